This design comes from an exercise in tuning for small area and a short achievable clock period on the open sky130 flow, not from production work.
In this exercise RTL edits were held to simulation tests only and were not proved equivalent to the original.
The runs stand in the order in which they began. Some may have run side by side, so a run need not build on the results above it, and the first need not be the original design.
Some runs may be left out. An edit can pass the tests and still lose a function that they never use.
Power figures rest on the tool's default switching activity, not on a simulated workload.

File: flow/run.sh
#!/bin/bash
# synth_recipe.tcl (not shown) runs the flow's synth.tcl, then flattens the netlist and writes it again
# the make line also repeats each setting of config.mk as NAME=value (left out here)
make -C /OpenROAD-flow-scripts/flow DESIGN_CONFIG=/design/flow/config.mk WORK_HOME=/design/flow/orfs CLKGATE_MAP_FILE= SYNTH_SCRIPT=/design/flow/synth_recipe.tcl finish
File: flow/config.mk
export PLATFORM = sky130hd
export DESIGN_NAME = MAC
export DESIGN_NICKNAME = MAC
export VERILOG_FILES = /design/flow/design.v
export SDC_FILE = /design/flow/constraint.sdc
export NUM_CORES = 4
export LEC_CHECK = 0
export CAP_MARGIN = 20
export CORE_MARGIN = 2
export CORE_UTILIZATION = 40
export SLEW_MARGIN = 20
File: flow/constraint.sdc
create_clock -name core_clock -period 11.0 [get_ports {clk}]
set_input_delay 2.2000 -clock core_clock [delete_from_list [all_inputs] [get_ports {clk}]]
set_output_delay 2.2000 -clock core_clock [all_outputs]
set_load 0.01 [all_outputs]
File: flow/design.v
module dr_rx #(
    parameter N = 16
) (
    input               clk,
    input               rst,
    input [2*N-1:0]     in,              
    output reg [N-1:0]  out,             
    output reg          out_rdy
);
    genvar i;
    integer j;
    wire [N-1:0]    in_rdy;
    wire            in_all_rdy;
    generate
    for (i = 0; i < N; i = i+1) begin
        assign in_rdy[i] = in[i*2] | in[(i*2)+1];    
    end
    endgenerate
    assign in_all_rdy = &in_rdy;     
    always @(posedge clk) begin
        if (rst) begin
            out <= 0;
            out_rdy <= 0;
        end else begin
            for (j = 0; j < N; j = j+1) begin
                out[j] <= in[(j*2)+1];
            end
            out_rdy <= in_all_rdy;
        end
    end
endmodule
module dr_tx #(
    parameter N = 16
) (
    input [N-1:0]           in,              
    input                   in_rdy,
    output wire [2*N-1:0]   out              
);
    genvar i;
    generate
    for (i = 0; i < N; i = i+1) begin
        assign out[i*2] = in_rdy ? (~in[i]) : 0;
        assign out[i*2+1] = in_rdy ? (in[i]) : 0;
    end
    endgenerate
endmodule
module MAC #(
    parameter NOC_WID = 16,
    parameter REGIONAL_ADDR_WID = 11
)(
    input                       clk,
    input                       rst,
    input [NOC_WID-1:0]                 cfg_dat,
    input [REGIONAL_ADDR_WID-1:0]       cfg_adr,
    input [REGIONAL_ADDR_WID-1:0]       slv_addr,
    input                       xr,
    input [1:0]                 xd,              
    output wire                 xa,
    input [2*(NOC_WID+1)-1:0]   ad,              
    output wire                 aa,
    output wire [2*NOC_WID-1:0] fd,              
    input                       fa
);
    reg [NOC_WID-1:0]   bits_peek, xmid, m;
    always @(posedge clk) begin
        if (rst) begin
            bits_peek <= 0;
            xmid <= 0;
            m <= 0;
        end else begin
            if (cfg_adr == slv_addr) begin
                bits_peek <= cfg_dat;
            end else if (cfg_adr == slv_addr+4) begin
                xmid <= cfg_dat;
            end else if (cfg_adr == slv_addr+8) begin
                m <= cfg_dat;
            end
        end
    end
    localparam [1:0]
        RX_IDLE     = 2'b00,
        RX_ACK_HI   = 2'b01,
        RX_ACK_LO   = 2'b10;
    reg [1:0]                   rx_state;
    reg [NOC_WID-1:0]           x;
    reg [$clog2(NOC_WID):0]     bits_recvd;
    wire                        xd_arrived;
    assign xd_arrived = xd[0] || xd[1];
    assign xa = (rx_state == RX_ACK_HI);
    always @(posedge clk) begin
        if (rst) begin
            rx_state <= RX_IDLE;
            x <= 0;
            bits_recvd <= 0;
        end else begin
            case (rx_state)
                RX_IDLE: begin
                    if (xr) begin
                        rx_state <= RX_ACK_HI;
                        x <= 0;
                        bits_recvd <= 0;
                    end
                end
                RX_ACK_HI: begin
                    if (xd_arrived) begin
                        rx_state <= RX_ACK_LO;
                        if (bits_recvd < bits_peek) begin
                            x <= (x << 1) | xd[1];
                            bits_recvd <= bits_recvd + 1;
                        end
                    end else if (~xr) begin
                        rx_state <= RX_IDLE;
                    end
                end
                RX_ACK_LO: begin
                    if (~xd_arrived) rx_state <= RX_ACK_HI;
                end
                default: begin
                    rx_state <= RX_IDLE;
                    x <= 0;
                    bits_recvd <= 0;
                end
            endcase
        end
    end
    wire [NOC_WID:0]    a_sync;
    wire                a_sync_rdy;
    dr_rx #(
        .N(NOC_WID+1)
    ) i_dr_rx (
        .clk(clk),
        .rst(rst),
        .in(ad),
        .out(a_sync),
        .out_rdy(a_sync_rdy)
    );
    wire                a_MSb;
    wire [NOC_WID-1:0]  b;
    assign a_MSb = a_sync[NOC_WID];
    assign b = a_sync[NOC_WID-1:0];
    wire [NOC_WID-1:0]  s_left, s_right;
    assign s_left = m*x;
    assign s_right = m*(xmid-x);
    wire [NOC_WID-1:0]  f_sync;
    reg                 f_sync_rdy;
    assign f_sync = a_MSb ? s_right : s_left;
    dr_tx #(
        .N(NOC_WID)
    ) i_dr_tx (
        .in(f_sync),
        .in_rdy(f_sync_rdy),
        .out(fd)
    );
    always @(posedge clk) begin
        if (rst) begin
            f_sync_rdy <= 0;
        end else begin
            f_sync_rdy <= a_sync_rdy;
        end
    end
    assign aa = fa;      
endmodule
==> results of run 1 <==
cells in the mapped netlist, drive strengths merged (13+ instances only):
cell	instances	area share (%)
a21oi	35	1.5
xor2	23	1.6
o21ai	31	1.3
nor2	107	3.3
fa	161	26
mux2i	57	4.7
dfxtp	74	12
clkbuf	58	1.8
a22oi	16	0.98
xnor2	73	5.2
nand2b	25	1.3
and2	174	8.9
nand2	90	2.8
inv	251	7.7
nor3	13	0.53
ha	120	12
nor2b	47	2.4
metrics by stage:
step | setup WS (ps) | cell area [um2] | hold WS [ps] | utilization [%]
detailed placement | 520 | 13800 | 485 | 45.4
global placement | 612 | 13800 | 478 | 45.4
CTS | 147 | 14100 | 501 | 46.5
finish | 492 | 14100 | 497 | 46.6
floorplan | 1260 | 12200 | 414 | -
global route | -17.7 | 14100 | 525 | 46.6
worst paths after layout:
kind / cells past startpoint / from / to
setup / recovery: 31 / x[2] / fd[30]
hold / removal: 2 / bits_peek[3] / bits_peek[3]
setup reg to reg: 11 / bits_peek[1] / x[8]
hold reg to reg: 2 / bits_peek[3] / bits_peek[3]
registers in the layout, summed over array words and instances, names as in the netlist:
register / cells
f_sync_rdy: 1
x: 16
bits_peek: 16
i_dr_rx.out: 1
xmid: 16
m: 16
bits_recvd: 5
i_dr_rx.out_rdy: 1
rx_state: 2
critical path: cells and delay by family (launching register included):
family	cells	cell delay, ps
fa+ha+maj	7	3040
xor+xnor	10	2060
compound gates	5	1160
buf+inv	5	820
simple gates	3	450
flops	1	320
mux	1	120
power by group through the flow:
stage	clock, mW	combinational, mW	sequential [mW]
finish	0.303	0.0980	0.273
floorplan	0	0.0470	0.277
detailed placement	0	0.0972	0.279
CTS	0.310	0.0975	0.273
global route	0.319	0.106	0.273
global placement	0	0.0965	0.279
timing repair:
action,CTS,global route
resized for setup,0,7
endpoints found under the hold margin,0,0
setup endpoints to repair,0,2
layout make-up:
class,instances,area [um2],share of cell area [%]
inverters,253,950,6.72
well taps,396,495,3.50
repair buffers,135,1280,9.08
clock inverters,6,72.6,0.513
clock buffers,10,239,1.69
multi-input cells,1054,9610,68.0
flip-flops and latches,74,1480,10.5
routing by layer:
layer | vias to the layer above | routed length, um
li1 | 4637 | -
met1 | 4542 | 14500
met3 | 29 | 1350
met4 | 0 | 454
met5 | - | 0
met2 | 235 | 14400
logic make-up after synthesis:
kind of cell | Yosys count | share of synthesized area, %
simple gates | 483 | 20.5
buf+inv | 314 | 9.66
fa+ha+maj | 281 | 38.6
compound gates | 133 | 6.90
xor+xnor | 100 | 7.60
flops | 74 | 12.1
mux | 57 | 4.66
==> out/qor.log, run 1 <==
qor: run_status.run_status timing/DRC/antenna clean
qor: global_route.groute.layer.met2.usage 34.4%
qor: drt.route.antenna.remaining_nets 0
qor: setup_path.worst-endpoint-arrival 8310 ps
qor: placed_design.dp_cells 1912
qor: clock_tree.postCtsSetupBuffers 0
qor: synth.synthCells 1442
qor: floorplan.core 30300 um2
qor: finish.syn2layout_area_growth 15.5%
qor: pwr.worst_ir_drop_vdd 0.0859 mV
qor: setup_path.slowest_delay 550 ps
qor: job.drv_cap 0
qor: synth.synthesis.yosys.warnings 2
qor: drt.detailedRoute.firstIterationViolations 425
qor: timing.highest_clock_rate 95.2 MHz
qor: finish.final-instance-count-excl-fill 1928
qor: synth.syn_nets 1801
qor: synth.synth.cell_area 12200 um2
qor: placed_design.dpl.hpwl 25.4 mm
qor: clock_tree.cts_htree_levels 3
qor: global_route.grt_overflow 0
qor: drt.first_pass_iters 5
qor: pwr.clock_power_share 44.9%
qor: pwr.p_sw_share 25.6%
qor: timing.worstMarginPinSlew 1060 ps
qor: clock_tree.ctsHoldBuffers 0
qor: global_route.grt_max_degree 73
qor: finish.layout.cells.most_common inv_1
qor: clock_tree.tritoncts_num_sinks 74
qor: timing.finalCritPeriodShare 95.5%
qor: timing.maxSlewHeadroom 29.3%
qor: timing.final.setup.tns 0 ps
qor: global_route.globalRouteMet3Util 2.71%
qor: drt.num_vias 9443
qor: worst_hold_path.holdCritPathClass reg2reg
qor: global_route.gr_usage_total 20.2%
qor: timing.max_slew_violation_total_from_the_final_report 0
qor: finish.layout_common_cells inv_1, and2_1, fa_1, ha_1
qor: synth.synth_async_sr_flop_share 0%
qor: setup_path.critical_path_s_slowest_cell clkdlybuf4s50_1
qor: synth.synth_unique_cells 50
qor: floorplan.die_h 179 um
qor: setup_path.timing.critical_path.required 8800 ps
qor: clock_tree.clkSlewWorstSetupHoldPaths 60 ps
qor: floorplan.std_cell_rows 64
qor: clock_tree.clock_tree.root_cell clkbuf_16
qor: synth.sequential_element_share_of_the_synthesized_area 12.1%
qor: global_route.grt_use_met1 27.8%
qor: drt.route.detailed.drc 0
qor: global_route.antenna_found_initial 0
qor: setup_path.worst_setup_path_start_kind flip-flop
qor: global_route.first_global_vias 9880
qor: setup_path.path_class reg2out
qor: finish.layout-drive-gt1-share 3.33%
qor: pwr.seq_power_share 40.5%
qor: synth.synthesis.area_per_instance 8.49 um2
qor: clock_tree.cts_tree built
qor: pwr.fin_total_pwr 0.673 mW
qor: timing.final.setup_skew 10.4 ps
qor: setup_path.category_of_the_worst_setup_path_capture_point output port
qor: clock_tree.clk-insertion-delay-late 340 ps
qor: setup_path.crit_path_frequent_cell fa_1
qor: drt.routed_wire_length_per_instance 15.9 um
qor: clock_tree.tritoncts.num_buffers 9
qor: placed_design.place.port_buffers 109
qor: global_route.wire_length_of_the_first_global_routing_pass 50.6 mm
qor: synth.synth_edf_count 0
qor: setup_path.worstPathMaxFanout 4
qor: drt.postRouteWirelength 30.7 mm
qor: clock_tree.cts_buffer_depth 2
qor: finish.nets 1886
qor: timing.final_hold_viol_count 0
qor: pwr.cell_internal_pwr 0.501 mW
qor: floorplan.initial_utilization 40.3%
qor: pwr.static-leakage-power 6.65 nW
qor: timing.min_period 10510 ps
qor: setup_path.r2r_slack 8580 ps
qor: pwr.cellPowerDensity 47.6 nW/um2
qor: floorplan.die-width 179 um
qor: timing.finalSetupViolCount 0
qor: floorplan.dieArea 32000 um2
qor: finish.layout.filler_cells 2998
qor: floorplan.design.portCount 112
qor: pwr.power.net_switching 0.172 mW
qor: pwr.share_comb_of_total_power 14.6%
qor: placed_design.routabilityCongestion 0.845
qor: synth.ys_seq_elements 74
qor: global_route.most_congested_layer_reported_by_global_routing met2
qor: synth.yosys_most_used_dff dfxtp_1
qor: finish.num_antenna_cells 0
qor: drt.avgViaCountPerCell 4.90
==> run 2: changes to the inputs <==
==> flow/design.v (replaced) <==
module dr_rx (
    input               clk,
    input               rst,
    input [33:0]        in,
    output reg          a_msb,
    output reg          out_rdy
);
    integer i;
    reg all_rdy;
    always @(*) begin
        all_rdy = 1'b1;
        for (i = 0; i < 17; i = i + 1)
            all_rdy = all_rdy & (in[2*i] | in[2*i+1]);
    end
    always @(posedge clk) begin
        if (rst) begin
            a_msb <= 0;
            out_rdy <= 0;
        end else begin
            a_msb <= in[33];
            out_rdy <= all_rdy;
        end
    end
endmodule
module dr_tx #(
    parameter N = 16
) (
    input [N-1:0]           in,
    input                   in_rdy,
    output wire [2*N-1:0]   out
);
    genvar i;
    generate
    for (i = 0; i < N; i = i+1) begin : g
        assign out[i*2]   = in_rdy & ~in[i];
        assign out[i*2+1] = in_rdy &  in[i];
    end
    endgenerate
endmodule
module MAC #(
    parameter NOC_WID = 16,
    parameter REGIONAL_ADDR_WID = 11
)(
    input                       clk,
    input                       rst,
    input [NOC_WID-1:0]                 cfg_dat,
    input [REGIONAL_ADDR_WID-1:0]       cfg_adr,
    input [REGIONAL_ADDR_WID-1:0]       slv_addr,
    input                       xr,
    input [1:0]                 xd,
    output wire                 xa,
    input [2*(NOC_WID+1)-1:0]   ad,
    output wire                 aa,
    output wire [2*NOC_WID-1:0] fd,
    input                       fa
);
    reg [4:0]           bp_lo;
    reg                 bp_hi;
    reg [NOC_WID-1:0]   xmid, m;
    wire [REGIONAL_ADDR_WID:0] adr = {1'b0, cfg_adr};
    wire [REGIONAL_ADDR_WID:0] sa  = {1'b0, slv_addr};
    wire sel0 = (adr == sa);
    wire sel4 = (adr == sa + 12'd4);
    wire sel8 = (adr == sa + 12'd8);
    always @(posedge clk) begin
        if (rst) begin
            bp_lo <= 0;
            bp_hi <= 0;
            xmid <= 0;
            m <= 0;
        end else begin
            if (sel0) begin
                bp_lo <= cfg_dat[4:0];
                bp_hi <= |cfg_dat[NOC_WID-1:5];
            end else if (sel4) begin
                xmid <= cfg_dat;
            end else if (sel8) begin
                m <= cfg_dat;
            end
        end
    end
    reg                 s_hi, s_lo;
    reg [NOC_WID-1:0]   x;
    reg [4:0]           bits_recvd;
    wire                xd_arrived = xd[0] | xd[1];
    wire                take = bp_hi | (bits_recvd < bp_lo);
    assign xa = s_hi;
    always @(posedge clk) begin
        if (rst) begin
            s_hi <= 0;
            s_lo <= 0;
            x <= 0;
            bits_recvd <= 0;
        end else if (s_hi) begin
            if (xd_arrived) begin
                s_hi <= 0;
                s_lo <= 1;
                if (take) begin
                    x <= {x[NOC_WID-2:0], xd[1]};
                    bits_recvd <= bits_recvd + 1'b1;
                end
            end else if (~xr) begin
                s_hi <= 0;
            end
        end else if (s_lo) begin
            if (~xd_arrived) begin
                s_hi <= 1;
                s_lo <= 0;
            end
        end else begin
            if (xr) begin
                s_hi <= 1;
                x <= 0;
                bits_recvd <= 0;
            end
        end
    end
    wire a_msb, a_rdy;
    dr_rx i_dr_rx (.clk(clk), .rst(rst), .in(ad), .a_msb(a_msb), .out_rdy(a_rdy));
    reg f_sync_rdy;
    always @(posedge clk) begin
        if (rst) f_sync_rdy <= 0;
        else     f_sync_rdy <= a_rdy;
    end
    wire [NOC_WID-1:0] y = a_msb ? (xmid - x) : x;
    wire [NOC_WID-1:0] f = m * y;
    dr_tx #(.N(NOC_WID)) i_dr_tx (.in(f), .in_rdy(f_sync_rdy), .out(fd));
    assign aa = fa;
endmodule
==> out/qor.log, run 2 <==
qor: run_status.run_status timing/DRC/antenna clean
qor: synth.synth_commonest_cells inv_1, nor2_1, fa_1, nand2_1, ha_1
qor: clock_tree.cts_tree built
qor: finish.nets 1319
qor: drt.avgViaCountPerCell 5.06
qor: clock_tree.tritoncts_num_sinks 64
qor: setup_path.critical_path_s_slowest_cell fa_1
qor: drt.detailedRoute.firstIterationViolations 392
qor: placed_design.dpl.hpwl 16.8 mm
qor: global_route.gr_usage_total 20.2%
qor: finish.layout.filler_cells 1997
qor: global_route.first_global_vias 7100
qor: setup_path.worst_setup_path_start_kind flip-flop
qor: synth.synth_edf_count 0
qor: floorplan.initial_utilization 40.5%
qor: synth.synthesis.area_per_instance 8.33 um2
qor: synth.ys_seq_elements 64
qor: drt.routed_wire_length_per_instance 15.4 um
qor: synth.yosys.cell_count.top_type inv_1
qor: drt.num_vias 6903
qor: placed_design.place.port_buffers 109
qor: timing.postLayoutSetupSlackWorst 384 ps
qor: timing.final_hold_viol_count 0
qor: pwr.fin_total_pwr 0.585 mW
qor: job.drv_cap 0
qor: global_route.globalRouteMet3Util 2.24%
qor: finish.largest_registers m (16), x (16), xmid (16)
qor: setup_path.category_of_the_worst_setup_path_capture_point output port
qor: synth.synthCells 981
qor: timing.finalSetupViolCount 0
qor: setup_path.worst-endpoint-arrival 8420 ps
qor: synth.synthesis.yosys.warnings 2
qor: clock_tree.clk-insertion-delay-late 330 ps
qor: global_route.grt_overflow 0
qor: global_route.grt_max_degree 63
qor: setup_path.worstPathMaxFanout 5
qor: drt.first_pass_iters 4
qor: floorplan.std_cell_rows 52
qor: timing.max_slew_violation_total_from_the_final_report 0
qor: timing.finalCritPeriodShare 96.5%
qor: global_route.wire_length_of_the_first_global_routing_pass 35.1 mm
qor: timing.highest_clock_rate 94.2 MHz
qor: timing.maxSlewHeadroom 29.1%
qor: synth.synth.cell_area 8180 um2
qor: drt.route.antenna.remaining_nets 0
qor: synth.sequential_element_share_of_the_synthesized_area 15.7%
qor: finish.layout-drive-gt1-share 6.22%
qor: finish.final-instance-count-excl-fill 1364
qor: timing.worstMarginPinSlew 1060 ps
qor: setup_path.timing.critical_path.required 8800 ps
qor: drt.route.detailed.drc 0
qor: placed_design.dp_cells 1341
qor: finish.syn2layout_area_growth 22.7%
qor: clock_tree.clock_tree.root_cell clkbuf_16
qor: setup_path.slowest_delay 530 ps
qor: pwr.cellPowerDensity 58.3 nW/um2
qor: synth.synth_area_leaders fa_1, dfxtp_1, ha_1
qor: pwr.worst_ir_drop_vdd 0.0860 mV
qor: global_route.most_congested_layer_reported_by_global_routing met2
qor: finish.num_antenna_cells 0
qor: clock_tree.tritoncts.num_buffers 9
qor: global_route.antenna_found_initial 0
qor: synth.synth_top_area_share 19.8%
qor: clock_tree.clkSlewWorstSetupHoldPaths 50 ps
qor: clock_tree.cts_buffer_depth 2
qor: global_route.groute.layer.met2.usage 36.1%
qor: floorplan.dieArea 21600 um2
qor: floorplan.design.portCount 112
qor: synth.synth_unique_cells 58
qor: timing.rsz0062_at_grt false
qor: clock_tree.ctsHoldBuffers 0
qor: timing.min_period 10620 ps
qor: global_route.grt_use_met1 26.1%
qor: floorplan.die-width 147 um
qor: synth.yosys_most_used_dff dfxtp_1
qor: finish.finish.utilization 49.7%
qor: setup_path.path_class reg2out
qor: pwr.static-leakage-power 4.49 nW
qor: placed_design.place_worst_setup_slack -96.7 ps
qor: finish.layout.cells.most_common inv_1
qor: clock_tree.cts_htree_levels 3
qor: synth.netlist.top_cell.by_area fa_1
qor: floorplan.die_h 147 um
qor: placed_design.routabilityCongestion 0.897
qor: drt.postRouteWirelength 21.0 mm
qor: worst_hold_path.holdCritPathClass reg2reg
qor: finish.layout_common_cells inv_1, clkdlybuf4s50_1, nor2_1, fa_1, nand2_1
qor: synth.syn_nets 1211
qor: floorplan.core 20200 um2
qor: timing.final.setup_skew 7.53 ps
qor: synth.synth_async_sr_flop_share 0%
[run 2: cell count changes after synthesis, sizes merged, moves of 24 or more]
cell	before	now
xnor2	73	36
nand3	7	31
and2	174	52
fa	161	81
ha	120	71
inv	251	133
[run 2: worst max-delay path, delay by kind of cell, from the launching register on]
family	cells	cell delay, ps
buffers and inverters	7	760
AOI/OAI and AO/OA	2	330
and+or+nand+nor	4	610
muxes	1	120
adders and majority gates	8	3160
DFF	1	330
xor gates and xnor gates	11	2770
[run 2: cell families after synthesis]
logic type	after synthesis	share of synthesized area (%)
compound gates	124	9.82
simple gates	363	22.5
mux	46	5.65
fa+ha+maj	152	30.7
flops	64	15.7
xor+xnor	58	7.51
buf+inv	174	8.13
[run 2: final timing paths]
path / startpoint / end / slack [ps] / cells after the start
min reg2reg: bp_hi / bp_hi / 460 / 2
min: bp_hi / bp_hi / 460 / 2
max reg2reg: bits_recvd[1] / x[7] / 8430 / 11
max: xmid[0] / fd[30] / 380 / 33
[run 2: layout make-up]
cell class,instances,area [um2],area share (%)
well taps,270,338,3.37
clock inverters,4,28.8,0.287
multi-input cells,743,6310,62.9
clock buffers,12,256,2.56
repair buffers,138,1320,13.1
inverters,133,499,4.98
flip-flops and latches,64,1280,12.8
[run 2: repair_timing]
| item | CTS | global route |
|---|---|---|
| buffers inserted | 6 | 1 |
| pin swaps | 6 | 7 |
| endpoints found under the setup margin | 2 | 2 |
| gates resized for setup | 7 | 13 |
[run 2: metrics by stage]
step / TNS, ps / hold slack, ps / area [um2]
floorplan: 0 / 414 / 8180
global placement: 0 / 447 / 9600
detailed placement: -96.7 / 457 / 9600
CTS: 0 / 467 / 9960
global route: 0 / 488 / 10000
finish: 0 / 463 / 10000
[run 2: layer usage]
| metal | part of all wire, % | vias up |
|---|---|---|
| met5 | 0 | - |
| met4 | 1.6 | 0 |
| met3 | 4.6 | 25 |
| met2 | 49 | 177 |
| met1 | 45 | 3275 |
| li1 | - | 3426 |
[run 2: power by group]
| part | switching, mW | leakage [nW] | internal [mW] |
|---|---|---|---|
| registers | 0.00338 | 0.516 | 0.233 |
| clock network | 0.105 | 0.135 | 0.165 |
| logic | 0.0389 | 3.83 | 0.0396 |
==> run 3: changes to the inputs <==
==> flow/design.v (replaced) <==
module dr_rx (
    input               clk,
    input               rst,
    input [33:0]        in,
    output wire         a_msb_nx,
    output reg          out_rdy
);
    integer i;
    reg all_rdy;
    always @(*) begin
        all_rdy = 1'b1;
        for (i = 0; i < 17; i = i + 1)
            all_rdy = all_rdy & (in[2*i] | in[2*i+1]);
    end
    assign a_msb_nx = in[33];
    always @(posedge clk) begin
        if (rst) out_rdy <= 0;
        else     out_rdy <= all_rdy;
    end
endmodule
module dr_tx #(
    parameter N = 16
) (
    input [N-1:0]           in,
    input                   in_rdy,
    output wire [2*N-1:0]   out
);
    genvar i;
    generate
    for (i = 0; i < N; i = i+1) begin : g
        assign out[i*2]   = in_rdy & ~in[i];
        assign out[i*2+1] = in_rdy &  in[i];
    end
    endgenerate
endmodule
module MAC #(
    parameter NOC_WID = 16,
    parameter REGIONAL_ADDR_WID = 11
)(
    input                       clk,
    input                       rst,
    input [NOC_WID-1:0]                 cfg_dat,
    input [REGIONAL_ADDR_WID-1:0]       cfg_adr,
    input [REGIONAL_ADDR_WID-1:0]       slv_addr,
    input                       xr,
    input [1:0]                 xd,
    output wire                 xa,
    input [2*(NOC_WID+1)-1:0]   ad,
    output wire                 aa,
    output wire [2*NOC_WID-1:0] fd,
    input                       fa
);
    reg [4:0]   bp_lo;
    reg         bp_hi;
    reg [15:0]  xmid, m;
    wire [11:0] adr = {1'b0, cfg_adr};
    wire [11:0] sa  = {1'b0, slv_addr};
    wire sel0 = (adr == sa);
    wire sel4 = (adr == sa + 12'd4);
    wire sel8 = (adr == sa + 12'd8);
    wire        we_bp   = ~rst & sel0;
    wire        we_xmid = ~rst & ~sel0 & sel4;
    wire        we_m    = ~rst & ~sel0 & ~sel4 & sel8;
    wire [15:0] xmid_nx = rst ? 16'd0 : (we_xmid ? cfg_dat : xmid);
    always @(posedge clk) begin
        if (rst) begin
            bp_lo <= 0;
            bp_hi <= 0;
            m <= 0;
        end else begin
            if (we_bp) begin
                bp_lo <= cfg_dat[4:0];
                bp_hi <= |cfg_dat[15:5];
            end
            if (we_m) m <= cfg_dat;
        end
        xmid <= xmid_nx;
    end
    reg         s_hi, s_lo;
    reg [15:0]  x;
    reg [4:0]   bits_recvd;
    wire        xd_arrived = xd[0] | xd[1];
    wire        take = bp_hi | (bits_recvd < bp_lo);
    assign xa = s_hi;
    wire        x_clr   = ~s_hi & ~s_lo & xr;
    wire        x_shift = s_hi & xd_arrived & take;
    wire [15:0] x_nx = (rst | x_clr) ? 16'd0 :
                       x_shift ? {x[14:0], xd[1]} : x;
    always @(posedge clk) begin
        if (rst) begin
            s_hi <= 0;
            s_lo <= 0;
            bits_recvd <= 0;
        end else if (s_hi) begin
            if (xd_arrived) begin
                s_hi <= 0;
                s_lo <= 1;
                if (take) bits_recvd <= bits_recvd + 1'b1;
            end else if (~xr) begin
                s_hi <= 0;
            end
        end else if (s_lo) begin
            if (~xd_arrived) begin
                s_hi <= 1;
                s_lo <= 0;
            end
        end else if (xr) begin
            s_hi <= 1;
            bits_recvd <= 0;
        end
        x <= x_nx;
    end
    wire a_nx, a_rdy;
    dr_rx i_dr_rx (.clk(clk), .rst(rst), .in(ad), .a_msb_nx(a_nx), .out_rdy(a_rdy));
    reg f_sync_rdy;
    always @(posedge clk) begin
        if (rst) f_sync_rdy <= 0;
        else     f_sync_rdy <= a_rdy;
    end
    wire [15:0] y_nx = a_nx ? (xmid_nx - x_nx) : x_nx;
    wire [16:0] ye = {y_nx, 1'b0};
    reg  [7:0]  bneg, bone, btwo;
    integer k;
    always @(posedge clk) begin
        for (k = 0; k < 8; k = k + 1) begin
            bneg[k] <= ye[2*k+2];
            bone[k] <= ye[2*k+1] ^ ye[2*k];
            btwo[k] <= (ye[2*k+2] & ~ye[2*k+1] & ~ye[2*k]) | (~ye[2*k+2] & ye[2*k+1] & ye[2*k]);
        end
    end
    wire [15:0] f;
    mul16 i_mul (.m(m), .bneg(bneg), .bone(bone), .btwo(btwo), .p(f));
    dr_tx #(.N(16)) i_dr_tx (.in(f), .in_rdy(f_sync_rdy), .out(fd));
    assign aa = fa;
endmodule
module mul16 (input [15:0] m, input [7:0] bneg, input [7:0] bone, input [7:0] btwo, output [15:0] p);
    wire pp1;
    wire pp2;
    wire pp3;
    wire pp4;
    wire pp5;
    wire pp6;
    wire pp7;
    wire pp8;
    wire pp9;
    wire pp10;
    wire pp11;
    wire pp12;
    wire pp13;
    wire pp14;
    wire pp15;
    wire pp16;
    wire pp17;
    wire pp18;
    wire pp19;
    wire pp20;
    wire pp21;
    wire pp22;
    wire pp23;
    wire pp24;
    wire pp25;
    wire pp26;
    wire pp27;
    wire pp28;
    wire pp29;
    wire pp30;
    wire pp31;
    wire pp32;
    wire pp33;
    wire pp34;
    wire pp35;
    wire pp36;
    wire pp37;
    wire pp38;
    wire pp39;
    wire pp40;
    wire pp41;
    wire pp42;
    wire pp43;
    wire pp44;
    wire pp45;
    wire pp46;
    wire pp47;
    wire pp48;
    wire pp49;
    wire pp50;
    wire pp51;
    wire pp52;
    wire pp53;
    wire pp54;
    wire pp55;
    wire pp56;
    wire pp57;
    wire pp58;
    wire pp59;
    wire pp60;
    wire pp61;
    wire pp62;
    wire pp63;
    wire pp64;
    wire pp65;
    wire pp66;
    wire pp67;
    wire pp68;
    wire pp69;
    wire pp70;
    wire pp71;
    wire pp72;
    wire s73;
    wire c74;
    wire s75;
    wire c76;
    wire s77;
    wire c78;
    wire s79;
    wire c80;
    wire s81;
    wire c82;
    wire s83;
    wire c84;
    wire s85;
    wire c86;
    wire s87;
    wire c88;
    wire s89;
    wire c90;
    wire s91;
    wire s92;
    wire s93;
    wire s94;
    wire c95;
    wire s96;
    wire c97;
    wire s98;
    wire c99;
    wire s100;
    wire c101;
    wire s102;
    wire c103;
    wire s104;
    wire c105;
    wire s106;
    wire c107;
    wire s108;
    wire c109;
    wire s110;
    wire c111;
    wire s112;
    wire c113;
    wire s114;
    wire c115;
    wire s116;
    wire c117;
    wire s118;
    wire c119;
    wire s120;
    wire c121;
    wire s122;
    wire c123;
    wire s124;
    wire c125;
    wire s126;
    wire s127;
    wire s128;
    wire c129;
    wire s130;
    wire c131;
    wire s132;
    wire c133;
    wire s134;
    wire c135;
    wire s136;
    wire c137;
    wire s138;
    wire c139;
    wire s140;
    wire c141;
    wire s142;
    wire c143;
    wire s144;
    wire c145;
    wire s146;
    wire c147;
    wire s148;
    wire c149;
    wire s150;
    wire s151;
    wire c152;
    wire s153;
    wire c154;
    wire s155;
    wire c156;
    wire s157;
    wire c158;
    wire s159;
    wire c160;
    wire s161;
    wire c162;
    wire s163;
    wire c164;
    wire s165;
    wire c166;
    wire s167;
    wire c168;
    wire s169;
    wire c170;
    wire s171;
    wire c172;
    wire s173;
    wire c174;
    wire s175;
    wire c176;
    wire s177;
    assign pp1 = (bone[0] & m[0]) ^ bneg[0];
    assign pp2 = ((bone[0] & m[1]) | (btwo[0] & m[0])) ^ bneg[0];
    assign pp3 = ((bone[0] & m[2]) | (btwo[0] & m[1])) ^ bneg[0];
    assign pp4 = ((bone[0] & m[3]) | (btwo[0] & m[2])) ^ bneg[0];
    assign pp5 = ((bone[0] & m[4]) | (btwo[0] & m[3])) ^ bneg[0];
    assign pp6 = ((bone[0] & m[5]) | (btwo[0] & m[4])) ^ bneg[0];
    assign pp7 = ((bone[0] & m[6]) | (btwo[0] & m[5])) ^ bneg[0];
    assign pp8 = ((bone[0] & m[7]) | (btwo[0] & m[6])) ^ bneg[0];
    assign pp9 = ((bone[0] & m[8]) | (btwo[0] & m[7])) ^ bneg[0];
    assign pp10 = ((bone[0] & m[9]) | (btwo[0] & m[8])) ^ bneg[0];
    assign pp11 = ((bone[0] & m[10]) | (btwo[0] & m[9])) ^ bneg[0];
    assign pp12 = ((bone[0] & m[11]) | (btwo[0] & m[10])) ^ bneg[0];
    assign pp13 = ((bone[0] & m[12]) | (btwo[0] & m[11])) ^ bneg[0];
    assign pp14 = ((bone[0] & m[13]) | (btwo[0] & m[12])) ^ bneg[0];
    assign pp15 = ((bone[0] & m[14]) | (btwo[0] & m[13])) ^ bneg[0];
    assign pp16 = ((bone[0] & m[15]) | (btwo[0] & m[14])) ^ bneg[0];
    assign pp17 = (bone[1] & m[0]) ^ bneg[1];
    assign pp18 = ((bone[1] & m[1]) | (btwo[1] & m[0])) ^ bneg[1];
    assign pp19 = ((bone[1] & m[2]) | (btwo[1] & m[1])) ^ bneg[1];
    assign pp20 = ((bone[1] & m[3]) | (btwo[1] & m[2])) ^ bneg[1];
    assign pp21 = ((bone[1] & m[4]) | (btwo[1] & m[3])) ^ bneg[1];
    assign pp22 = ((bone[1] & m[5]) | (btwo[1] & m[4])) ^ bneg[1];
    assign pp23 = ((bone[1] & m[6]) | (btwo[1] & m[5])) ^ bneg[1];
    assign pp24 = ((bone[1] & m[7]) | (btwo[1] & m[6])) ^ bneg[1];
    assign pp25 = ((bone[1] & m[8]) | (btwo[1] & m[7])) ^ bneg[1];
    assign pp26 = ((bone[1] & m[9]) | (btwo[1] & m[8])) ^ bneg[1];
    assign pp27 = ((bone[1] & m[10]) | (btwo[1] & m[9])) ^ bneg[1];
    assign pp28 = ((bone[1] & m[11]) | (btwo[1] & m[10])) ^ bneg[1];
    assign pp29 = ((bone[1] & m[12]) | (btwo[1] & m[11])) ^ bneg[1];
    assign pp30 = ((bone[1] & m[13]) | (btwo[1] & m[12])) ^ bneg[1];
    assign pp31 = (bone[2] & m[0]) ^ bneg[2];
    assign pp32 = ((bone[2] & m[1]) | (btwo[2] & m[0])) ^ bneg[2];
    assign pp33 = ((bone[2] & m[2]) | (btwo[2] & m[1])) ^ bneg[2];
    assign pp34 = ((bone[2] & m[3]) | (btwo[2] & m[2])) ^ bneg[2];
    assign pp35 = ((bone[2] & m[4]) | (btwo[2] & m[3])) ^ bneg[2];
    assign pp36 = ((bone[2] & m[5]) | (btwo[2] & m[4])) ^ bneg[2];
    assign pp37 = ((bone[2] & m[6]) | (btwo[2] & m[5])) ^ bneg[2];
    assign pp38 = ((bone[2] & m[7]) | (btwo[2] & m[6])) ^ bneg[2];
    assign pp39 = ((bone[2] & m[8]) | (btwo[2] & m[7])) ^ bneg[2];
    assign pp40 = ((bone[2] & m[9]) | (btwo[2] & m[8])) ^ bneg[2];
    assign pp41 = ((bone[2] & m[10]) | (btwo[2] & m[9])) ^ bneg[2];
    assign pp42 = ((bone[2] & m[11]) | (btwo[2] & m[10])) ^ bneg[2];
    assign pp43 = (bone[3] & m[0]) ^ bneg[3];
    assign pp44 = ((bone[3] & m[1]) | (btwo[3] & m[0])) ^ bneg[3];
    assign pp45 = ((bone[3] & m[2]) | (btwo[3] & m[1])) ^ bneg[3];
    assign pp46 = ((bone[3] & m[3]) | (btwo[3] & m[2])) ^ bneg[3];
    assign pp47 = ((bone[3] & m[4]) | (btwo[3] & m[3])) ^ bneg[3];
    assign pp48 = ((bone[3] & m[5]) | (btwo[3] & m[4])) ^ bneg[3];
    assign pp49 = ((bone[3] & m[6]) | (btwo[3] & m[5])) ^ bneg[3];
    assign pp50 = ((bone[3] & m[7]) | (btwo[3] & m[6])) ^ bneg[3];
    assign pp51 = ((bone[3] & m[8]) | (btwo[3] & m[7])) ^ bneg[3];
    assign pp52 = ((bone[3] & m[9]) | (btwo[3] & m[8])) ^ bneg[3];
    assign pp53 = (bone[4] & m[0]) ^ bneg[4];
    assign pp54 = ((bone[4] & m[1]) | (btwo[4] & m[0])) ^ bneg[4];
    assign pp55 = ((bone[4] & m[2]) | (btwo[4] & m[1])) ^ bneg[4];
    assign pp56 = ((bone[4] & m[3]) | (btwo[4] & m[2])) ^ bneg[4];
    assign pp57 = ((bone[4] & m[4]) | (btwo[4] & m[3])) ^ bneg[4];
    assign pp58 = ((bone[4] & m[5]) | (btwo[4] & m[4])) ^ bneg[4];
    assign pp59 = ((bone[4] & m[6]) | (btwo[4] & m[5])) ^ bneg[4];
    assign pp60 = ((bone[4] & m[7]) | (btwo[4] & m[6])) ^ bneg[4];
    assign pp61 = (bone[5] & m[0]) ^ bneg[5];
    assign pp62 = ((bone[5] & m[1]) | (btwo[5] & m[0])) ^ bneg[5];
    assign pp63 = ((bone[5] & m[2]) | (btwo[5] & m[1])) ^ bneg[5];
    assign pp64 = ((bone[5] & m[3]) | (btwo[5] & m[2])) ^ bneg[5];
    assign pp65 = ((bone[5] & m[4]) | (btwo[5] & m[3])) ^ bneg[5];
    assign pp66 = ((bone[5] & m[5]) | (btwo[5] & m[4])) ^ bneg[5];
    assign pp67 = (bone[6] & m[0]) ^ bneg[6];
    assign pp68 = ((bone[6] & m[1]) | (btwo[6] & m[0])) ^ bneg[6];
    assign pp69 = ((bone[6] & m[2]) | (btwo[6] & m[1])) ^ bneg[6];
    assign pp70 = ((bone[6] & m[3]) | (btwo[6] & m[2])) ^ bneg[6];
    assign pp71 = (bone[7] & m[0]) ^ bneg[7];
    assign pp72 = ((bone[7] & m[1]) | (btwo[7] & m[0])) ^ bneg[7];
    assign s73 = pp11 ^ pp25;
    assign c74 = pp11 & pp25;
    assign s75 = pp12 ^ pp26;
    assign c76 = pp12 & pp26;
    assign s77 = pp13 ^ pp27 ^ pp39;
    assign c78 = (pp13 & pp27) | (pp13 & pp39) | (pp27 & pp39);
    assign s79 = pp49 ^ pp57;
    assign c80 = pp49 & pp57;
    assign s81 = pp14 ^ pp28 ^ pp40;
    assign c82 = (pp14 & pp28) | (pp14 & pp40) | (pp28 & pp40);
    assign s83 = pp50 ^ pp58;
    assign c84 = pp50 & pp58;
    assign s85 = pp15 ^ pp29 ^ pp41;
    assign c86 = (pp15 & pp29) | (pp15 & pp41) | (pp29 & pp41);
    assign s87 = pp51 ^ pp59 ^ pp65;
    assign c88 = (pp51 & pp59) | (pp51 & pp65) | (pp59 & pp65);
    assign s89 = pp69 ^ pp71;
    assign c90 = pp69 & pp71;
    assign s91 = pp16 ^ pp30 ^ pp42;
    assign s92 = pp52 ^ pp60 ^ pp66;
    assign s93 = pp70 ^ pp72;
    assign s94 = pp7 ^ pp21;
    assign c95 = pp7 & pp21;
    assign s96 = pp8 ^ pp22;
    assign c97 = pp8 & pp22;
    assign s98 = pp9 ^ pp23 ^ pp35;
    assign c99 = (pp9 & pp23) | (pp9 & pp35) | (pp23 & pp35);
    assign s100 = pp45 ^ pp53;
    assign c101 = pp45 & pp53;
    assign s102 = pp10 ^ pp24 ^ pp36;
    assign c103 = (pp10 & pp24) | (pp10 & pp36) | (pp24 & pp36);
    assign s104 = pp46 ^ pp54;
    assign c105 = pp46 & pp54;
    assign s106 = s73 ^ pp37 ^ pp47;
    assign c107 = (s73 & pp37) | (s73 & pp47) | (pp37 & pp47);
    assign s108 = pp55 ^ pp61 ^ bneg[5];
    assign c109 = (pp55 & pp61) | (pp55 & bneg[5]) | (pp61 & bneg[5]);
    assign s110 = c74 ^ s75 ^ pp38;
    assign c111 = (c74 & s75) | (c74 & pp38) | (s75 & pp38);
    assign s112 = pp48 ^ pp56 ^ pp62;
    assign c113 = (pp48 & pp56) | (pp48 & pp62) | (pp56 & pp62);
    assign s114 = c76 ^ s77 ^ s79;
    assign c115 = (c76 & s77) | (c76 & s79) | (s77 & s79);
    assign s116 = pp63 ^ pp67 ^ bneg[6];
    assign c117 = (pp63 & pp67) | (pp63 & bneg[6]) | (pp67 & bneg[6]);
    assign s118 = c78 ^ c80 ^ s81;
    assign c119 = (c78 & c80) | (c78 & s81) | (c80 & s81);
    assign s120 = s83 ^ pp64 ^ pp68;
    assign c121 = (s83 & pp64) | (s83 & pp68) | (pp64 & pp68);
    assign s122 = c82 ^ c84 ^ s85;
    assign c123 = (c82 & c84) | (c82 & s85) | (c84 & s85);
    assign s124 = s87 ^ s89 ^ bneg[7];
    assign c125 = (s87 & s89) | (s87 & bneg[7]) | (s89 & bneg[7]);
    assign s126 = c86 ^ c88 ^ c90;
    assign s127 = s91 ^ s92 ^ s93;
    assign s128 = pp5 ^ pp19;
    assign c129 = pp5 & pp19;
    assign s130 = pp6 ^ pp20;
    assign c131 = pp6 & pp20;
    assign s132 = s94 ^ pp33 ^ pp43;
    assign c133 = (s94 & pp33) | (s94 & pp43) | (pp33 & pp43);
    assign s134 = c95 ^ s96 ^ pp34;
    assign c135 = (c95 & s96) | (c95 & pp34) | (s96 & pp34);
    assign s136 = c97 ^ s98 ^ s100;
    assign c137 = (c97 & s98) | (c97 & s100) | (s98 & s100);
    assign s138 = c99 ^ c101 ^ s102;
    assign c139 = (c99 & c101) | (c99 & s102) | (c101 & s102);
    assign s140 = c103 ^ c105 ^ s106;
    assign c141 = (c103 & c105) | (c103 & s106) | (c105 & s106);
    assign s142 = c107 ^ c109 ^ s110;
    assign c143 = (c107 & c109) | (c107 & s110) | (c109 & s110);
    assign s144 = c111 ^ c113 ^ s114;
    assign c145 = (c111 & c113) | (c111 & s114) | (c113 & s114);
    assign s146 = c115 ^ c117 ^ s118;
    assign c147 = (c115 & c117) | (c115 & s118) | (c117 & s118);
    assign s148 = c119 ^ c121 ^ s122;
    assign c149 = (c119 & c121) | (c119 & s122) | (c121 & s122);
    assign s150 = c123 ^ c125 ^ s126;
    assign s151 = pp3 ^ pp17;
    assign c152 = pp3 & pp17;
    assign s153 = pp4 ^ pp18;
    assign c154 = pp4 & pp18;
    assign s155 = s128 ^ pp31 ^ bneg[2];
    assign c156 = (s128 & pp31) | (s128 & bneg[2]) | (pp31 & bneg[2]);
    assign s157 = c129 ^ s130 ^ pp32;
    assign c158 = (c129 & s130) | (c129 & pp32) | (s130 & pp32);
    assign s159 = c131 ^ s132 ^ bneg[3];
    assign c160 = (c131 & s132) | (c131 & bneg[3]) | (s132 & bneg[3]);
    assign s161 = c133 ^ s134 ^ pp44;
    assign c162 = (c133 & s134) | (c133 & pp44) | (s134 & pp44);
    assign s163 = c135 ^ s136 ^ bneg[4];
    assign c164 = (c135 & s136) | (c135 & bneg[4]) | (s136 & bneg[4]);
    assign s165 = c137 ^ s138 ^ s104;
    assign c166 = (c137 & s138) | (c137 & s104) | (s138 & s104);
    assign s167 = c139 ^ s140 ^ s108;
    assign c168 = (c139 & s140) | (c139 & s108) | (s140 & s108);
    assign s169 = c141 ^ s142 ^ s112;
    assign c170 = (c141 & s142) | (c141 & s112) | (s142 & s112);
    assign s171 = c143 ^ s144 ^ s116;
    assign c172 = (c143 & s144) | (c143 & s116) | (s144 & s116);
    assign s173 = c145 ^ s146 ^ s120;
    assign c174 = (c145 & s146) | (c145 & s120) | (s146 & s120);
    assign s175 = c147 ^ s148 ^ s124;
    assign c176 = (c147 & s148) | (c147 & s124) | (s148 & s124);
    assign s177 = c149 ^ s150 ^ s127;
    wire [15:0] ra = {c176, c174, c172, c170, c168, c166, c164, c162, c160, c158, c156, c154, c152, s151, pp2, pp1};
    wire [15:0] rb = {s177, s175, s173, s171, s169, s167, s165, s163, s161, s159, s157, s155, s153, bneg[1], 1'b0, bneg[0]};
    assign p = ra + rb;
endmodule
==> out/qor.log, run 3 <==
qor: clock_tree.cts_tree built
qor: clock_tree.cts_buffer_depth 2
qor: finish.nets 1168
qor: synth.syn_nets 1097
qor: setup_path.critPathTopFamily adder cells
qor: synth.netlist.top_cell.by_area dfxtp_1
qor: global_route.antenna_found_initial 0
qor: synth.synth_async_sr_flop_share 0%
qor: drt.first_pass_iters 5
qor: setup_path.crit_path_frequent_cell fa_1
qor: synth.yosys_most_used_dff dfxtp_1
qor: timing.final.setup.tns 0 ps
qor: synth.synth_commonest_cells xnor2_1, dfxtp_1, inv_1, nor2_1, nand2_1
qor: finish.finish.utilization 48.7%
qor: pwr.seq_power_share 42.6%
qor: global_route.wire_length_of_the_first_global_routing_pass 31.1 mm
qor: setup_path.worst-endpoint-arrival 5370 ps
qor: timing.highest_clock_rate 132 MHz
qor: clock_tree.clkSlewWorstSetupHoldPaths 70 ps
qor: synth.synth_adder_area_share 16.7%
qor: timing.worstMarginPinSlew 877 ps
qor: synth.synth_compound_area_share 17.3%
qor: clock_tree.cts_htree_levels 3
qor: drt.route.detailed.drc 0
qor: setup_path.r2r_slack 6310 ps
qor: synth.synth.cell_area 7800 um2
qor: synth.yosys.cell_count.top_type xnor2_1
qor: timing.final.setup_skew 7.25 ps
qor: run_status.run_status timing/DRC/antenna clean
qor: setup_path.worstPathMaxFanout 17
qor: synth.share_of_synthesized_cell_area_in_and_or_nand_and_nor_gates 15.8%
qor: finish.layout-drive-gt1-share 4.55%
qor: timing.finalCritPeriodShare 68.8%
qor: drt.num_vias 6578
qor: floorplan.die-width 144 um
qor: drt.route.antenna.remaining_nets 0
qor: clock_tree.clock_tree.root_cell clkbuf_16
qor: finish.syn2layout_area_growth 20.2%
qor: pwr.worst_ir_drop_vdd 0.0792 mV
qor: pwr.power.net_switching 0.180 mW
qor: drt.routed_wire_length_per_instance 14.5 um
qor: clock_tree.tritoncts.num_buffers 9
qor: floorplan.die_h 144 um
qor: synth.synth_top_area_share 22.3%
qor: global_route.gr_usage_total 18.7%
qor: floorplan.core 19300 um2
qor: setup_path.worstReg2RegEnd btwo[7]
qor: synth.synthCells 936
qor: global_route.first_global_vias 6249
qor: worst_hold_path.worstHoldPathCells 1
qor: setup_path.worstPathBufferInverterCount 4
qor: synth.sequential_element_share_of_the_synthesized_area 22.3%
qor: synth.synth_area_leaders dfxtp_1, xnor2_1, fa_1
qor: finish.num_antenna_cells 0
qor: pwr.cell_internal_pwr 0.573 mW
qor: worst_hold_path.hold-path-endpoint bp_lo[3]
qor: setup_path.path_class reg2out
qor: timing.final_hold_viol_count 0
qor: setup_path.worstRegToRegCells 18
qor: setup_path.crit_chain xor2_1, fa_1, inv_1, fa_1, fa_1, inv_1, fa_1, inv_1, ha_1, nand3_1, a211oi_1, o31ai_1, xnor2_1, and2_1, clkdlybuf4s50_1
qor: setup_path.timing.critical_path.required 8800 ps
qor: floorplan.initial_utilization 40.5%
qor: synth.post_synth_xor_area_fraction 15.8%
qor: synth.synthesis.yosys.warnings 2
qor: setup_path.critical_path_s_slowest_cell dfxtp_1
qor: placed_design.routabilityCongestion 0.871
qor: finish.largest_registers m (16), x (16), xmid (16)
qor: floorplan.design.portCount 112
qor: timing.max_slew_violation_total_from_the_final_report 0
qor: worst_hold_path.hold_path.startpoint bp_lo[3]
qor: timing.maxSlewHeadroom 41.5%
qor: clock_tree.tritoncts_num_sinks 87
qor: pwr.clock_power_share 44.5%
qor: pwr.static-leakage-power 3.60 nW
qor: setup_path.slowest_delay 890 ps
qor: finish.layout.cells.most_common clkdlybuf4s50_1
qor: clock_tree.postCtsSetupBuffers 0
qor: pwr.p_sw_share 23.9%
qor: timing.rsz0062_at_grt false
qor: finish.layout.filler_cells 1917
qor: timing.postLayoutSetupSlackWorst 3430 ps
qor: pwr.fin_total_pwr 0.752 mW
qor: floorplan.dieArea 20600 um2
qor: global_route.grt_overflow 0
qor: global_route.grt_max_degree 32
qor: synth.synth_edf_count 0
qor: placed_design.place.port_buffers 109
qor: placed_design.dpl.hpwl 14.8 mm
qor: drt.detailedRoute.firstIterationViolations 368
qor: synth.synth.mux.area_fraction 5.34%
qor: clock_tree.post_cts_gate_resize_count 0
qor: synth.largest_family_of_logic_cells_by_synthesized_area compound AO/OA/AOI/OAI gates
qor: job.drv_cap 0
qor: setup_path.worst_setup_path_start_kind flip-flop
qor: synth.synth_unique_cells 68
qor: synth.synthesis.area_per_instance 8.33 um2
qor: worst_hold_path.holdCritPathClass reg2reg
qor: setup_path.category_of_the_worst_setup_path_capture_point output port
qor: placed_design.place_worst_setup_slack 3790 ps
qor: timing.min_period 7570 ps
qor: clock_tree.clk-insertion-delay-late 340 ps
qor: drt.avgViaCountPerCell 5.15
qor: setup_path.critical_path.reg2reg.startpoint bp_lo[1]
qor: floorplan.std_cell_rows 51
qor: drt.postRouteWirelength 18.5 mm
qor: pwr.share_comb_of_total_power 12.9%
qor: synth.ys_seq_elements 87
qor: clock_tree.ctsHoldBuffers 0
qor: timing.finalSetupViolCount 0
qor: finish.layout_common_cells clkdlybuf4s50_1, xnor2_1, dfxtp_1, inv_1, nor2_1
qor: pwr.cellPowerDensity 80.2 nW/um2
[run 3: logic make-up (layout without fill, tap and decap cells)]
| logic type | after synthesis | after routing |
|---|---|---|
| compound gates | 192 | 192 |
| simple gates | 254 | 254 |
| mux | 41 | 41 |
| xor+xnor | 141 | 141 |
| flops | 87 | 87 |
| fa+ha+maj | 84 | 84 |
| buf+inv | 137 | 213 |
[run 3: cell type report]
class / count / area (um2) / share of cell area (%)
flip-flops and latches: 87 / 1740 / 18.6
repair buffers: 112 / 1110 / 11.9
well taps: 265 / 332 / 3.54
clock buffers: 10 / 239 / 2.55
clock inverters: 6 / 92.6 / 0.987
inverters: 85 / 319 / 3.40
multi-input cells: 712 / 5540 / 59.1
[run 3: metal layers]
metal  routed length [um]  track usage (%)  vias up
met5                    0                0        -
met4                  206             3.61        0
met3                  821             2.90       17
met2                 8500             31.3      174
met1                 9000             25.8     3072
li1                     -                -     3315
[run 3: how the worst max path moves through the flow]
stage / depth (start not counted) / from / to
2_1_floorplan: 14 / bneg[0] / fd[31]
3_5_place_dp: 15 / bneg[0] / fd[31]
5_1_grt: 15 / bneg[0] / fd[31]
3_3_place_gp: 15 / bneg[0] / fd[31]
6_report: 15 / bneg[0] / fd[31]
4_1_cts: 15 / bneg[0] / fd[31]
[run 3: metrics by stage]
stage	instances	area, um2	hold slack (ps)
finish	1277	9380	486
detailed placement	1261	9040	466
floorplan	936	7800	414
CTS	1277	9380	482
global route	1277	9380	493
global placement	1261	9040	470
[run 3: power by group through the flow]
stage	sequential, mW	combinational [mW]	clock, mW
after CTS	0.321	0.0980	0.339
after detailed placement	0.328	0.0975	0
after floorplan	0.325	0.0544	0
final	0.321	0.0973	0.335
after global routing	0.321	0.108	0.353
after global placement	0.328	0.0969	0
==> run 4: changes to the inputs <==
==> flow/flow/run.sh (new file) <==
#!/bin/bash
set -euo pipefail
bash standard.sh "BUFFER_PORTS_ARGS=-buffer_cell sky130_fd_sc_hd__buf_1" finish > standard_flow.log 2>&1
==> flow/standard.sh (new file) <==
#!/bin/bash
# synth_recipe.tcl (not shown) runs the flow's synth.tcl, then flattens the netlist and writes it again
# the make line also repeats each setting of config.mk as NAME=value (left out here)
make -C /OpenROAD-flow-scripts/flow DESIGN_CONFIG=/design/flow/config.mk WORK_HOME=/design/flow/orfs CLKGATE_MAP_FILE= SYNTH_SCRIPT=/design/flow/synth_recipe.tcl "${@:-finish}"
--- a/flow/config.mk
+++ b/flow/config.mk
@@ -8,4 +8,5 @@
 export CAP_MARGIN = 20
 export CORE_MARGIN = 2
 export CORE_UTILIZATION = 40
+export SETUP_SLACK_MARGIN = 4
 export SLEW_MARGIN = 20
removed: flow/run.sh
==> out/qor.log, run 4 <==
qor: floorplan.std_cell_rows 51
qor: clock_tree.cts_buffer_depth 2
qor: synth.synth_top_area_share 22.3%
qor: setup_path.path_class reg2out
qor: floorplan.initial_utilization 40.5%
qor: finish.layout-drive-gt1-share 6.72%
qor: placed_design.place.port_buffers 109
qor: timing.final.setup.tns 0 ps
qor: drt.detailedRoute.firstIterationViolations 378
qor: timing.min_period 6740 ps
qor: finish.largest_registers m (16), x (16), xmid (16)
qor: synth.syn_nets 1097
qor: synth.synth.cell_area 7800 um2
qor: global_route.first_global_vias 6152
qor: clock_tree.tritoncts_num_sinks 87
qor: setup_path.worst-endpoint-arrival 4540 ps
qor: timing.fin_hold_ws 488 ps
qor: finish.num_antenna_cells 0
qor: floorplan.die_h 144 um
qor: drt.avgViaCountPerCell 5.08
qor: clock_tree.cts_tree built
qor: synth.synth_edf_count 0
qor: drt.first_pass_iters 5
qor: placed_design.routabilityCongestion 0.895
qor: global_route.gr_usage_total 18.2%
qor: synth.synth_area_leaders dfxtp_1, xnor2_1, fa_1
qor: pwr.cellPowerDensity 79.0 nW/um2
qor: synth.synth_commonest_cells xnor2_1, dfxtp_1, inv_1, nor2_1, nand2_1
qor: timing.max_slew_violation_total_from_the_final_report 0
qor: synth.ys_seq_elements 87
qor: setup_path.worstPathMaxFanout 14
qor: synth.sequential_element_share_of_the_synthesized_area 22.3%
qor: synth.synthesis.area_per_instance 8.33 um2
qor: drt.route.detailed.drc 0
qor: global_route.wire_length_of_the_first_global_routing_pass 30.4 mm
qor: floorplan.die-width 144 um
qor: finish.layout_common_cells buf_1, xnor2_1, inv_1, nor2_1, nand2_1
qor: clock_tree.cts_htree_levels 3
qor: floorplan.dieArea 20600 um2
qor: synth.synth_async_sr_flop_share 0%
qor: clock_tree.postCtsSetupBuffers 0
qor: clock_tree.clock_tree.root_cell clkbuf_16
qor: timing.highest_clock_rate 148 MHz
qor: global_route.grt_max_degree 32
qor: timing.final_hold_viol_count 0
qor: run_status.run_status timing/DRC/antenna clean
qor: global_route.grt_overflow 0
qor: placed_design.placed_cell_area 8360 um2
qor: synth.synth_unique_cells 68
qor: placed_design.dp_cells 1261
qor: timing.maxSlewHeadroom 53.1%
qor: worst_hold_path.holdCritPathClass reg2reg
qor: drt.num_vias 6488
qor: synth.synthCells 936
qor: finish.final-instance-count-excl-fill 1277
qor: drt.postRouteWirelength 18.1 mm
qor: timing.worstMarginPinSlew 701 ps
qor: synth.netlist.top_cell.by_area dfxtp_1
qor: timing.finalSetupViolCount 0
qor: synth.synthesis.yosys.warnings 2
qor: timing.final.setup_skew 11.5 ps
qor: clock_tree.clk-insertion-delay-late 340 ps
qor: pwr.fin_total_pwr 0.688 mW
qor: global_route.antenna_found_initial 0
qor: drt.routed_wire_length_per_instance 14.2 um
qor: finish.nets 1168
qor: floorplan.core 19300 um2
qor: setup_path.category_of_the_worst_setup_path_capture_point output port
qor: clock_tree.tritoncts.num_buffers 9
qor: setup_path.worst_setup_path_start_kind flip-flop
qor: synth.yosys.cell_count.top_type xnor2_1
qor: floorplan.design.portCount 112
qor: synth.yosys_most_used_dff dfxtp_1
qor: drt.route.antenna.remaining_nets 0
qor: job.drv_cap 0
qor: timing.finalCritPeriodShare 61.3%
qor: placed_design.dpl.hpwl 14.5 mm
qor: timing.rsz0062_at_grt false
qor: finish.syn2layout_area_growth 11.7%
qor: setup_path.timing.critical_path.required 8800 ps
qor: clock_tree.clkSlewWorstSetupHoldPaths 70 ps
qor: pwr.static-leakage-power 3.31 nW
qor: finish.layout.cells.most_common buf_1
qor: finish.layout.cell_area.non_filler 8710 um2
qor: pwr.worst_ir_drop_vdd 0.0670 mV
## run 4: worst max-delay path, cell delays in order (launching register included)
cell     delay [ps]
dfxtp_4         400
a22oi_1         240
xor2_1          230
fa_1            450
inv_1            90
fa_1            440
fa_1            490
inv_1            50
fa_1            490
inv_1            40
ha_1            210
or3_1           370
o31ai_1         250
xnor2_1         170
and2_1          140
buf_1           150
## run 4: cell type report
class / count / area (um2)
fillers: 1989 / 10600
multi-input cells: 712 / 5550
flip-flops and latches: 87 / 1790
repair buffers: 112 / 432
well taps: 265 / 332
inverters: 85 / 319
clock buffers: 10 / 239
clock inverters: 6 / 51.3
## run 4: final timing paths
kind         startpoint  cells after the start  slack [ps]       end
max reg2reg    bp_lo[1]                     18        6270   btwo[6]
max             bone[1]                     15        4260    fd[31]
min reg2reg    bp_lo[2]                      1         490  bp_lo[2]
min            bp_lo[2]                      1         490  bp_lo[2]
## run 4: routing by layer
layer,part of all wire [%],wire (um),track usage [%],vias up
met5,0,0,0,-
li1,-,-,-,3320
met1,51,9180,25.6,2996
met4,1.1,202,3.92,0
met2,44,8010,30.1,151
met3,3.9,700,2.13,21
## run 4: cell families (layout without fill, tap and decap cells)
kind of cell | after synthesis | after routing | synth area share [%]
flops | 87 | 87 | 22.3
compound gates | 192 | 192 | 17.3
simple gates | 254 | 254 | 15.8
fa+ha+maj | 84 | 84 | 16.7
xor+xnor | 141 | 141 | 15.8
mux | 41 | 41 | 5.34
buf+inv | 137 | 213 | 6.72
## run 4: repair_timing
| action | in CTS | in global routing |
|---|---|---|
| setup endpoints to repair | 6 | 9 |
| hold buffers | 0 | 0 |
| pin swaps | 0 | 0 |
| resized for setup | 6 | 25 |
## run 4: power by group
part | internal, mW | leakage [nW] | total, mW | switching (mW)
logic | 0.0318 | 2.46 | 0.0790 | 0.0472
registers | 0.314 | 0.713 | 0.319 | 0.00415
clock network | 0.162 | 0.140 | 0.291 | 0.129
## run 4: metrics by stage
step	util, %	worst slack, ps
2_1_floorplan	-	4420
3_3_place_gp	43.4	4270
3_5_place_dp	43.4	4220
4_1_cts	44.9	3980
5_1_grt	45.2	4000
6_report	45.2	4260
==> run 5: changes to the inputs <==
--- a/flow/design.v
+++ b/flow/design.v
@@ -225,65 +225,65 @@
     wire s89;
     wire c90;
     wire s91;
-    wire s92;
+    wire c92;
     wire s93;
-    wire s94;
-    wire c95;
-    wire s96;
-    wire c97;
-    wire s98;
-    wire c99;
-    wire s100;
-    wire c101;
-    wire s102;
-    wire c103;
-    wire s104;
-    wire c105;
-    wire s106;
-    wire c107;
-    wire s108;
-    wire c109;
-    wire s110;
-    wire c111;
-    wire s112;
-    wire c113;
-    wire s114;
-    wire c115;
-    wire s116;
-    wire c117;
-    wire s118;
-    wire c119;
-    wire s120;
-    wire c121;
-    wire s122;
-    wire c123;
-    wire s124;
-    wire c125;
-    wire s126;
+    wire c94;
+    wire s95;
+    wire c96;
+    wire s97;
+    wire c98;
+    wire s99;
+    wire c100;
+    wire s101;
+    wire c102;
+    wire s103;
+    wire c104;
+    wire s105;
+    wire c106;
+    wire s107;
+    wire c108;
+    wire s109;
+    wire c110;
+    wire s111;
+    wire c112;
+    wire s113;
+    wire c114;
+    wire s115;
+    wire c116;
+    wire s117;
+    wire c118;
+    wire s119;
+    wire c120;
+    wire s121;
+    wire c122;
+    wire s123;
+    wire c124;
+    wire s125;
+    wire c126;
     wire s127;
-    wire s128;
-    wire c129;
-    wire s130;
-    wire c131;
-    wire s132;
-    wire c133;
-    wire s134;
-    wire c135;
-    wire s136;
-    wire c137;
-    wire s138;
-    wire c139;
-    wire s140;
-    wire c141;
-    wire s142;
-    wire c143;
-    wire s144;
-    wire c145;
-    wire s146;
-    wire c147;
-    wire s148;
-    wire c149;
-    wire s150;
+    wire c128;
+    wire s129;
+    wire c130;
+    wire s131;
+    wire c132;
+    wire s133;
+    wire c134;
+    wire s135;
+    wire c136;
+    wire s137;
+    wire c138;
+    wire s139;
+    wire c140;
+    wire s141;
+    wire c142;
+    wire s143;
+    wire c144;
+    wire s145;
+    wire c146;
+    wire s147;
+    wire c148;
+    wire s149;
+    wire c150;
     wire s151;
     wire c152;
     wire s153;
@@ -305,11 +305,11 @@
     wire s169;
     wire c170;
     wire s171;
-    wire c172;
+    wire s172;
     wire s173;
-    wire c174;
+    wire s174;
     wire s175;
-    wire c176;
+    wire s176;
     wire s177;
     assign pp1 = (bone[0] & m[0]) ^ bneg[0];
     assign pp2 = ((bone[0] & m[1]) | (btwo[0] & m[0])) ^ bneg[0];
@@ -383,112 +383,112 @@
     assign pp70 = ((bone[6] & m[3]) | (btwo[6] & m[2])) ^ bneg[6];
     assign pp71 = (bone[7] & m[0]) ^ bneg[7];
     assign pp72 = ((bone[7] & m[1]) | (btwo[7] & m[0])) ^ bneg[7];
-    assign s73 = pp11 ^ pp25;
-    assign c74 = pp11 & pp25;
-    assign s75 = pp12 ^ pp26;
-    assign c76 = pp12 & pp26;
-    assign s77 = pp13 ^ pp27 ^ pp39;
-    assign c78 = (pp13 & pp27) | (pp13 & pp39) | (pp27 & pp39);
-    assign s79 = pp49 ^ pp57;
-    assign c80 = pp49 & pp57;
-    assign s81 = pp14 ^ pp28 ^ pp40;
-    assign c82 = (pp14 & pp28) | (pp14 & pp40) | (pp28 & pp40);
-    assign s83 = pp50 ^ pp58;
-    assign c84 = pp50 & pp58;
-    assign s85 = pp15 ^ pp29 ^ pp41;
-    assign c86 = (pp15 & pp29) | (pp15 & pp41) | (pp29 & pp41);
-    assign s87 = pp51 ^ pp59 ^ pp65;
-    assign c88 = (pp51 & pp59) | (pp51 & pp65) | (pp59 & pp65);
-    assign s89 = pp69 ^ pp71;
-    assign c90 = pp69 & pp71;
-    assign s91 = pp16 ^ pp30 ^ pp42;
-    assign s92 = pp52 ^ pp60 ^ pp66;
-    assign s93 = pp70 ^ pp72;
-    assign s94 = pp7 ^ pp21;
-    assign c95 = pp7 & pp21;
-    assign s96 = pp8 ^ pp22;
-    assign c97 = pp8 & pp22;
-    assign s98 = pp9 ^ pp23 ^ pp35;
-    assign c99 = (pp9 & pp23) | (pp9 & pp35) | (pp23 & pp35);
-    assign s100 = pp45 ^ pp53;
-    assign c101 = pp45 & pp53;
-    assign s102 = pp10 ^ pp24 ^ pp36;
-    assign c103 = (pp10 & pp24) | (pp10 & pp36) | (pp24 & pp36);
-    assign s104 = pp46 ^ pp54;
-    assign c105 = pp46 & pp54;
-    assign s106 = s73 ^ pp37 ^ pp47;
-    assign c107 = (s73 & pp37) | (s73 & pp47) | (pp37 & pp47);
-    assign s108 = pp55 ^ pp61 ^ bneg[5];
-    assign c109 = (pp55 & pp61) | (pp55 & bneg[5]) | (pp61 & bneg[5]);
-    assign s110 = c74 ^ s75 ^ pp38;
-    assign c111 = (c74 & s75) | (c74 & pp38) | (s75 & pp38);
-    assign s112 = pp48 ^ pp56 ^ pp62;
-    assign c113 = (pp48 & pp56) | (pp48 & pp62) | (pp56 & pp62);
-    assign s114 = c76 ^ s77 ^ s79;
-    assign c115 = (c76 & s77) | (c76 & s79) | (s77 & s79);
-    assign s116 = pp63 ^ pp67 ^ bneg[6];
-    assign c117 = (pp63 & pp67) | (pp63 & bneg[6]) | (pp67 & bneg[6]);
-    assign s118 = c78 ^ c80 ^ s81;
-    assign c119 = (c78 & c80) | (c78 & s81) | (c80 & s81);
-    assign s120 = s83 ^ pp64 ^ pp68;
-    assign c121 = (s83 & pp64) | (s83 & pp68) | (pp64 & pp68);
-    assign s122 = c82 ^ c84 ^ s85;
-    assign c123 = (c82 & c84) | (c82 & s85) | (c84 & s85);
-    assign s124 = s87 ^ s89 ^ bneg[7];
-    assign c125 = (s87 & s89) | (s87 & bneg[7]) | (s89 & bneg[7]);
-    assign s126 = c86 ^ c88 ^ c90;
-    assign s127 = s91 ^ s92 ^ s93;
-    assign s128 = pp5 ^ pp19;
-    assign c129 = pp5 & pp19;
-    assign s130 = pp6 ^ pp20;
-    assign c131 = pp6 & pp20;
-    assign s132 = s94 ^ pp33 ^ pp43;
-    assign c133 = (s94 & pp33) | (s94 & pp43) | (pp33 & pp43);
-    assign s134 = c95 ^ s96 ^ pp34;
-    assign c135 = (c95 & s96) | (c95 & pp34) | (s96 & pp34);
-    assign s136 = c97 ^ s98 ^ s100;
-    assign c137 = (c97 & s98) | (c97 & s100) | (s98 & s100);
-    assign s138 = c99 ^ c101 ^ s102;
-    assign c139 = (c99 & c101) | (c99 & s102) | (c101 & s102);
-    assign s140 = c103 ^ c105 ^ s106;
-    assign c141 = (c103 & c105) | (c103 & s106) | (c105 & s106);
-    assign s142 = c107 ^ c109 ^ s110;
-    assign c143 = (c107 & c109) | (c107 & s110) | (c109 & s110);
-    assign s144 = c111 ^ c113 ^ s114;
-    assign c145 = (c111 & c113) | (c111 & s114) | (c113 & s114);
-    assign s146 = c115 ^ c117 ^ s118;
-    assign c147 = (c115 & c117) | (c115 & s118) | (c117 & s118);
-    assign s148 = c119 ^ c121 ^ s122;
-    assign c149 = (c119 & c121) | (c119 & s122) | (c121 & s122);
-    assign s150 = c123 ^ c125 ^ s126;
-    assign s151 = pp3 ^ pp17;
-    assign c152 = pp3 & pp17;
-    assign s153 = pp4 ^ pp18;
-    assign c154 = pp4 & pp18;
-    assign s155 = s128 ^ pp31 ^ bneg[2];
-    assign c156 = (s128 & pp31) | (s128 & bneg[2]) | (pp31 & bneg[2]);
-    assign s157 = c129 ^ s130 ^ pp32;
-    assign c158 = (c129 & s130) | (c129 & pp32) | (s130 & pp32);
-    assign s159 = c131 ^ s132 ^ bneg[3];
-    assign c160 = (c131 & s132) | (c131 & bneg[3]) | (s132 & bneg[3]);
-    assign s161 = c133 ^ s134 ^ pp44;
-    assign c162 = (c133 & s134) | (c133 & pp44) | (s134 & pp44);
-    assign s163 = c135 ^ s136 ^ bneg[4];
-    assign c164 = (c135 & s136) | (c135 & bneg[4]) | (s136 & bneg[4]);
-    assign s165 = c137 ^ s138 ^ s104;
-    assign c166 = (c137 & s138) | (c137 & s104) | (s138 & s104);
-    assign s167 = c139 ^ s140 ^ s108;
-    assign c168 = (c139 & s140) | (c139 & s108) | (s140 & s108);
-    assign s169 = c141 ^ s142 ^ s112;
-    assign c170 = (c141 & s142) | (c141 & s112) | (s142 & s112);
-    assign s171 = c143 ^ s144 ^ s116;
-    assign c172 = (c143 & s144) | (c143 & s116) | (s144 & s116);
-    assign s173 = c145 ^ s146 ^ s120;
-    assign c174 = (c145 & s146) | (c145 & s120) | (s146 & s120);
-    assign s175 = c147 ^ s148 ^ s124;
-    assign c176 = (c147 & s148) | (c147 & s124) | (s148 & s124);
-    assign s177 = c149 ^ s150 ^ s127;
-    wire [15:0] ra = {c176, c174, c172, c170, c168, c166, c164, c162, c160, c158, c156, c154, c152, s151, pp2, pp1};
-    wire [15:0] rb = {s177, s175, s173, s171, s169, s167, s165, s163, s161, s159, s157, s155, s153, bneg[1], 1'b0, bneg[0]};
+    assign s73 = bneg[1] ^ pp17;
+    assign c74 = bneg[1] & pp17;
+    assign s75 = pp18 ^ pp4;
+    assign c76 = pp18 & pp4;
+    assign s77 = bneg[2] ^ pp19 ^ pp31;
+    assign c78 = (bneg[2] & pp19) | (bneg[2] & pp31) | (pp19 & pp31);
+    assign s79 = pp5 ^ c76;
+    assign c80 = pp5 & c76;
+    assign s81 = pp20 ^ pp32 ^ pp6;
+    assign c82 = (pp20 & pp32) | (pp20 & pp6) | (pp32 & pp6);
+    assign s83 = c78 ^ s81;
+    assign c84 = c78 & s81;
+    assign s85 = bneg[3] ^ pp21 ^ pp33;
+    assign c86 = (bneg[3] & pp21) | (bneg[3] & pp33) | (pp21 & pp33);
+    assign s87 = pp43 ^ pp7 ^ c82;
+    assign c88 = (pp43 & pp7) | (pp43 & c82) | (pp7 & c82);
+    assign s89 = s85 ^ c84;
+    assign c90 = s85 & c84;
+    assign s91 = pp22 ^ pp34 ^ pp44;
+    assign c92 = (pp22 & pp34) | (pp22 & pp44) | (pp34 & pp44);
+    assign s93 = pp8 ^ c86 ^ s91;
+    assign c94 = (pp8 & c86) | (pp8 & s91) | (c86 & s91);
+    assign s95 = c88 ^ s93;
+    assign c96 = c88 & s93;
+    assign s97 = bneg[4] ^ pp23 ^ pp35;
+    assign c98 = (bneg[4] & pp23) | (bneg[4] & pp35) | (pp23 & pp35);
+    assign s99 = pp45 ^ pp53 ^ pp9;
+    assign c100 = (pp45 & pp53) | (pp45 & pp9) | (pp53 & pp9);
+    assign s101 = c92 ^ s97 ^ s99;
+    assign c102 = (c92 & s97) | (c92 & s99) | (s97 & s99);
+    assign s103 = c94 ^ s101;
+    assign c104 = c94 & s101;
+    assign s105 = pp10 ^ pp24 ^ pp36;
+    assign c106 = (pp10 & pp24) | (pp10 & pp36) | (pp24 & pp36);
+    assign s107 = pp46 ^ pp54 ^ c100;
+    assign c108 = (pp46 & pp54) | (pp46 & c100) | (pp54 & c100);
+    assign s109 = c98 ^ s105 ^ c102;
+    assign c110 = (c98 & s105) | (c98 & c102) | (s105 & c102);
+    assign s111 = s107 ^ c104;
+    assign c112 = s107 & c104;
+    assign s113 = bneg[5] ^ pp11 ^ pp25;
+    assign c114 = (bneg[5] & pp11) | (bneg[5] & pp25) | (pp11 & pp25);
+    assign s115 = pp37 ^ pp47 ^ pp55;
+    assign c116 = (pp37 & pp47) | (pp37 & pp55) | (pp47 & pp55);
+    assign s117 = pp61 ^ c106 ^ s113;
+    assign c118 = (pp61 & c106) | (pp61 & s113) | (c106 & s113);
+    assign s119 = s115 ^ c108 ^ s117;
+    assign c120 = (s115 & c108) | (s115 & s117) | (c108 & s117);
+    assign s121 = c110 ^ s119;
+    assign c122 = c110 & s119;
+    assign s123 = pp12 ^ pp26 ^ pp38;
+    assign c124 = (pp12 & pp26) | (pp12 & pp38) | (pp26 & pp38);
+    assign s125 = pp48 ^ pp56 ^ pp62;
+    assign c126 = (pp48 & pp56) | (pp48 & pp62) | (pp56 & pp62);
+    assign s127 = c114 ^ c116 ^ s123;
+    assign c128 = (c114 & c116) | (c114 & s123) | (c116 & s123);
+    assign s129 = s125 ^ c118 ^ s127;
+    assign c130 = (s125 & c118) | (s125 & s127) | (c118 & s127);
+    assign s131 = c120 ^ s129;
+    assign c132 = c120 & s129;
+    assign s133 = bneg[6] ^ pp13 ^ pp27;
+    assign c134 = (bneg[6] & pp13) | (bneg[6] & pp27) | (pp13 & pp27);
+    assign s135 = pp39 ^ pp49 ^ pp57;
+    assign c136 = (pp39 & pp49) | (pp39 & pp57) | (pp49 & pp57);
+    assign s137 = pp63 ^ pp67 ^ c124;
+    assign c138 = (pp63 & pp67) | (pp63 & c124) | (pp67 & c124);
+    assign s139 = c126 ^ s133 ^ s135;
+    assign c140 = (c126 & s133) | (c126 & s135) | (s133 & s135);
+    assign s141 = c128 ^ s137 ^ s139;
+    assign c142 = (c128 & s137) | (c128 & s139) | (s137 & s139);
+    assign s143 = c130 ^ s141;
+    assign c144 = c130 & s141;
+    assign s145 = pp14 ^ pp28 ^ pp40;
+    assign c146 = (pp14 & pp28) | (pp14 & pp40) | (pp28 & pp40);
+    assign s147 = pp50 ^ pp58 ^ pp64;
+    assign c148 = (pp50 & pp58) | (pp50 & pp64) | (pp58 & pp64);
+    assign s149 = pp68 ^ c134 ^ c136;
+    assign c150 = (pp68 & c134) | (pp68 & c136) | (c134 & c136);
+    assign s151 = s145 ^ s147 ^ c138;
+    assign c152 = (s145 & s147) | (s145 & c138) | (s147 & c138);
+    assign s153 = c140 ^ s149 ^ s151;
+    assign c154 = (c140 & s149) | (c140 & s151) | (s149 & s151);
+    assign s155 = c142 ^ c144;
+    assign c156 = c142 & c144;
+    assign s157 = bneg[7] ^ pp15 ^ pp29;
+    assign c158 = (bneg[7] & pp15) | (bneg[7] & pp29) | (pp15 & pp29);
+    assign s159 = pp41 ^ pp51 ^ pp59;
+    assign c160 = (pp41 & pp51) | (pp41 & pp59) | (pp51 & pp59);
+    assign s161 = pp65 ^ pp69 ^ pp71;
+    assign c162 = (pp65 & pp69) | (pp65 & pp71) | (pp69 & pp71);
+    assign s163 = c146 ^ c148 ^ s157;
+    assign c164 = (c146 & c148) | (c146 & s157) | (c148 & s157);
+    assign s165 = s159 ^ s161 ^ c150;
+    assign c166 = (s159 & s161) | (s159 & c150) | (s161 & c150);
+    assign s167 = s163 ^ c152 ^ s165;
+    assign c168 = (s163 & c152) | (s163 & s165) | (c152 & s165);
+    assign s169 = c154 ^ s167;
+    assign c170 = c154 & s167;
+    assign s171 = pp16 ^ pp30 ^ pp42;
+    assign s172 = pp52 ^ pp60 ^ pp66;
+    assign s173 = pp70 ^ pp72 ^ c158;
+    assign s174 = c160 ^ c162 ^ s171;
+    assign s175 = s172 ^ c164 ^ s173;
+    assign s176 = s174 ^ c166 ^ s175;
+    assign s177 = c168 ^ s176;
+    wire [15:0] ra = {c170, c156, s153, c132, c122, c112, s109, c96, c90, s87, c80, s77, c74, pp3, pp2, bneg[0]};
+    wire [15:0] rb = {s177, s169, s155, s143, s131, s121, s111, s103, s95, s89, s83, s79, s75, s73, 1'b0, pp1};
     assign p = ra + rb;
 endmodule
--- a/flow/config.mk
+++ b/flow/config.mk
@@ -8,5 +8,6 @@
 export CAP_MARGIN = 20
 export CORE_MARGIN = 2
 export CORE_UTILIZATION = 40
+export CTS_BUF_LIST = sky130_fd_sc_hd__clkbuf_8
 export SETUP_SLACK_MARGIN = 4
 export SLEW_MARGIN = 20
==> out/qor.log, run 5 <==
qor: run_status.run_status timing/DRC/antenna clean
qor: pwr.p_sw_share 28.0%
qor: drt.route.detailed.drc 0
qor: synth.syn_nets 1063
qor: synth.synth_async_sr_flop_share 0%
qor: finish.nets 1136
qor: pwr.clock_power_share 37.6%
qor: drt.routed_wire_length_per_instance 14.9 um
qor: setup_path.worst-endpoint-arrival 4520 ps
qor: floorplan.initial_utilization 40.8%
qor: timing.final.setup_skew 12.1 ps
qor: synth.synthesis.area_per_instance 8.51 um2
qor: timing.maxSlewHeadroom 33.2%
qor: finish.layout-drive-gt1-share 6.13%
qor: floorplan.dieArea 20300 um2
qor: floorplan.core 18800 um2
qor: synth.post_synth_xor_area_fraction 15.4%
qor: drt.detailedRoute.firstIterationViolations 463
qor: placed_design.place.port_buffers 109
qor: setup_path.category_of_the_worst_setup_path_capture_point output port
qor: synth.synth.mux.area_fraction 6.34%
qor: global_route.gr_usage_total 18.3%
qor: finish.layout.cells.most_common buf_1
qor: timing.worstMarginPinSlew 1000 ps
qor: pwr.share_comb_of_total_power 8.9%
qor: synth.synth_area_leaders dfxtp_1, fa_1, xnor2_1
qor: pwr.static-leakage-power 3.44 nW
qor: synth.synthesis.yosys.warnings 2
qor: synth.synth.cell_area 7650 um2
qor: synth.ys_seq_elements 87
qor: global_route.wire_length_of_the_first_global_routing_pass 30.2 mm
qor: synth.sequential_element_share_of_the_synthesized_area 22.8%
qor: clock_tree.cts_tree built
qor: clock_tree.clkSlewWorstSetupHoldPaths 100 ps
qor: synth.synth_adder_area_share 17.6%
qor: clock_tree.clock_tree.root_cell clkbuf_8
qor: timing.highest_clock_rate 149 MHz
qor: pwr.seq_power_share 53.5%
qor: clock_tree.tritoncts_num_sinks 87
qor: clock_tree.tritoncts.num_buffers 9
qor: finish.largest_registers m (16), x (16), xmid (16)
qor: drt.avgViaCountPerCell 5.21
qor: clock_tree.cts_buffer_depth 2
qor: finish.layout.area.seq 1780 um2
qor: finish.layout_common_cells buf_1, nor2_1, xnor2_1, a22oi_1, dfxtp_1
qor: timing.fin_hold_ws 466 ps
qor: timing.min_period 6720 ps
qor: global_route.first_global_vias 6120
qor: finish.layout.filler_cells 1877
qor: synth.yosys_most_used_dff dfxtp_1
qor: setup_path.worstPathMaxFanout 12
qor: job.drv_cap 0
qor: drt.route.antenna.remaining_nets 0
qor: placed_design.routabilityCongestion 0.856
qor: floorplan.die_h 142 um
qor: floorplan.std_cell_rows 50
qor: synth.synth_commonest_cells dfxtp_1, xnor2_1, nor2_1, a22oi_1, inv_1
qor: synth.share_of_synthesized_cell_area_in_and_or_nand_and_nor_gates 16.2%
qor: finish.num_antenna_cells 0
qor: timing.max_slew_violation_total_from_the_final_report 0
qor: clock_tree.clk-insertion-delay-late 370 ps
qor: synth.synthCells 900
qor: synth.netlist.top_cell.by_area dfxtp_1
qor: finish.layout.cell_area.non_filler 8440 um2
qor: synth.synth_compound_area_share 16.1%
qor: drt.first_pass_iters 5
qor: pwr.cellPowerDensity 69.8 nW/um2
qor: clock_tree.cts_htree_levels 3
qor: floorplan.die-width 142 um
qor: global_route.grt_max_degree 48
qor: synth.synth_unique_cells 61
qor: synth.synth_top_area_share 22.8%
qor: setup_path.path_class reg2out
qor: synth.synth_edf_count 0
qor: worst_hold_path.holdCritPathClass reg2reg
qor: placed_design.dpl.hpwl 14.0 mm
qor: timing.finalCritPeriodShare 61.0%
qor: finish.syn2layout_area_growth 10.3%
qor: global_route.grt_overflow 0
qor: pwr.worst_ir_drop_vdd 0.0609 mV
qor: placed_design.placed_cell_area 8190 um2
qor: finish.finish.utilization 45.0%
qor: timing.rsz0062_at_grt false
qor: setup_path.worst_setup_path_start_kind flip-flop
qor: timing.final_hold_viol_count 0
qor: finish.multi_input_combinational_cell_area 5500 um2
qor: drt.postRouteWirelength 18.0 mm
qor: timing.final.setup.tns 0 ps
qor: setup_path.timing.critical_path.required 8800 ps
qor: pwr.power.net_switching 0.165 mW
qor: drt.num_vias 6320
qor: pwr.cell_internal_pwr 0.424 mW
qor: timing.finalSetupViolCount 0
qor: global_route.antenna_found_initial 0
qor: synth.largest_family_of_logic_cells_by_synthesized_area adder cells
qor: floorplan.design.portCount 112
qor: synth.yosys.cell_count.top_type dfxtp_1
## run 5: per-stage QoR
step | setup WS (ps) | total power, mW | cells
2_1_floorplan | 4520 | 0.355 | 900
3_5_place_dp | 4030 | 0.377 | 1196
3_3_place_gp | 4110 | 0.377 | 1196
4_1_cts | 4000 | 0.598 | 1212
6_report | 4280 | 0.589 | 1212
5_1_grt | 4000 | 0.615 | 1212
## run 5: layer usage
layer	global-route usage, %	part of all wire (%)	vias up
met4	3.70	0.86	0
li1	-	-	3229
met5	0	0	-
met2	29.8	45	133
met1	26.4	51	2948
met3	1.75	3.6	10
## run 5: cell families after synthesis
logic type | count (synthesis)
multiplexers | 46
XOR/XNOR | 135
flip-flops | 87
AND/OR/NAND/NOR | 251
AO/OA/AOI/OAI | 182
adder cells (fa/ha/maj) | 86
buffers and inverters | 113
## run 5: final timing paths
path	from	to	slack [ps]	depth (start not counted)
worst max-delay path	bone[2]	fd[31]	4280	16
worst min-delay path	i_dr_rx.out_rdy	f_sync_rdy	470	1
worst min register to register	i_dr_rx.out_rdy	f_sync_rdy	470	1
worst max register to register	bp_lo[2]	btwo[7]	6200	19
## run 5: timing repair
item                       4_1_cts  5_1_grt
buffers inserted                 0        0
pin swaps                        0        1
hold buffers                     0        0
resized for setup                7       24
setup endpoints to repair        6        8
## run 5: cell type report
type | count | area share (%)
Timing Repair Buffer | 111 | 5.04
Clock inverter | 7 | 0.830
Sequential cell | 87 | 21.1
Clock buffer | 9 | 1.47
Tap cell | 234 | 3.47
Inverter | 64 | 2.85
Multi-Input combinational cell | 700 | 65.2
## run 5: critical path, stage by stage, from the launching register on
cell and delay (ps):
dfxtp_2 490, a22oi_1 140, xor2_1 180, fa_1 470, fa_1 390, fa_1 490, inv_1 50, fa_1 480
ha_1 160, xor2_1 180, xnor2_1 160, xnor2_1 160, xnor2_1 180, xnor2_2 170, xnor2_1 160, and2_1 140
buf_1 150
## run 5: power groups by stage
| stage | sequential (mW) | clock (mW) | combinational, mW |
|---|---|---|---|
| after floorplan | 0.324 | 0 | 0.0313 |
| after global placement | 0.324 | 0 | 0.0524 |
| after detailed placement | 0.324 | 0 | 0.0526 |
| after CTS | 0.317 | 0.228 | 0.0528 |
| after global routing | 0.316 | 0.240 | 0.0587 |
| final | 0.315 | 0.221 | 0.0527 |
==> run 6: changes to the inputs <==
--- a/flow/design.v
+++ b/flow/design.v
@@ -52,7 +52,7 @@
 );
     reg [4:0]   bp_lo;
     reg         bp_hi;
-    reg [15:0]  xmid, m;
+    reg [15:0]  xmid;
     wire [11:0] adr = {1'b0, cfg_adr};
     wire [11:0] sa  = {1'b0, slv_addr};
     wire sel0 = (adr == sa);
@@ -66,13 +66,9 @@
         if (rst) begin
             bp_lo <= 0;
             bp_hi <= 0;
-            m <= 0;
-        end else begin
-            if (we_bp) begin
-                bp_lo <= cfg_dat[4:0];
-                bp_hi <= |cfg_dat[15:5];
-            end
-            if (we_m) m <= cfg_dat;
+        end else if (we_bp) begin
+            bp_lo <= cfg_dat[4:0];
+            bp_hi <= |cfg_dat[15:5];
         end
         xmid <= xmid_nx;
     end
@@ -117,19 +113,27 @@
         if (rst) f_sync_rdy <= 0;
         else     f_sync_rdy <= a_rdy;
     end
-    wire [15:0] y_nx = a_nx ? (xmid_nx - x_nx) : x_nx;
-    wire [16:0] ye = {y_nx, 1'b0};
-    reg  [7:0]  bneg, bone, btwo;
+    wire [16:0] me = {cfg_dat, 1'b0};
+    reg  [7:0]  mneg, mone, mtwo;
     integer k;
     always @(posedge clk) begin
-        for (k = 0; k < 8; k = k + 1) begin
-            bneg[k] <= ye[2*k+2];
-            bone[k] <= ye[2*k+1] ^ ye[2*k];
-            btwo[k] <= (ye[2*k+2] & ~ye[2*k+1] & ~ye[2*k]) | (~ye[2*k+2] & ye[2*k+1] & ye[2*k]);
+        if (rst) begin
+            mneg <= 0;
+            mone <= 0;
+            mtwo <= 0;
+        end else if (we_m) begin
+            for (k = 0; k < 8; k = k + 1) begin
+                mneg[k] <= me[2*k+2];
+                mone[k] <= me[2*k+1] ^ me[2*k];
+                mtwo[k] <= (me[2*k+2] & ~me[2*k+1] & ~me[2*k]) | (~me[2*k+2] & me[2*k+1] & me[2*k]);
+            end
         end
     end
+    reg  [15:0] y;
+    always @(posedge clk)
+        y <= a_nx ? (xmid_nx - x_nx) : x_nx;
     wire [15:0] f;
-    mul16 i_mul (.m(m), .bneg(bneg), .bone(bone), .btwo(btwo), .p(f));
+    mul16 i_mul (.m(y), .bneg(mneg), .bone(mone), .btwo(mtwo), .p(f));
     dr_tx #(.N(16)) i_dr_tx (.in(f), .in_rdy(f_sync_rdy), .out(fd));
     assign aa = fa;
 endmodule
==> flow/flow/run.sh (replaced) <==
#!/bin/bash
# The standard layout with two changes to how it is made:
#  - the port buffers are plain buf_1 cells instead of the delay buffers
#    buffer_ports picks by itself (every port still gets one);
#  - ABC's mapping script leaves out its final "upsize -c", so gate sizing
#    is left to OpenROAD's timing repair on the placed design.
# The ORFS scripts are used from a copy in this folder that differs from
# FLOW_HOME/scripts only in abc_speed.script.
set -euo pipefail
here=$(pwd)
rm -rf "$here/orfs_scripts"
cp -r "$FLOW_HOME/scripts" "$here/orfs_scripts"
cp "$here/flow/abc_speed.script" "$here/orfs_scripts/abc_speed.script"
bash standard.sh "SCRIPTS_DIR=$here/orfs_scripts" \
    "BUFFER_PORTS_ARGS=-buffer_cell sky130_fd_sc_hd__buf_1" finish > standard_flow.log 2>&1
==> flow/flow/abc_speed.script (new file) <==
&get -n
&st
&dch
&nf
&st
&syn2
&if -g -K 6
&synch2
&nf
&st
&syn2
&if -g -K 6
&synch2
&nf
&st
&syn2
&if -g -K 6
&synch2
&nf
&st
&syn2
&if -g -K 6
&synch2
&nf
&st
&syn2
&if -g -K 6
&synch2
&nf
&put
buffer -c
topo
stime -c
dnsize -c
--- a/flow/config.mk
+++ b/flow/config.mk
@@ -9,5 +9,5 @@
 export CORE_MARGIN = 2
 export CORE_UTILIZATION = 40
 export CTS_BUF_LIST = sky130_fd_sc_hd__clkbuf_8
-export SETUP_SLACK_MARGIN = 4
+export SETUP_SLACK_MARGIN = 4.3
 export SLEW_MARGIN = 20
==> out/qor.log, run 6 <==
qor: floorplan.die-width 142 um
qor: worst_hold_path.holdCritPathClass reg2reg
qor: drt.route.detailed.drc 0
qor: finish.layout-drive-gt1-share 7.93%
qor: global_route.antenna_found_initial 0
qor: global_route.grt_max_degree 55
qor: global_route.first_global_vias 5732
qor: setup_path.critical_path.reg2reg.startpoint bp_lo[1]
qor: synth.sequential_element_share_of_the_synthesized_area 22.8%
qor: timing.finalCritPeriodShare 59.4%
qor: global_route.groute.layer.met2.usage 28.3%
qor: worst_hold_path.hold-path-endpoint f_sync_rdy
qor: floorplan.std_cell_rows 50
qor: timing.max_slew_violation_total_from_the_final_report 0
qor: clock_tree.clk-insertion-delay-late 360 ps
qor: synth.synthesis.area_per_instance 8.43 um2
qor: timing.worstMarginPinSlew 1040 ps
qor: timing.highest_clock_rate 153 MHz
qor: synth.synth.cell_area 7650 um2
qor: synth.ys_seq_elements 87
qor: worst_hold_path.hold_path.startpoint i_dr_rx.out_rdy
qor: setup_path.slowest_delay 500 ps
qor: synth.yosys_most_used_dff dfxtp_1
qor: timing.rsz0062_at_grt true
qor: timing.fin_hold_ws 491 ps
qor: setup_path.worst-endpoint-arrival 4330 ps
qor: drt.postRouteWirelength 17.7 mm
qor: synth.synth_async_sr_flop_share 0%
qor: setup_path.worstPathBufferInverterCount 2
qor: setup_path.worstPathMaxFanout 17
qor: setup_path.path_class reg2out
qor: finish.layout.cells.most_common buf_1
qor: drt.detailedRoute.firstIterationViolations 327
qor: synth.synth_edf_count 0
qor: timing.final.setup.tns 0 ps
qor: clock_tree.cts_htree_levels 3
qor: clock_tree.tritoncts.num_buffers 9
qor: finish.syn2layout_area_growth 11.4%
qor: job.drv_cap 0
qor: placed_design.dpl.hpwl 13.9 mm
qor: timing.min_period 6530 ps
qor: finish.largest_registers x (16), xmid (16), y (16)
qor: drt.first_pass_iters 5
qor: synth.synthesis.yosys.warnings 2
qor: clock_tree.cts_tree built
qor: floorplan.design.portCount 112
qor: global_route.grt_overflow 0
qor: finish.nets 1149
qor: global_route.wire_length_of_the_first_global_routing_pass 28.8 mm
qor: setup_path.critPathTopFamily adder cells
qor: clock_tree.tritoncts_num_sinks 87
qor: placed_design.dp_cells 1200
qor: placed_design.placed_cell_area 8200 um2
qor: drt.route.antenna.remaining_nets 0
qor: synth.synth_top_area_share 22.8%
qor: floorplan.dieArea 20200 um2
qor: timing.finalSetupViolCount 0
qor: pwr.worst_ir_drop_vdd 0.0573 mV
qor: synth.yosys.cell_count.top_type dfxtp_1
qor: clock_tree.ctsHoldBuffers 0
qor: synth.syn_nets 1075
qor: finish.layout.cell_area.non_filler 8520 um2
qor: floorplan.die_h 142 um
qor: worst_hold_path.worstHoldPathCells 1
qor: run_status.run_status timing/DRC/antenna clean
qor: timing.final_hold_viol_count 0
qor: synth.synth_commonest_cells dfxtp_1, nor2_1, inv_1, xnor2_1, a22oi_1
qor: drt.avgViaCountPerCell 5.15
qor: setup_path.critical_path_s_slowest_cell fa_1
qor: setup_path.worst_setup_path_start_kind flip-flop
qor: finish.finish.utilization 45.5%
qor: placed_design.routabilityCongestion 0.854
qor: synth.synth_unique_cells 48
qor: clock_tree.clock_tree.root_cell clkbuf_8
qor: finish.multi_input_combinational_cell_area 5480 um2
qor: global_route.grt_use_met1 25.1%
qor: finish.layout.filler_cells 1860
qor: global_route.most_congested_layer_reported_by_global_routing met2
qor: floorplan.core 18700 um2
qor: finish.final-instance-count-excl-fill 1217
qor: pwr.cellPowerDensity 69.2 nW/um2
qor: drt.num_vias 6266
qor: floorplan.initial_utilization 40.9%
qor: finish.num_antenna_cells 0
qor: synth.synth_area_leaders dfxtp_1, fa_1, ha_1
qor: placed_design.place_worst_setup_slack 4370 ps
qor: setup_path.r2r_slack 6830 ps
qor: setup_path.crit_chain a22oi_2, xor2_1, fa_1, fa_1, fa_1, inv_1, fa_1, ha_1, xor2_1, xnor2_1, xnor2_1, xnor2_1, xnor2_1, xnor2_1, and2_1, buf_1
qor: clock_tree.cts_buffer_depth 2
qor: pwr.fin_total_pwr 0.589 mW
qor: clock_tree.clkSlewWorstSetupHoldPaths 80 ps
qor: timing.maxSlewHeadroom 30.8%
qor: placed_design.place.port_buffers 109
qor: setup_path.category_of_the_worst_setup_path_capture_point output port
qor: drt.routed_wire_length_per_instance 14.5 um
qor: global_route.globalRouteMet3Util 1.72%
qor: setup_path.worstRegToRegCells 17
qor: timing.final.setup_skew 11.1 ps
qor: finish.layout_common_cells buf_1, nor2_1, inv_1, xnor2_1
qor: synth.synthCells 907
qor: global_route.gr_usage_total 17.6%
qor: setup_path.timing.critical_path.required 8800 ps
qor: pwr.static-leakage-power 3.43 nW
qor: finish.layout.area.seq 1810 um2
qor: setup_path.worstReg2RegEnd y[15]
qor: setup_path.crit_path_frequent_cell xnor2_1
qor: synth.netlist.top_cell.by_area dfxtp_1
qor: timing.postLayoutSetupSlackWorst 4470 ps
## run 6: area by class of cell
class | instances | area share [%]
inverters | 73 | 3.22
well taps | 234 | 3.44
repair buffers | 117 | 5.52
flip-flops and latches | 87 | 21.3
clock inverters | 2 | 0.397
clock buffers | 11 | 1.78
multi-input cells | 693 | 64.4
## run 6: worst max-delay path by stage
stage	start	endpoint	slack (ps)	depth (start not counted)
floorplan	mneg[0]	fd[27]	4630	16
global placement	slv_addr[3]	y[10]	4420	21
detailed placement	mneg[0]	fd[31]	4370	15
CTS	mone[2]	fd[31]	4310	16
global route	mone[0]	fd[31]	4210	16
finish	mone[0]	fd[31]	4470	16
## run 6: logic make-up (layout without fill, tap and decap cells)
family | Yosys count | in the layout | synth area share (%)
multiplexers | 52 | 52 | 6.86
AND/OR/NAND/NOR | 233 | 233 | 14.8
XOR/XNOR | 129 | 129 | 14.8
AO/OA/AOI/OAI | 189 | 189 | 16.1
adder cells (fa/ha/maj) | 90 | 90 | 18.3
buffers and inverters | 127 | 203 | 6.40
flip-flops | 87 | 87 | 22.8
## run 6: timing repair
item / 4_1_cts / 5_1_grt
pin swaps: 0 / 3
endpoints found under the setup margin: 10 / 11
resized for setup: 24 / 27
buffers inserted: 0 / 4
## run 6: routing by layer
layer | share of wire, % | vias up
met4 | 1.1 | 0
met1 | 49 | 2897
met5 | 0 | -
li1 | - | 3221
met2 | 46 | 132
met3 | 3.6 | 16
## run 6: where the power goes
group / total [mW] / internal, mW / switching (mW)
registers: 0.313 / 0.312 / 0.00157
logic: 0.0535 / 0.0212 / 0.0323
clock network: 0.222 / 0.113 / 0.109
total: 0.589 / 0.446 / 0.143

separate check: timing with driven ports:
In the flow no input, the clock included, has a driving cell. The finished layouts below were timed again as built, in two steps. Step 1 assumes that a clkbuf_16 drives the clock port and a buf_2 every other input. Step 2 moves the port delays by t, midway between the first and last clock arrival at a register: inputs arrive t later, outputs are due t later. That takes back most of the time a late clock gives input paths. Slacks: ideal ports / drivers / drivers and shift; pairs: ideal ports / drivers.
run	t, ns	setup slack, ns	hold slack, ns	latest minus earliest clock arrival (ns)
run 1	0.373	0.492 / 0.451 / 0.825	0.497 / 0.497 / 0.497	0.011 / 0.011
run 2	0.365	0.384 / 0.345 / 0.711	0.463 / 0.463 / 0.463	0.008 / 0.007
run 3	0.378	3.433 / 3.396 / 3.774	0.486 / 0.486 / 0.486	0.008 / 0.008
run 4	0.375	4.256 / 4.216 / 4.296	0.488 / 0.488 / 0.488	0.012 / 0.012
run 5	0.395	4.285 / 4.252 / 3.992	0.466 / 0.466 / 0.466	0.013 / 0.013
run 6	0.389	4.466 / 4.433 / 4.471	0.491 / 0.491 / 0.491	0.011 / 0.011
After both steps every run listed still meets setup and hold. For run 5, which loses most, drivers alone change the setup slack by -0.033 ns; drivers and shift together by -0.293 ns.
